From an optimization exercise on the open Yosys and OpenROAD flow, aimed at small area; shortcuts taken in it are not production practice.
At most, simulation tests tie the RTL to the original design; equivalence was not proved.
Order is by start time. A run may have started before the one above it ended, and the first run may already hold edits.
The series may have gaps, and a smaller design here may also do less where the tests do not look.
No functional check of the RTL was part of runs 3 and 4.
The clock cells of runs 9 and 12 to 14 come from the design's own scripts or RTL, not from TritonCTS.
No driver is modelled on the clock port, so clock power and skew are understated where the tree is cut down; a real chip needs a root buffer or a tree.
No activity file was given, so power comes from the tool's default toggle rates.

==> design/flow/design.v <==
module vga_sync(
    input logic clk,
    input logic rst,
    output logic h_sync,
    output logic v_sync,
    output logic [9:0] xcounter,
    output logic [9:0] ycounter
  );
  wire x_max = (xcounter == 800);  
  always_ff @(posedge clk) begin
    if (rst)
      xcounter <= 0;
    else if (x_max)
      xcounter <= 0;
    else
      xcounter <= xcounter + 1;
  end
  always_ff @(posedge clk) begin
    if (rst)
      h_sync <= 0;
    else
      h_sync <= (xcounter > (640 + 16)) && (xcounter < (640 + 16 + 96));    
  end
  wire y_max = (ycounter == 525);  
  always_ff @(posedge clk) begin
    if (rst)
      ycounter <= 0;
    else if (x_max) begin
      if (y_max)
        ycounter <= 0;
      else
        ycounter <= ycounter + 1;
    end
  end
  always_ff @(posedge clk) begin
    if (rst)
      v_sync <= 0;
    else
      v_sync <= (ycounter > (480 + 10)) && (ycounter < (480 + 10 + 2));    
  end
endmodule
module box_logic (
    input logic clk,                
    input logic rst,
    input logic box_enable,         
    input logic [9:0] max_x,        
    input logic [9:0] max_y,        
    input logic [9:0] box_width,    
    input logic [9:0] box_height,   
    input logic [9:0] xcounter,     
    input logic [9:0] ycounter,     
    output logic [9:0] box_x_pos,   
    output logic [9:0] box_y_pos,   
    output logic x_dir,             
    output logic y_dir              
);
    always_ff @(posedge clk) begin
        if (rst) begin
            box_x_pos <= 0;
            box_y_pos <= 0;
            x_dir <= 0;
            y_dir <= 0;
        end else if (box_x_pos == 0 && box_y_pos == 0) begin
            box_x_pos <= (max_x - box_width) / 2;
            box_y_pos <= (max_y - box_height) / 2;
            x_dir <= 0;   
            y_dir <= 0;   
        end else begin
            if (ycounter == 0 && xcounter == 0) begin
                if (x_dir == 0) begin   
                    if (box_x_pos + box_width >= max_x)
                        x_dir <= 1;   
                    else
                        box_x_pos <= box_x_pos + 1;
                end else begin   
                    if (box_x_pos <= 0)
                        x_dir <= 0;   
                    else
                        box_x_pos <= box_x_pos - 1;
                end
                if (y_dir == 0) begin   
                    if (box_y_pos + box_height >= max_y)
                        y_dir <= 1;   
                    else
                        box_y_pos <= box_y_pos + 1;
                end else begin   
                    if (box_y_pos <= 0)
                        y_dir <= 0;   
                    else
                        box_y_pos <= box_y_pos - 1;
                end
            end
        end
    end
endmodule
module in_display_area_check (
    input logic clk,              
    input logic rst,
    input logic [9:0] xcounter,  
    input logic [9:0] ycounter,  
    input logic [9:0] max_x,     
    input logic [9:0] max_y,     
    output logic inDisplayArea   
);
    always_ff @(posedge clk) begin
        if (rst)
            inDisplayArea <= 0;
        else if (xcounter < max_x && ycounter < max_y)
            inDisplayArea <= 1;
        else
            inDisplayArea <= 0;
    end
endmodule
module display_generator (
    input logic clk,               
    input logic rst,
    input logic inDisplayArea,     
    input logic gradient,          
    input logic red,               
    input logic green,             
    input logic blue,              
    input logic white,             
    input logic box_enable,        
    input logic [9:0] xcounter,    
    input logic [9:0] ycounter,    
    input logic [9:0] max_x,       
    input logic [9:0] max_y,       
    input logic [9:0] box_x_pos,   
    input logic [9:0] box_y_pos,   
    input logic [9:0] box_width,   
    input logic [9:0] box_height,  
    output logic [7:0] VGA_R,      
    output logic [7:0] VGA_G,      
    output logic [7:0] VGA_B       
);
    always_ff @(posedge clk) begin
        if (rst) begin
            VGA_R <= 8'b00000000;
            VGA_G <= 8'b00000000;
            VGA_B <= 8'b00000000;
        end else if (inDisplayArea) begin
            if ((gradient + red + green + blue + white + box_enable) > 1) begin
                VGA_R <= 8'b00000000;
                VGA_G <= 8'b00000000;
                VGA_B <= 8'b00000000;
            end else begin
                if (gradient) begin
                    VGA_R <= (xcounter * 255) / (max_x - 1);    
                    VGA_G <= 8'b00000000;
                    VGA_B <= (ycounter * 255) / (max_y - 1);   
                end else if (red) begin
                    VGA_R <= 8'b11111111;
                    VGA_G <= 8'b00000000;
                    VGA_B <= 8'b00000000;
                end else if (green) begin
                    VGA_R <= 8'b00000000;
                    VGA_G <= 8'b11111111;
                    VGA_B <= 8'b00000000;
                end else if (blue) begin
                    VGA_R <= 8'b00000000;
                    VGA_G <= 8'b00000000;
                    VGA_B <= 8'b11111111;
                end else if (white) begin
                    VGA_R <= 8'b11111111;
                    VGA_G <= 8'b11111111;
                    VGA_B <= 8'b11111111;
                end else if (box_enable) begin
                    if (xcounter >= box_x_pos && 
                        xcounter < (box_x_pos + box_width) && 
                        ycounter >= box_y_pos && 
                        ycounter < (box_y_pos + box_height)) begin
                        VGA_R <= 8'b11111111;
                        VGA_G <= 8'b00000000;
                        VGA_B <= 8'b11111111;
                    end else begin
                        VGA_R <= 8'b00000000;
                        VGA_G <= 8'b00000000;
                        VGA_B <= 8'b00000000;
                    end
                end
            end
        end else begin
            VGA_R <= 8'b00000000;
            VGA_G <= 8'b00000000;
            VGA_B <= 8'b00000000;
        end
    end
endmodule
module top (
    input logic clk,               
    input logic rst,               
    input logic gradient,          
    input logic red,               
    input logic green,             
    input logic blue,              
    input logic white,             
    input logic box_enable,        
    output logic vga_h_sync,       
    output logic vga_v_sync,       
    output logic [7:0] VGA_R,      
    output logic [7:0] VGA_G,      
    output logic [7:0] VGA_B,      
    output logic vga_sync,         
    output logic vga_display       
);
    logic [9:0] xcounter;   
    logic [9:0] ycounter;   
    logic inDisplayArea;     
    wire [9:0] max_x = 10'd640;      
    wire [9:0] max_y = 10'd480;      
    wire [9:0] box_width = 10'd50;   
    wire [9:0] box_height = 10'd50;  
    logic [9:0] box_x_pos;        
    logic [9:0] box_y_pos;        
    logic x_dir;                  
    logic y_dir;                  
    vga_sync sync_gen (
        .clk(clk),
        .rst(rst), 
        .h_sync(vga_h_sync),
        .v_sync(vga_v_sync),
        .xcounter(xcounter),
        .ycounter(ycounter)
    );
    box_logic box_logic (
        .clk(clk),
        .rst(rst),
        .box_enable(box_enable),
        .max_x(max_x),
        .max_y(max_y),
        .box_width(box_width),
        .box_height(box_height),
        .xcounter(xcounter),
        .ycounter(ycounter),
        .box_x_pos(box_x_pos),
        .box_y_pos(box_y_pos),
        .x_dir(x_dir),
        .y_dir(y_dir)
    );
    in_display_area_check display_area (
        .clk(clk),
        .rst(rst),
        .xcounter(xcounter),
        .ycounter(ycounter),
        .max_x(max_x),
        .max_y(max_y),
        .inDisplayArea(inDisplayArea)
    );
    display_generator color_gen (
        .clk(clk),
        .rst(rst),
        .inDisplayArea(inDisplayArea),
        .gradient(gradient),
        .red(red),
        .green(green),
        .blue(blue),
        .white(white),
        .box_enable(box_enable),
        .xcounter(xcounter),
        .ycounter(ycounter),
        .max_x(max_x),
        .max_y(max_y),
        .box_x_pos(box_x_pos),
        .box_y_pos(box_y_pos),
        .box_width(box_width),
        .box_height(box_height),
        .VGA_R(VGA_R),
        .VGA_G(VGA_G),
        .VGA_B(VGA_B)
    );
    assign vga_sync = vga_h_sync & vga_v_sync;
    assign vga_display = inDisplayArea;
endmodule
==> design/flow/run.sh <==
#!/bin/bash
# synth_recipe.tcl (not shown) runs the flow's synth.tcl, then flattens the netlist and writes it again
# the make line also repeats each setting of config.mk as NAME=value (left out here)
make -C /OpenROAD-flow-scripts/flow DESIGN_CONFIG=/design/flow/config.mk WORK_HOME=/design/flow/orfs CLKGATE_MAP_FILE= SYNTH_SCRIPT=/design/flow/synth_recipe.tcl finish
==> design/flow/config.mk <==
export PLATFORM = sky130hd
export DESIGN_NAME = top
export DESIGN_NICKNAME = top
export VERILOG_FILES = /design/flow/design.v
export SDC_FILE = /design/flow/constraint.sdc
export NUM_CORES = 4
export LEC_CHECK = 0
export CAP_MARGIN = 20
export CORE_MARGIN = 2
export CORE_UTILIZATION = 40
export SLEW_MARGIN = 20
==> design/flow/constraint.sdc <==
create_clock -name core_clock -period 20.0 [get_ports {clk}]
set_input_delay 4.0000 -clock core_clock [delete_from_list [all_inputs] [get_ports {clk}]]
set_output_delay 4.0000 -clock core_clock [all_outputs]
set_load 0.01 [all_outputs]
==> flow_metrics.env, run 1 <==
export IMPL_status="finished clean"
export IMPL_synthFlopType="dfxtp_1"
export IMPL_synthesis_nets=2145
export IMPL_hold_viol_final=0
export IMPL_cts_max_path_buffers=2
export IMPL_antenna_found_initial=0
export IMPL_syn_inst=1884
export IMPL_ys_seq_elements=62
export IMPL_fin_skew_ns=0.00963
export IMPL_postCtsSetupBuffers=0
export IMPL_worst_slack_ns=6.82
export IMPL_cts_tree="yes"
export IMPL_routabilityCongestion=0.875
export IMPL_reg2reg_depth=38
export IMPL_dp_hpwl_microns=31900
export IMPL_ioPinCount=36
export IMPL_ir_drop_uv=30.9
export IMPL_cts_buffers=9
export IMPL_drt_vias_per_instance=5.91
export IMPL_timing_fmax_mhz=75.8
export IMPL_grt_pass1_vias=13500
export IMPL_top_layer_used="met4"
export IMPL_end_kind="flip-flop"
export IMPL_setup_viol=0
export IMPL_num_antenna_cells=0
export IMPL_drive_gt1_share_pct=7.86
export IMPL_die_w_microns=197
export IMPL_r2r_start="sync_gen.xcounter[0]"
export IMPL_avgRoutedWirePerCell_microns=16.7
export IMPL_grtUsageTotal_pct=20.6
export IMPL_grt_pass1_wl_microns=66700
export IMPL_worstHoldEndpoint="color_gen.VGA_R[3]"
export IMPL_yosysSeqAreaShare_pct=8.36
export IMPL_min_path_cells=2
export IMPL_m1WireLength_microns=18000
export IMPL_die_area_sq_um=38700
export IMPL_final_net_count=2151
export IMPL_arrival_ns=13.42
export IMPL_drc=0
export IMPL_path_clk_slew_ns=0.06
export IMPL_clock_sinks=62
export IMPL_fillCellCount=3716
export IMPL_met2WireLength_microns=18900
export IMPL_reg2reg_to="color_gen.VGA_R[0]"
export IMPL_port_buffers=35
export IMPL_crit_path_max_incr_delay_ns=0.73
export IMPL_slowest_stage="a2111oi_0"
export IMPL_maxSlewViolCount=0
export IMPL_cts_hold_buf=0
export IMPL_min_path_type="reg -> reg"
export IMPL_met3_length_microns=1630
export IMPL_postCtsResizedCells=0
export IMPL_critPathTopFamily="compound AO/OA/AOI/OAI gates"
export IMPL_rsz0062_at_grt="no"
export IMPL_synth_edff_count=0
export IMPL_leakage_uw=0.00692
export IMPL_synth_cell_type_count=131
export IMPL_slew_headroom_pct=25.8
export IMPL_place_ws_ns=6.79
export IMPL_grt_max_degree=20
export IMPL_die_h_microns=197
export IMPL_start_kind="flip-flop"
export IMPL_ant_nets=0
export IMPL_wirelength_microns=39400
export IMPL_cts_root_buffer="clkbuf_16"
export IMPL_critical_path_required_ns=20.24
export IMPL_finalCritPeriodShare_pct=65.9
export IMPL_grt_ovfl_total=0
export IMPL_detailedRoute_firstIterationViolations=825
export IMPL_powerDensity_nw_per_um2=40.4
export IMPL_synth_area_sq_um=14800
export IMPL_ys_warn_count=4
export IMPL_setup_tns_ns=0
export IMPL_min_period_ns=13.18
export IMPL_synthArstFlopShare_pct=0
export IMPL_postSynthAreaPerCell_sq_um=7.88
export IMPL_htreeDepth=3
export IMPL_syn_to_final_growth_pct=7.00
export IMPL_routed_via_count=14000
export IMPL_worstHoldStart="color_gen.VGA_R[3]"
export IMPL_critPathMaxFanout=11
export IMPL_drv_cap=0
export IMPL_r2r_slack_ns=6.82
export IMPL_rows=70
export IMPL_initial_core_util_pct=40.5
export IMPL_criticalPathCategory="reg -> reg"
export IMPL_core_sq_um=36600
export IMPL_cpMostUsedCell="ha_1"
export IMPL_insertion_delay_ns=0.34
export IMPL_cp_num_buf_inv=3
export IMPL_tightest_slew_ns=1.11
export IMPL_dr_pass1_iters=5
==> worst register-to-register path: cells and delay by family, from the launching register on <==
family          cells  cell delay [ns]
flops               1             0.60
xor+xnor            2             0.44
buf+inv             3             0.29
compound gates     17             6.04
simple gates        8             1.96
mux                 2             1.28
fa+ha+maj           6             2.48
==> cell usage after synthesis, types with 12 or more instances <==
library cell | n | area share, %
a211oi_1 | 16 | 0.81
a21o_1 | 33 | 1.7
a21oi_1 | 122 | 4.1
a31oi_1 | 25 | 1.1
and2_1 | 14 | 0.59
and3_1 | 29 | 1.2
clkbuf_1 | 23 | 0.58
dfxtp_1 | 62 | 8.4
fa_1 | 84 | 11
ha_1 | 169 | 14
inv_1 | 179 | 4.5
mux2i_1 | 23 | 1.6
nand2_1 | 123 | 3.1
nand2b_1 | 24 | 1.0
nand3_1 | 59 | 2.0
nand4_1 | 35 | 1.5
nor2_1 | 163 | 4.1
nor2b_1 | 14 | 0.59
nor3_1 | 38 | 1.3
o2111ai_1 | 14 | 0.83
o211ai_1 | 28 | 1.4
o21a_1 | 23 | 1.2
o21ai_0 | 92 | 3.1
or2_2 | 12 | 0.51
or3_1 | 14 | 0.59
xnor2_1 | 99 | 5.8
xor2_1 | 31 | 1.8
==> registers in the layout, indices dropped and copies added (netlist names) <==
signal / flops
box_logic.x_dir: 1
box_logic.box_x_pos: 10
display_area.inDisplayArea: 1
box_logic.box_y_pos: 10
sync_gen.xcounter: 10
sync_gen.v_sync: 1
sync_gen.ycounter: 10
color_gen.VGA_B: 8
color_gen.VGA_R: 8
sync_gen.h_sync: 1
box_logic.y_dir: 1
color_gen.VGA_G: 1
==> power breakdown <==
| part | total (uW) | internal, uW | switching (uW) |
|---|---|---|---|
| Sequential | 157 | 136 | 21.6 |
| Clock | 164 | 103 | 61.1 |
| Combinational | 320 | 127 | 193 |
==> placed cells by master, fill, tap and decap left out, types with 15 or more instances in the layout <==
cell | netlist | layout
ha_1 | 169 | 169
a31oi_1 | 25 | 25
o21a_1 | 23 | 23
nand4_1 | 35 | 35
inv_1 | 179 | 179
a21oi_1 | 122 | 122
o211ai_1 | 28 | 28
clkdlybuf4s50_1 | 0 | 35
xnor2_1 | 99 | 99
nand3_1 | 59 | 59
xor2_1 | 31 | 31
a211oi_1 | 16 | 15
o21ai_0 | 92 | 92
a21o_1 | 33 | 33
and3_1 | 29 | 29
nor3_1 | 38 | 38
mux2i_1 | 23 | 23
nand2_1 | 123 | 123
dfxtp_1 | 62 | 62
nor2_1 | 163 | 163
fa_1 | 84 | 84
nand2b_1 | 24 | 24
==> area by class of cell <==
type	count	area, sq um	area share, %
Clock buffer	11	253	1.59
Clock inverter	5	56.3	0.354
Inverter	179	672	4.23
Multi-Input combinational cell	1595	12700	79.7
Sequential cell	62	1240	7.81
Tap cell	468	586	3.69
Timing Repair Buffer	43	410	2.58
==> per-stage QoR <==
step / total power [uW] / util [%] / area [sq um] / hold slack, ns / cells
after global routing: 697 / 43.4 / 15900 / 0.559 / 2363
after floorplan: 387 / - / 14800 / 0.510 / 1884
after detailed placement: 477 / 42.5 / 15600 / 0.505 / 2347
after global placement: 473 / 42.5 / 15600 / 0.498 / 2347
after CTS: 647 / 43.4 / 15900 / 0.517 / 2363
final: 641 / 43.4 / 15900 / 0.519 / 2363
==> worst max-delay path by stage <==
stage	cells after the start	start	to	slack (ns)
after floorplan	38	sync_gen.ycounter[7]	color_gen.VGA_B[0]	8.69
after global placement	35	sync_gen.xcounter[0]	color_gen.VGA_R[0]	6.77
after detailed placement	35	sync_gen.xcounter[0]	color_gen.VGA_R[0]	6.79
after CTS	35	sync_gen.xcounter[0]	color_gen.VGA_R[0]	6.74
after global routing	38	sync_gen.xcounter[0]	color_gen.VGA_R[0]	5.61
final	38	sync_gen.xcounter[0]	color_gen.VGA_R[0]	6.82
==> routing by layer <==
metal,up-vias,global-route usage [%]
li1,6896,-
met1,6650,27.1
met2,370,36.3
met3,53,1.44
met4,0,6.15
met5,-,0
==> cell families (layout without fill, tap and decap cells) <==
| family | Yosys count | count (layout) | share of synthesized area (%) |
|---|---|---|---|
| simple gates | 610 | 610 | 21.6 |
| xor+xnor | 132 | 132 | 7.97 |
| mux | 32 | 32 | 2.25 |
| flops | 62 | 62 | 8.36 |
| compound gates | 567 | 567 | 27.8 |
| fa+ha+maj | 254 | 254 | 25.6 |
| buf+inv | 227 | 238 | 6.42 |
==> inputs of run 2 (changes only) <==
==> design/flow/design.v (replaced) <==
module top (
    input  logic       clk,
    input  logic       rst,
    input  logic       gradient,
    input  logic       red,
    input  logic       green,
    input  logic       blue,
    input  logic       white,
    input  logic       box_enable,
    output logic       vga_h_sync,
    output logic       vga_v_sync,
    output logic [7:0] VGA_R,
    output logic [7:0] VGA_G,
    output logic [7:0] VGA_B,
    output logic       vga_sync,
    output logic       vga_display
);
    logic [7:0] xk;
    logic       xc;
    logic [1:0] xj;
    logic [5:0] yq;
    logic [2:0] ya;
    logic       yb;
    logic [9:0] ux;
    logic [8:0] uy;
    logic       dx, dy;
    logic [7:0] r, b;
    logic       g;
    wire x0   = (xk == 8'd0) && !xc && (xj == 2'd0);      
    wire x1   = (xk == 8'd0) && !xc && (xj == 2'd1);      
    wire xend = (xk == 8'd159) && xc && (xj == 2'd1);     
    wire yend = (yq == 6'd34) && (ya == 3'd7) && yb;      
    wire y0   = (yq == 6'd0) && (ya == 3'd0) && !yb;      
    wire fend = xend && yend;
    wire disp_x = !xk[7] && !x0 && !((xk == 8'd127) && xc && (xj == 2'd2));
    wire disp_y = (yq < 6'd31) || ((yq == 6'd31) && !((ya == 3'd7) && yb));
    wire disp   = disp_x && disp_y;
    wire hs = ((xk > 8'd131) && (xk < 8'd150)) ||
              ((xk == 8'd131) && (xc || (xj != 2'd0))) ||
              ((xk == 8'd150) && !xc && (xj == 2'd0));
    wire vs = (yq == 6'd32) && (ya == 3'd5) && (yb == x0);
    assign vga_h_sync  = hs;
    assign vga_v_sync  = vs;
    assign vga_sync    = hs & vs;
    assign vga_display = disp;
    wire xo3 = (xk == 8'd0) || ((xk >= 8'd43) && (xk <= 8'd85));    
    wire xl2 = (xk >= 8'd43) && (xk <= 8'd84);                      
    wire xlo_end = !xc && (xj == (xo3 ? 2'd2 : 2'd1));
    wire xhi_end =  xc && ((xj == (xl2 ? 2'd1 : 2'd2)) || xend);
    always_ff @(posedge clk) begin
        if (rst || xend) begin
            xk <= 8'd0; xc <= 1'b0; xj <= 2'd0;
        end else if (xlo_end) begin
            xc <= 1'b1; xj <= 2'd0;
        end else if (xhi_end) begin
            xk <= xk + 8'd1; xc <= 1'b0; xj <= 2'd0;
        end else begin
            xj <= xj + 2'd1;
        end
    end
    logic [2:0] ys;    
    always_comb begin
        if (yq <= 6'd4) ys = 3'd0;
        else if (yq <= 6'd8) ys = 3'd1;
        else if (yq <= 6'd13) ys = 3'd2;
        else if (yq <= 6'd17) ys = 3'd3;
        else if (yq <= 6'd22) ys = 3'd4;
        else if (yq <= 6'd26) ys = 3'd5;
        else ys = 3'd6;
    end
    wire ysingle = (yq != 6'd0) && (ya == ys);
    always_ff @(posedge clk) begin
        if (rst) begin
            yq <= 6'd0; ya <= 3'd0; yb <= 1'b0;
        end else if (xend) begin
            if (yend) begin
                yq <= 6'd0; ya <= 3'd0; yb <= 1'b0;
            end else if (!yb && !ysingle) begin
                yb <= 1'b1;
            end else begin
                yb <= 1'b0;
                ya <= ya + 3'd1;
                if (ya == 3'd7) yq <= yq + 6'd1;
            end
        end
    end
    wire xhold = (xk >= 8'd128) && (xk <= 8'd130);
    wire yhold = (yq == 6'd34) && !(ya == 3'd7 && yb);
    wire bx_zero = (ux == 10'd785);
    wire bx_max  = (ux <= 10'd195);           
    wire by_zero = (uy == 9'd511);
    wire by_max  = (uy <= 9'd81);             
    wire recentre = x1 && y0 && (ux == 10'd1) && (uy == 9'd0);
    wire mvx_r = fend && !dx && !bx_max;      
    wire mvx_l = fend &&  dx && !bx_zero;     
    wire mvy_d = fend && !dy && !by_max;
    wire mvy_u = fend &&  dy && !by_zero;
    wire       ux_en = !xhold && !mvx_r;
    wire       ux_up = ux[0] || mvx_l;
    wire [8:0] ux_hi = (ux[9] && ux[8] && ux[4]) ? 9'd0 : ux[9:1] + 9'd1;   
    wire       uy_en = xend && !yhold && !mvy_d;
    wire       uy_up = uy[0] || mvy_u;
    always_ff @(posedge clk) begin
        if (rst) begin
            ux <= 10'd491;            
            uy <= 9'd297;             
            dx <= 1'b0;
            dy <= 1'b0;
        end else if (recentre) begin
            ux <= 10'd493;            
            uy <= 9'd297;
            dx <= 1'b0;
            dy <= 1'b0;
        end else begin
            if (ux_en) ux <= {ux_up ? ux_hi : ux[9:1], ux[0] ^ !mvx_l};
            if (uy_en) uy <= {uy_up ? uy[8:1] + 8'd1 : uy[8:1], uy[0] ^ !mvy_u};
            if (fend && !dx && bx_max) dx <= 1'b1;
            if (fend &&  dx && bx_zero) dx <= 1'b0;
            if (fend && !dy && by_max) dy <= 1'b1;
            if (fend &&  dy && by_zero) dy <= 1'b0;
        end
    end
    wire hit = (ux < 10'd50) && (uy < 9'd50);
    wire [2:0] nsel = gradient + red + green + blue + white + box_enable;
    wire none  = (nsel == 3'd0);
    wire black = rst || !disp || (nsel > 3'd1);
    wire [7:0] r_val = gradient ? {xk[6:0], xc} : ((red || white || (box_enable && hit)) ? 8'hff : 8'h00);
    wire       g_val = green || white;
    wire [7:0] b_val = gradient ? {yq[4:0], ya} : ((blue || white || (box_enable && hit)) ? 8'hff : 8'h00);
    always_ff @(posedge clk) begin
        if (black) begin
            r <= 8'h00; g <= 1'b0; b <= 8'h00;
        end else if (!none) begin
            r <= r_val; g <= g_val; b <= b_val;
        end
    end
    assign VGA_R = r;
    assign VGA_G = {8{g}};
    assign VGA_B = b;
endmodule
--- a/design/flow/config.mk
+++ b/design/flow/config.mk
@@ -6,4 +6,5 @@
 export NUM_CORES = 4
 export LEC_CHECK = 0
+export ABC_AREA = 1
 export CAP_MARGIN = 20
 export CORE_MARGIN = 2
==> run 2 against run 1 <==
Net effect:
- still clean on timing, DRC and antenna
- combinational power decreased by 76%
- register-to-register slack better by 10 ns
- sequential cell count fell by 3
- fmax grew 74%
- first-iteration DRC count down 75%
- clock power down 24%
- via count decreased by 74%
- final area shrank 72%
- critical endpoint is now b[4]
==> flow_metrics.env, run 2 <==
export IMPL_drv_cap=0
export IMPL_hold_viol_final=0
export IMPL_finalCritPeriodShare_pct=37.9
export IMPL_final_net_count=614
export IMPL_largest_register_ffs=10
export IMPL_cts_tree="yes"
export IMPL_routed_via_count=3624
export IMPL_status="finished clean"
export IMPL_mostFrequentLayoutCells="nand2_1 (105), inv_1 (76), dfxtp_1 (59)"
export IMPL_syn_to_final_growth_pct=15.5
export IMPL_syn_inst=553
export IMPL_initial_core_util_pct=40.6
export IMPL_fin_skew_ns=0.0111
export IMPL_largest_register="ux"
export IMPL_synthTopCellsByCount="nand2_1 (105), inv_1 (76), dfxtp_1 (59)"
export IMPL_rows=36
export IMPL_critical_path_required_ns=20.27
export IMPL_arrival_ns=7.86
export IMPL_drt_vias_per_instance=5.05
export IMPL_grt_max_degree=19
export IMPL_r2r_start="xc"
export IMPL_avgRoutedWirePerCell_microns=13.5
export IMPL_grt_ovfl_total=0
export IMPL_yosysSeqAreaShare_pct=30.2
export IMPL_wirelength_microns=9720
export IMPL_synth_edff_count=0
export IMPL_ys_seq_elements=59
export IMPL_postCtsResizedCells=0
export IMPL_synth_largest_area_cell="dfxtp_1"
export IMPL_ys_warn_count=1
export IMPL_synth_cell_type_count=51
export IMPL_port_buffers=35
export IMPL_synth_area_top_cells="dfxtp_1 (30%), nand2_1 (10%), ha_1 (7.4%)"
export IMPL_reg2reg_to="ux[3]"
export IMPL_critPathMaxFanout=18
export IMPL_synth_top_cell_area_share_pct=30.2
export IMPL_maxSlewViolCount=0
export IMPL_clock_sinks=59
export IMPL_start_kind="primary input"
export IMPL_die_h_microns=103
export IMPL_drc=0
export IMPL_rsz0062_at_grt="no"
export IMPL_ir_drop_uv=29.3
export IMPL_cts_buffers=9
export IMPL_ioPinCount=36
export IMPL_die_area_sq_um=10600
export IMPL_min_path_type="reg -> reg"
export IMPL_end_kind="flip-flop"
export IMPL_dp_hpwl_microns=7560
export IMPL_cts_hold_buf=0
export IMPL_cts_max_path_buffers=2
export IMPL_postSynthAreaPerCell_sq_um=7.07
export IMPL_core_sq_um=9640
export IMPL_powerDensity_nw_per_um2=74.4
export IMPL_critical_path_startpoint="gradient"
export IMPL_synthArstFlopShare_pct=0
export IMPL_timing_fmax_mhz=132
export IMPL_cts_root_buffer="clkbuf_8"
export IMPL_synth_area_sq_um=3910
export IMPL_routabilityCongestion=0.872
export IMPL_drive_gt1_share_pct=10.6
export IMPL_place_ws_ns=12.06
export IMPL_synth_most_common_cell="nand2_1"
export IMPL_synthesis_nets=587
export IMPL_grtUsageTotal_pct=19.7
export IMPL_antenna_found_initial=0
export IMPL_dr_pass1_iters=5
export IMPL_insertion_delay_ns=0.35
export IMPL_detailedRoute_firstIterationViolations=210
export IMPL_reg_largest_list="ux: 10 flops, uy: 9 flops"
export IMPL_worst_slack_ns=12.41
export IMPL_postCtsSetupBuffers=0
export IMPL_ant_nets=0
export IMPL_layout_commonest_cell="nand2_1"
export IMPL_tightest_slew_ns=0.775
export IMPL_num_antenna_cells=0
export IMPL_min_period_ns=7.59
export IMPL_path_clk_slew_ns=0.07
export IMPL_leakage_uw=0.00194
export IMPL_criticalPathCategory="in -> reg"
export IMPL_setup_tns_ns=0
export IMPL_slew_headroom_pct=48.1
export IMPL_htreeDepth=3
export IMPL_die_w_microns=103
export IMPL_r2r_slack_ns=17.25
export IMPL_grt_pass1_vias=3384
export IMPL_cp_endpoint="b[4]"
export IMPL_synthFlopType="dfxtp_1"
export IMPL_setup_viol=0
export IMPL_reg2reg_depth=11
export IMPL_grt_pass1_wl_microns=16300
run 2: cell count changes after synthesis, moves of 27 or more:
cell     delta
and3_1     -29
xnor2_1    -97
nor2_1    -115
a21o_1     -33
inv_1     -103
o21ai_0    -63
fa_1       -81
a21oi_1    -82
nand3_1    -27
ha_1      -146
run 2: stage by stage:
stage	utilization [%]	hold WS, ns	total power, uW	cells	area [sq um]
after detailed placement	44.6	0.443	215	702	4300
final	46.9	0.452	336	718	4520
after CTS	46.9	0.454	340	718	4520
after global placement	44.6	0.436	214	702	4300
after global routing	46.9	0.476	354	718	4520
after floorplan	-	0.417	187	553	3910
run 2: metal layers:
layer / vias up / track usage, % / part of all wire, %
li1: 1860 / - / -
met1: 1685 / 25.7 / 46
met2: 63 / 32.6 / 48
met3: 16 / 3.19 / 4.0
met4: 0 / 7.89 / 1.8
met5: - / 0 / 0
run 2: critical path, cell delays in order:
cell and delay [ns]:
clkdlybuf4s50_1 0.78, fa_1 0.69, inv_1 0.05, fa_1 0.47, inv_1 0.04, ha_1 0.18
fa_1 0.43, nor2_1 0.11, inv_1 0.08, nor3_2 0.64, o21ai_0 0.23, a21oi_1 0.16
run 2: logic make-up after synthesis:
group	after synthesis	synth area share (%)
compound gates	105	15.5
simple gates	247	31.5
fa+ha+maj	26	8.90
xor+xnor	10	2.24
buf+inv	106	11.7
flops	59	30.2
run 2: how the worst min path moves through the flow:
stage          slack [ns]  startpoint     to  cells after the start
6_report             0.45       xj[0]  xj[0]                      1
5_1_grt              0.48       xj[0]  xj[0]                      1
4_1_cts              0.45       xj[0]  xj[0]                      1
3_5_place_dp         0.44       xj[0]  xj[0]                      1
3_3_place_gp         0.44       xj[0]  xj[0]                      1
2_1_floorplan        0.42       xj[0]  xj[0]                      1
run 2: report_power, final:
group | internal [uW] | total (uW) | switching, uW
Clock | 73.7 | 124 | 50.4
Sequential | 125 | 136 | 10.9
Combinational | 29.9 | 76.0 | 46.2
Total | 229 | 336 | 107
run 2: layout make-up:
type / instances / area, sq um
fill: 973 / 5120
tap: 133 / 166
inverter: 87 / 328
sequential: 59 / 1180
multi-input combinational: 388 / 2270
timing repair buffer: 35 / 350
clock buffer: 12 / 145
clock inverter: 4 / 73.8
==> inputs of run 3 (changes only) <==
--- a/design/flow/design.v
+++ b/design/flow/design.v
@@ -85,20 +85,28 @@
         end
     end
-    wire xhold = (xk >= 8'd128) && (xk <= 8'd130);
+    wire xhold = xk[7] && (xk[6:2] == 5'd0) && !(xk[1] && xk[0]);    
     wire yhold = (yq == 6'd34) && !(ya == 3'd7 && yb);
-    wire bx_zero = (ux == 10'd785);
-    wire bx_max  = (ux <= 10'd195);           
-    wire by_zero = (uy == 9'd511);
-    wire by_max  = (uy <= 9'd81);             
-    wire recentre = x1 && y0 && (ux == 10'd1) && (uy == 9'd0);
-    wire mvx_r = fend && !dx && !bx_max;      
-    wire mvx_l = fend &&  dx && !bx_zero;     
-    wire mvy_d = fend && !dy && !by_max;
-    wire mvy_u = fend &&  dy && !by_zero;
+    wire hx  = (ux < 10'd50);
+    wire hy  = (uy < 9'd50);
+    wire hit = hx && hy;
+    wire fx      = (xk == 8'd127) && xc && (xj == 2'd0) && yend;
+    wire bx_zero = ux[9] && (ux[6:0] == 7'h7f);           
+    wire bx_max  = hx;                                     
+    wire fy      = xend && (yq == 6'd31) && (ya == 3'd7) && !yb;
+    wire by_zero = uy[8] && uy[7] && uy[6] && (uy[4:0] == 5'h1f);    
+    wire by_max  = hy;                                     
+    wire recentre = x1 && y0 && (ux[9:7] == 3'd0) && (uy[8:6] == 3'd0);
+    wire mvx_r = fx && !dx && !bx_max;        
+    wire mvx_l = fx &&  dx && !bx_zero;       
+    wire mvy_d = fy && !dy && !by_max;
+    wire mvy_u = fy &&  dy && !by_zero;
     wire       ux_en = !xhold && !mvx_r;
-    wire       ux_up = ux[0] || mvx_l;
-    wire [8:0] ux_hi = (ux[9] && ux[8] && ux[4]) ? 9'd0 : ux[9:1] + 9'd1;   
+    wire       ux_c  = ux_en && (ux[0] || mvx_l);
+    wire [8:0] ux_hi = (ux_c && ux[9] && ux[8] && ux[4]) ? 9'd0 : ux[9:1] + {8'd0, ux_c};   
+    wire       ux_lo = ux[0] ^ (ux_en && !mvx_l);
     wire       uy_en = xend && !yhold && !mvy_d;
-    wire       uy_up = uy[0] || mvy_u;
+    wire       uy_c  = uy_en && (uy[0] || mvy_u);
+    wire [7:0] uy_hi = uy[8:1] + {7'd0, uy_c};
+    wire       uy_lo = uy[0] ^ (uy_en && !mvy_u);
     always_ff @(posedge clk) begin
         if (rst) begin
@@ -113,25 +121,28 @@
             dy <= 1'b0;
         end else begin
-            if (ux_en) ux <= {ux_up ? ux_hi : ux[9:1], ux[0] ^ !mvx_l};
-            if (uy_en) uy <= {uy_up ? uy[8:1] + 8'd1 : uy[8:1], uy[0] ^ !mvy_u};
-            if (fend && !dx && bx_max) dx <= 1'b1;
-            if (fend &&  dx && bx_zero) dx <= 1'b0;
-            if (fend && !dy && by_max) dy <= 1'b1;
-            if (fend &&  dy && by_zero) dy <= 1'b0;
+            ux <= {ux_hi, ux_lo};
+            uy <= {uy_hi, uy_lo};
+            if (fx && (dx ? bx_zero : bx_max)) dx <= !dx;
+            if (fy && (dy ? by_zero : by_max)) dy <= !dy;
         end
     end
-    wire hit = (ux < 10'd50) && (uy < 9'd50);
-    wire [2:0] nsel = gradient + red + green + blue + white + box_enable;
-    wire none  = (nsel == 3'd0);
-    wire black = rst || !disp || (nsel > 3'd1);
-    wire [7:0] r_val = gradient ? {xk[6:0], xc} : ((red || white || (box_enable && hit)) ? 8'hff : 8'h00);
-    wire       g_val = green || white;
-    wire [7:0] b_val = gradient ? {yq[4:0], ya} : ((blue || white || (box_enable && hit)) ? 8'hff : 8'h00);
+    wire any2 = (gradient && (red || green || blue || white || box_enable)) ||
+                (red && (green || blue || white || box_enable)) ||
+                (green && (blue || white || box_enable)) ||
+                (blue && (white || box_enable)) ||
+                (white && box_enable);
+    wire none = !(gradient || red || green || blue || white || box_enable);
+    wire live = !rst && disp;
+    wire keep = live && none;                  
+    wire one  = live && !any2;                 
+    wire boxc = box_enable && hit;
+    wire g_ok = one && gradient;
+    wire r_s  = one && (red || white || boxc);
+    wire g_s  = one && (green || white);
+    wire b_s  = one && (blue || white || boxc);
     always_ff @(posedge clk) begin
-        if (black) begin
-            r <= 8'h00; g <= 1'b0; b <= 8'h00;
-        end else if (!none) begin
-            r <= r_val; g <= g_val; b <= b_val;
-        end
+        r <= ({8{keep}} & r) | ({8{g_ok}} & {xk[6:0], xc}) | {8{r_s}};
+        g <= (keep & g) | g_s;
+        b <= ({8{keep}} & b) | ({8{g_ok}} & {yq[4:0], ya}) | {8{b_s}};
     end
     assign VGA_R = r;
==> design/flow/flow/run.sh (new file) <==
#!/bin/bash
# Standard ORFS layout, with three changes that only affect cell area:
#  - synthesis maps the logic with an area-only ABC script (no buffering or
#    upsizing against the clock target; flip-flops are mapped as usual),
#  - ports are buffered with buf_1 cells,
#  - the clock tree uses small buffers and no dummy loads.
set -euo pipefail
W=$(pwd)
S=$W/scripts_area
rm -rf "$S"
cp -r "$FLOW_HOME/scripts" "$S"
cp "$W/flow/abc_area.script" "$S/abc_area.script"

bash standard.sh "SCRIPTS_DIR=$S" synth > "$W/run_synth.log" 2>&1

CTS="-sink_clustering_enable -repair_clock_nets -dont_use_dummy_load -sink_clustering_size 30 -buf_list sky130_fd_sc_hd__clkbuf_4"
bash standard.sh "BUFFER_PORTS_ARGS=-buffer_cell sky130_fd_sc_hd__buf_1" "CTS_ARGS=$CTS" finish > "$W/run_layout.log" 2>&1
==> design/flow/flow/abc_area.script (new file) <==
strash
dc2
balance
rewrite
refactor
balance
rewrite
rewrite -z
balance
refactor -z
rewrite -z
balance
dch -f
map -a
topo
==> design/flow/standard.sh (new file) <==
#!/bin/bash
# synth_recipe.tcl (not shown) runs the flow's synth.tcl, then flattens the netlist and writes it again
# the make line also repeats each setting of config.mk as NAME=value (left out here)
make -C /OpenROAD-flow-scripts/flow DESIGN_CONFIG=/design/flow/config.mk WORK_HOME=/design/flow/orfs CLKGATE_MAP_FILE= SYNTH_SCRIPT=/design/flow/synth_recipe.tcl "${@:-finish}"
--- a/design/flow/config.mk
+++ b/design/flow/config.mk
@@ -9,4 +9,4 @@
 export CAP_MARGIN = 20
 export CORE_MARGIN = 2
-export CORE_UTILIZATION = 40
+export CORE_UTILIZATION = 60
 export SLEW_MARGIN = 20
removed: design/flow/run.sh
==> run 3 against run 2 <==
Net effect:
- area after synthesis down 19%
- count of clock-buffer cells in the layout shrank 3
- critical path type is now reg -> out
- final cell count decreased by 26%
- still clean
==> flow_metrics.env, run 3 <==
export IMPL_synthFlopType="dfxtp_1"
export IMPL_die_h_microns=76.9
export IMPL_timing_fmax_mhz=158
export IMPL_die_area_sq_um=5910
export IMPL_postCtsSetupBuffers=0
export IMPL_synth_most_common_cell="clkinv_1"
export IMPL_critical_path_startpoint="xj[0]"
export IMPL_postCtsResizedCells=0
export IMPL_postSynthAreaPerCell_sq_um=7.46
export IMPL_initial_core_util_pct=62.4
export IMPL_port_buffers=35
export IMPL_setup_tns_ns=0
export IMPL_rsz0062_at_grt="no"
export IMPL_tightest_slew_ns=1.07
export IMPL_final_net_count=495
export IMPL_ys_seq_elements=59
export IMPL_synth_area_sq_um=3190
export IMPL_ant_nets=0
export IMPL_ir_drop_uv=54.5
export IMPL_slew_headroom_pct=28.6
export IMPL_drc=0
export IMPL_setup_viol=0
export IMPL_dpl_cell_count=525
export IMPL_maxSlewViolCount=0
export IMPL_clock_sinks=59
export IMPL_antenna_found_initial=0
export IMPL_routed_via_count=3000
export IMPL_reg_largest_list="ux: 10 flops, uy: 9 flops"
export IMPL_synth_top_cell_area_share_pct=37.1
export IMPL_cts_root_buffer="clkbuf_4"
export IMPL_num_antenna_cells=0
export IMPL_cp_num_cells=10
export IMPL_synth_area_top_cells="dfxtp_1 (37%), ha_1 (8.2%), clkinv_1 (7.5%)"
export IMPL_cts_tree="yes"
export IMPL_r2r_start="xk[1]"
export IMPL_ys_warn_count=1
export IMPL_cp_num_buf_inv=3
export IMPL_dp_hpwl_microns=5560
export IMPL_htreeDepth=3
export IMPL_synth_edff_count=0
export IMPL_synthesis_nets=456
export IMPL_layout_commonest_cell="clkinv_1"
export IMPL_die_w_microns=76.9
export IMPL_rows=26
export IMPL_worst_slack_ns=13.69
export IMPL_criticalPathCategory="reg -> out"
export IMPL_cts_buffers=9
export IMPL_largest_register="ux"
export IMPL_grt_pass1_vias=2767
export IMPL_critPathTopFamily="simple AND/OR/NAND/NOR gates"
export IMPL_r2r_slack_ns=16.56
export IMPL_end_kind="output port"
export IMPL_reg2reg_depth=15
export IMPL_hold_viol_final=0
export IMPL_fillCellCount=481
export IMPL_drive_gt1_share_pct=3.23
export IMPL_grt_ovfl_total=0
export IMPL_fin_skew_ns=0.0300
export IMPL_grtUsageTotal_pct=25.9
export IMPL_mostFrequentLayoutCells="clkinv_1 (64), dfxtp_1 (59), nor2_1 (58)"
export IMPL_min_path_type="reg -> reg"
export IMPL_detailedRoute_firstIterationViolations=185
export IMPL_yosysSeqAreaShare_pct=37.1
export IMPL_synth_cell_type_count=30
export IMPL_wirelength_microns=7340
export IMPL_drt_vias_per_instance=5.62
export IMPL_critical_path_required_ns=16.00
export IMPL_routabilityCongestion=0.974
export IMPL_min_path_cells=2
export IMPL_grt_max_degree=19
export IMPL_powerDensity_nw_per_um2=70.2
export IMPL_min_period_ns=6.31
export IMPL_leakage_uw=0.00121
export IMPL_drv_cap=0
export IMPL_synthArstFlopShare_pct=0
export IMPL_finalCritPeriodShare_pct=31.6
export IMPL_path_clk_slew_ns=0.08
export IMPL_ioPinCount=36
export IMPL_worstHoldStart="b[5]"
export IMPL_avgRoutedWirePerCell_microns=13.7
export IMPL_start_kind="flip-flop"
export IMPL_place_ws_ns=14.13
export IMPL_syn_to_final_growth_pct=7.50
export IMPL_synth_largest_area_cell="dfxtp_1"
export IMPL_crit_path_cell_trace="clkinv_1 > ha_1 > clkinv_1 > nor2_1 > nand2_1 > nand3_1 > a21oi_1 > nor4_1 > and2_2 > buf_1"
export IMPL_dr_pass1_iters=5
export IMPL_cts_max_path_buffers=2
export IMPL_cts_hold_buf=0
export IMPL_slowest_stage="nor4_1"
export IMPL_crit_path_max_incr_delay_ns=0.41
export IMPL_arrival_ns=2.31
export IMPL_status="finished clean"
export IMPL_critPathMaxFanout=5
export IMPL_fin_cells=534
export IMPL_synthTopCellsByCount="clkinv_1 (64), dfxtp_1 (59), nor2_1 (58)"
export IMPL_syn_inst=427
export IMPL_core_sq_um=5110
export IMPL_insertion_delay_ns=0.40
export IMPL_grt_pass1_wl_microns=12300
export IMPL_largest_register_ffs=10
export IMPL_cpMostUsedCell="clkinv_1"
-- run 3: cell types whose count changed after synthesis, moves of 11 or more --
cell and change:
a21oi_1 -12, o21ai_1 -11, clkinv_1 +64, o211ai_1 +14, nand2_1 -70, inv_1 -76
-- run 3: metal layers --
metal,wire length (microns),global-route usage (%),up-vias
met3,318,4.24,17
met4,161,12.2,0
li1,-,-,1564
met2,3270,41.5,92
met5,0,0,-
met1,3590,34.1,1327
-- run 3: worst reg2reg max path, cell delays in order (launching register included) --
cell and delay [ns]:
dfxtp_1 0.43, ha_1 0.27, clkinv_1 0.11, nor4_1 0.39, nand3_1 0.23, nor3_1 0.40, nand2_1 0.11, a21boi_0 0.26
ha_1 0.24, ha_1 0.17, and2_2 0.16, nand2_1 0.07, nor2_1 0.17, nand3_1 0.13, xor2_1 0.16, nor2_1 0.11
-- run 3: area by class of cell --
| cell class | count | area (sq um) | share of cell area (%) |
|---|---|---|---|
| multi-input combinational | 296 | 1710 | 49.9 |
| tap | 70 | 87.6 | 2.56 |
| timing repair buffer | 36 | 139 | 4.06 |
| inverter | 64 | 240 | 7.01 |
| sequential | 59 | 1180 | 34.5 |
| clock buffer | 9 | 67.6 | 1.97 |
-- run 3: metrics by stage --
| step | hold slack [ns] | utilization, % | total power [uW] | instance area [sq um] |
|---|---|---|---|---|
| 2_1_floorplan | 0.445 | - | 167 | 3190 |
| 3_3_place_gp | 0.484 | 65.7 | 184 | 3360 |
| 3_5_place_dp | 0.488 | 65.7 | 184 | 3360 |
| 4_1_cts | 0.503 | 67.1 | 241 | 3420 |
| 5_1_grt | 0.534 | 67.1 | 253 | 3420 |
| 6_report | 0.504 | 67.1 | 240 | 3420 |
-- run 3: logic make-up (layout without fill, tap and decap cells) --
family | count (synthesis) | after routing | share of synthesized area (%)
compound gates | 106 | 106 | 20.7
fa+ha+maj | 21 | 21 | 8.25
xor+xnor | 7 | 7 | 1.92
buf+inv | 72 | 109 | 9.43
flops | 59 | 59 | 37.1
simple gates | 162 | 162 | 22.7
-- run 3: worst paths after layout --
kind,endpoint
worst max-delay path,vga_sync
worst min-delay path,b[5]
worst max register to register,ux[9]
worst min register to register,b[5]
-- run 3: report_power, final --
| part | leakage [uW] | internal [uW] | switching (uW) |
|---|---|---|---|
| Clock | 0.0000414 | 20.9 | 37.2 |
| Combinational | 0.000692 | 18.1 | 34.7 |
| Sequential | 0.000478 | 123 | 6.23 |
==> inputs of run 4 (changes only) <==
==> design/flow/flow/run.sh (replaced) <==
#!/bin/bash
# Standard ORFS layout, with changes that only affect cell area:
#  - synthesis maps the logic with an area-only ABC script (no buffering or
#    upsizing against the clock target) and leaves adders to ABC instead of
#    mapping them to half/full-adder cells first; flip-flops are mapped as usual,
#  - ports are buffered with buf_1 cells,
#  - the clock tree uses few, larger clusters and no dummy loads.
set -euo pipefail
W=$(pwd)
S=$W/scripts_area
rm -rf "$S"
cp -r "$FLOW_HOME/scripts" "$S"
cp "$W/flow/abc_area.script" "$S/abc_area.script"

bash standard.sh "SCRIPTS_DIR=$S" "ADDER_MAP_FILE=" synth > "$W/run_synth.log" 2>&1

CTS="-sink_clustering_enable -repair_clock_nets -dont_use_dummy_load -sink_clustering_size 30 -sink_clustering_max_diameter 100 -buf_list sky130_fd_sc_hd__clkbuf_8"
bash standard.sh "BUFFER_PORTS_ARGS=-buffer_cell sky130_fd_sc_hd__buf_1" "CTS_ARGS=$CTS" finish > "$W/run_layout.log" 2>&1
--- a/design/flow/config.mk
+++ b/design/flow/config.mk
@@ -9,4 +9,4 @@
 export CAP_MARGIN = 20
 export CORE_MARGIN = 2
-export CORE_UTILIZATION = 60
+export CORE_UTILIZATION = 75
 export SLEW_MARGIN = 20
==> run 4 against run 3 <==
Net effect:
- setup slack lost 0.66 ns
- utilization grew 19 points
- final cell count shrank 2.6%
- final area shrank 6.2%
- clock power grew 38%
- total power shrank 7.4%
- combinational power shrank 63%
- non-clock buffer count shrank 1
- register-to-register slack lost 0.96 ns
- sequential power shrank 5%
- critical path type unchanged
- highest routed layer unchanged
==> flow_metrics.env, run 4 <==
export IMPL_slowest_stage="dfxtp_1"
export IMPL_start_kind="flip-flop"
export IMPL_synth_area_top_cells="dfxtp_1 (40%), clkinv_1 (12%), nor2_1 (10%)"
export IMPL_yosysSeqAreaShare_pct=40.0
export IMPL_synth_largest_area_cell="dfxtp_1"
export IMPL_die_area_sq_um=4460
export IMPL_initial_core_util_pct=79.5
export IMPL_synthFlopType="dfxtp_1"
export IMPL_die_h_microns=66.8
export IMPL_cts_root_buffer="clkbuf_8"
export IMPL_num_antenna_cells=0
export IMPL_critPathTopFamily="simple AND/OR/NAND/NOR gates"
export IMPL_p_clk_share_pct=35.9
export IMPL_setup_tns_ns=0
export IMPL_r2r_slack_ns=15.60
export IMPL_timing_fmax_mhz=143
export IMPL_p_sw_uw=56.1
export IMPL_antenna_found_initial=0
export IMPL_finalInstanceArea_sq_um=3210
export IMPL_die_w_microns=66.8
export IMPL_cts_tree="yes"
export IMPL_reg_largest_list="ux: 10 flops, uy: 9 flops"
export IMPL_postCtsResizedCells=0
export IMPL_dp_hpwl_microns=5310
export IMPL_postSynthAreaPerCell_sq_um=6.78
export IMPL_syn_to_final_growth_pct=8.64
export IMPL_setup_viol=0
export IMPL_drc=0
export IMPL_routed_via_count=3115
export IMPL_cp_num_buf_inv=4
export IMPL_rows=22
export IMPL_cpMostUsedCell="nor2_1"
export IMPL_grt_pass1_vias=2754
export IMPL_dpl_cell_count=511
export IMPL_combPwrFrac_pct=8.8
export IMPL_final_net_count=482
export IMPL_pwr_share_seq_pct=55.3
export IMPL_fin_cells=520
export IMPL_holdWs_ns=0.495
export IMPL_worstHoldStart="xj[0]"
export IMPL_drt_vias_per_instance=5.99
export IMPL_ys_seq_elements=59
export IMPL_tightest_slew_ns=0.930
export IMPL_grt_pass1_wl_microns=11700
export IMPL_r2r_start="ya[1]"
export IMPL_avgRoutedWirePerCell_microns=13.7
export IMPL_cts_max_path_buffers=2
export IMPL_layout_commonest_cell="clkinv_1"
export IMPL_htreeDepth=3
export IMPL_min_period_ns=6.97
export IMPL_ant_nets=0
export IMPL_reg2reg_to="ux[8]"
export IMPL_leakage_uw=0.00111
export IMPL_synth_cell_type_count=24
export IMPL_status="finished clean"
export IMPL_synth_top_cell_area_share_pct=40.0
export IMPL_synth_edff_count=0
export IMPL_crit_path_max_incr_delay_ns=0.37
export IMPL_maxSlewViolCount=0
export IMPL_criticalPathCategory="reg -> out"
export IMPL_clock_sinks=59
export IMPL_synthesis_nets=444
export IMPL_postCtsSetupBuffers=0
export IMPL_arrival_ns=2.97
export IMPL_grt_max_degree=18
export IMPL_insertion_delay_ns=0.34
export IMPL_fin_skew_ns=0.0111
export IMPL_grt_ovfl_total=0
export IMPL_rsz0062_at_grt="no"
export IMPL_wirelength_microns=7130
export IMPL_fillCellCount=232
export IMPL_core_sq_um=3720
export IMPL_fin_util_pct=86.4
export IMPL_grtUsageTotal_pct=34.6
export IMPL_drive_gt1_share_pct=2.12
export IMPL_path_clk_slew_ns=0.06
export IMPL_synth_area_sq_um=2960
export IMPL_critPathMaxFanout=4
export IMPL_sw_frac_of_total_pct=25.2
export IMPL_end_kind="output port"
export IMPL_ir_drop_uv=54.3
export IMPL_drv_cap=0
export IMPL_mostFrequentLayoutCells="clkinv_1 (97), nor2_1 (80), dfxtp_1 (59)"
export IMPL_largest_register_ffs=10
export IMPL_critical_path_startpoint="xk[0]"
export IMPL_slew_headroom_pct=37.4
export IMPL_ioPinCount=36
export IMPL_cts_hold_buf=0
export IMPL_critical_path_required_ns=16.00
export IMPL_dpl_cell_area_sq_um=3090
export IMPL_min_path_cells=1
export IMPL_hold_viol_final=0
export IMPL_synthArstFlopShare_pct=0
export IMPL_powerDensity_nw_per_um2=69.3
export IMPL_largest_register="ux"
export IMPL_reg2reg_depth=24
export IMPL_ys_warn_count=1
export IMPL_finalCritPeriodShare_pct=34.9
export IMPL_cts_buffers=9
export IMPL_synthTopCellsByCount="clkinv_1 (97), nor2_1 (80), dfxtp_1 (59)"
export IMPL_port_buffers=35
export IMPL_crit_path_cell_trace="clkinv_1 > nor2_1 > clkinv_1 > nor2_1 > nand2_1 > nor2_1 > clkinv_1 > nor3_1 > a21oi_1 > o21ai_0 > nand2_1 > nor2_1 > nand2_1 > nor2_1 > a221oi_1 > buf_1"
export IMPL_min_path_type="reg -> reg"
export IMPL_synth_most_common_cell="clkinv_1"
export IMPL_routabilityCongestion=0.974
export IMPL_detailedRoute_firstIterationViolations=244
export IMPL_worstHoldEndpoint="xj[0]"
export IMPL_power_internal_uw=166
export IMPL_syn_inst=436
export IMPL_dr_pass1_iters=5
[run 4: how the worst max path moves through the flow]
stage / to / slack, ns / cells after the start
floorplan: vga_display / 13.93 / 15
CTS: vga_display / 13.09 / 16
global route: vga_display / 12.69 / 16
finish: vga_display / 13.03 / 16
detailed placement: vga_display / 13.47 / 16
global placement: vga_display / 13.59 / 16
[run 4: area by class of cell]
type | instances | area, sq um | share of cell area (%)
timing repair buffer | 35 | 131 | 4.09
tap | 48 | 60.1 | 1.87
sequential | 59 | 1180 | 36.8
multi-input combinational | 272 | 1350 | 42.0
inverter | 97 | 364 | 11.3
clock buffer | 9 | 124 | 3.86
[run 4: power groups by stage]
stage                     Combinational (uW)  Clock (uW)  Sequential [uW]
final                                   19.6        79.9              123
after detailed placement                19.1           0              125
after floorplan                         13.7           0              125
after global placement                  18.3           0              125
after global routing                    22.2        86.1              123
after CTS                               19.2        79.8              123
[run 4: kinds of logic (layout without fill, tap and decap cells)]
| family | Yosys count | in the layout | share of synthesized area [%] |
|---|---|---|---|
| AO/OA/AOI/OAI | 96 | 96 | 20.1 |
| XOR/XNOR | 1 | 1 | 0.296 |
| adder cells (fa/ha/maj) | 1 | 1 | 0.339 |
| buffers and inverters | 105 | 141 | 14.4 |
| flip-flops | 59 | 59 | 40.0 |
| AND/OR/NAND/NOR | 174 | 174 | 24.9 |
[run 4: through the flow]
step	setup WS [ns]	total power, uW
after detailed placement	13.47	145
after global routing	12.69	231
final	13.03	223
after floorplan	13.93	139
after global placement	13.59	144
after CTS	13.09	222
[run 4: routing by layer]
metal	wire [microns]	GRT usage, %	vias up
li1	-	-	1533
met1	3040	42.9	1387
met2	3330	57.6	183
met3	675	9.46	12
met4	89	12.2	0
met5	0	0	-
==> inputs of run 5 (changes only) <==
--- a/design/flow/design.v
+++ b/design/flow/design.v
@@ -16,5 +16,5 @@
     output logic       vga_display
 );
-    logic [7:0] xk;
+    logic [6:0] xk;
     logic       xc;
     logic [1:0] xj;
@@ -27,16 +27,15 @@
     logic [7:0] r, b;
     logic       g;
-    wire x0   = (xk == 8'd0) && !xc && (xj == 2'd0);      
-    wire x1   = (xk == 8'd0) && !xc && (xj == 2'd1);      
-    wire xend = (xk == 8'd159) && xc && (xj == 2'd1);     
-    wire yend = (yq == 6'd34) && (ya == 3'd7) && yb;      
-    wire y0   = (yq == 6'd0) && (ya == 3'd0) && !yb;      
-    wire fend = xend && yend;
-    wire disp_x = !xk[7] && !x0 && !((xk == 8'd127) && xc && (xj == 2'd2));
+    wire       blank = (xj == 2'd3);
+    wire [7:0] xbl   = {xk, xc};                           
+    wire x0   = (xk == 7'd0) && !xc && (xj == 2'd0);       
+    wire x1   = (xk == 7'd0) && !xc && (xj == 2'd1);       
+    wire xend = blank && xk[6] && (xk[3:0] == 4'hf);       
+    wire yend = (yq == 6'd34) && (ya == 3'd7) && yb;       
+    wire y0   = (yq == 6'd0) && (ya == 3'd0) && !yb;       
+    wire disp_x = !blank && !x0 && !((xk == 7'd127) && xc && (xj == 2'd2));
     wire disp_y = (yq < 6'd31) || ((yq == 6'd31) && !((ya == 3'd7) && yb));
     wire disp   = disp_x && disp_y;
-    wire hs = ((xk > 8'd131) && (xk < 8'd150)) ||
-              ((xk == 8'd131) && (xc || (xj != 2'd0))) ||
-              ((xk == 8'd150) && !xc && (xj == 2'd0));
+    wire hs = blank && (xbl >= 8'd16) && (xbl <= 8'd110);
     wire vs = (yq == 6'd32) && (ya == 3'd5) && (yb == x0);
     assign vga_h_sync  = hs;
@@ -44,15 +43,18 @@
     assign vga_sync    = hs & vs;
     assign vga_display = disp;
-    wire xo3 = (xk == 8'd0) || ((xk >= 8'd43) && (xk <= 8'd85));    
-    wire xl2 = (xk >= 8'd43) && (xk <= 8'd84);                      
+    wire xo3 = (xk == 7'd0) || ((xk >= 7'd43) && (xk <= 7'd85));    
+    wire xl2 = (xk >= 7'd43) && (xk <= 7'd84);                      
     wire xlo_end = !xc && (xj == (xo3 ? 2'd2 : 2'd1));
-    wire xhi_end =  xc && ((xj == (xl2 ? 2'd1 : 2'd2)) || xend);
+    wire xhi_end =  xc && (xj == (xl2 ? 2'd1 : 2'd2));
+    wire [6:0] xk_inc = xk + {6'd0, blank ? xc : 1'b1};
     always_ff @(posedge clk) begin
         if (rst || xend) begin
-            xk <= 8'd0; xc <= 1'b0; xj <= 2'd0;
+            xk <= 7'd0; xc <= 1'b0; xj <= 2'd0;
+        end else if (blank) begin
+            xk <= xk_inc; xc <= !xc;
         end else if (xlo_end) begin
             xc <= 1'b1; xj <= 2'd0;
         end else if (xhi_end) begin
-            xk <= xk + 8'd1; xc <= 1'b0; xj <= 2'd0;
+            xk <= xk_inc; xc <= 1'b0; xj <= (xk == 7'd127) ? 2'd3 : 2'd0;
         end else begin
             xj <= xj + 2'd1;
@@ -85,10 +87,10 @@
         end
     end
-    wire xhold = xk[7] && (xk[6:2] == 5'd0) && !(xk[1] && xk[0]);    
+    wire xhold = blank && (xbl < 8'd15);                   
     wire yhold = (yq == 6'd34) && !(ya == 3'd7 && yb);
     wire hx  = (ux < 10'd50);
     wire hy  = (uy < 9'd50);
     wire hit = hx && hy;
-    wire fx      = (xk == 8'd127) && xc && (xj == 2'd0) && yend;
+    wire fx      = (xk == 7'd127) && xc && (xj == 2'd0) && yend;
     wire bx_zero = ux[9] && (ux[6:0] == 7'h7f);           
     wire bx_max  = hx;                                     
==> run 5 against run 4 <==
Net effect:
- still clean
- sequential cell count is 1 lower
- sequential power is 5% higher
- clock power fell by 2%
- fmax up 9.0%
- sequential share of layout area is 0.24 points higher
- utilization is 1.4 points lower
- hold slack improved by 0.0041 ns
- register-to-register slack gained 0.92 ns
- combinational power up 140%
- clock skew is 0.0061 ns higher
- count of clock-buffer cells in the layout unchanged
- area after synthesis is 2.5% lower
- critical endpoint unchanged
==> flow_metrics.env, run 5 <==
export IMPL_status="finished clean"
export IMPL_path_clk_slew_ns=0.05
export IMPL_r2r_start="yq[1]"
export IMPL_rows=22
export IMPL_postCtsResizedCells=0
export IMPL_final_net_count=464
export IMPL_pwr_share_seq_pct=50.7
export IMPL_die_w_microns=66.0
export IMPL_hold_viol_final=0
export IMPL_setup_tns_ns=0
export IMPL_grt_util_met2_pct=58.7
export IMPL_cts_buffers=9
export IMPL_synth_top_cell_area_share_pct=40.3
export IMPL_maxSlewViolCount=0
export IMPL_grt_busiest_layer="met2"
export IMPL_arrival_ns=2.40
export IMPL_gr_usage_met3_pct=7.67
export IMPL_worstHoldEndpoint="r[5]"
export IMPL_grt_pass1_vias=2750
export IMPL_initial_core_util_pct=78.1
export IMPL_r2r_slack_ns=16.52
export IMPL_routabilityCongestion=1.04
export IMPL_layout_commonest_cell="nor2_1"
export IMPL_dr_pass1_iters=6
export IMPL_mostFrequentLayoutCells="nor2_1 (82), clkinv_1 (72), dfxtp_1 (58)"
export IMPL_rsz0062_at_grt="no"
export IMPL_grt_use_met1_pct=42.0
export IMPL_syn_inst=418
export IMPL_grt_pass1_wl_microns=11700
export IMPL_cts_root_buffer="clkbuf_8"
export IMPL_cts_hold_buf=0
export IMPL_combPwrFrac_pct=18.5
export IMPL_synth_most_common_cell="nor2_1"
export IMPL_ys_seq_elements=58
export IMPL_synth_area_top_cells="dfxtp_1 (40%), nor2_1 (11%), clkinv_1 (9.4%)"
export IMPL_synthesis_nets=426
export IMPL_drc=0
export IMPL_criticalPathCategory="reg -> out"
export IMPL_drive_gt1_share_pct=2.42
export IMPL_critical_path_required_ns=16.00
export IMPL_insertion_delay_ns=0.35
export IMPL_drv_cap=0
export IMPL_drt_vias_per_instance=6.05
export IMPL_synthTopCellsByCount="nor2_1 (82), clkinv_1 (72), dfxtp_1 (58)"
export IMPL_yosysSeqAreaShare_pct=40.3
export IMPL_leakage_uw=0.00106
export IMPL_cts_max_path_buffers=2
export IMPL_sw_frac_of_total_pct=30.9
export IMPL_reg2reg_depth=20
export IMPL_grt_ovfl_total=0
export IMPL_ioPinCount=36
export IMPL_grtUsageTotal_pct=35.3
export IMPL_port_buffers=35
export IMPL_synth_edff_count=0
export IMPL_htreeDepth=3
export IMPL_holdWs_ns=0.500
export IMPL_postCtsSetupBuffers=0
export IMPL_avgRoutedWirePerCell_microns=14.0
export IMPL_setup_viol=0
export IMPL_routed_via_count=3036
export IMPL_synthFlopType="dfxtp_1"
export IMPL_finalCritPeriodShare_pct=32.0
export IMPL_ir_drop_uv=72.0
export IMPL_reg2reg_to="uy[8]"
export IMPL_p_clk_share_pct=30.8
export IMPL_dp_hpwl_microns=5170
export IMPL_end_kind="output port"
export IMPL_p_sw_uw=78.7
export IMPL_tightest_slew_ns=1.03
export IMPL_synth_area_sq_um=2880
export IMPL_largest_register="ux"
export IMPL_clock_sinks=58
export IMPL_die_h_microns=66.0
export IMPL_worstHoldStart="r[5]"
export IMPL_min_path_type="reg -> reg"
export IMPL_reg_largest_list="ux: 10 flops, uy: 9 flops"
export IMPL_postSynthAreaPerCell_sq_um=6.89
export IMPL_grt_max_degree=19
export IMPL_synthArstFlopShare_pct=0
export IMPL_ys_warn_count=1
export IMPL_power_internal_uw=176
export IMPL_core_sq_um=3690
export IMPL_min_period_ns=6.40
export IMPL_syn_to_final_growth_pct=8.86
export IMPL_min_path_cells=2
export IMPL_ant_nets=0
export IMPL_fin_skew_ns=0.0172
export IMPL_timing_fmax_mhz=156
export IMPL_synth_largest_area_cell="dfxtp_1"
export IMPL_num_antenna_cells=0
export IMPL_cts_tree="yes"
export IMPL_start_kind="flip-flop"
export IMPL_antenna_found_initial=0
export IMPL_slew_headroom_pct=30.8
export IMPL_critPathMaxFanout=5
export IMPL_die_area_sq_um=4350
export IMPL_detailedRoute_firstIterationViolations=288
export IMPL_largest_register_ffs=10
export IMPL_powerDensity_nw_per_um2=81.2
export IMPL_synth_cell_type_count=26
export IMPL_wirelength_microns=7050
run 5: cell types whose count changed after synthesis, moves of 3 or more:
cell      change
nand3_1      +20
a21oi_1      -11
o221ai_1     -15
clkinv_1     -25
o211ai_1     +14
nand2_1       -5
nand4_1       -3
run 5: worst max path at each step:
stage,cells after the start,slack [ns],start,end
global placement,8,14.20,yq[1],vga_display
floorplan,6,14.50,xk[3],vga_display
CTS,8,13.72,yq[1],vga_display
detailed placement,8,14.10,yq[1],vga_display
global route,8,13.45,yq[1],vga_display
finish,8,13.60,yq[1],vga_display
run 5: cell type report:
| cell class | count | area, sq um |
|---|---|---|
| flip-flops and latches | 58 | 1160 |
| multi-input cells | 280 | 1390 |
| well taps | 48 | 60.1 |
| clock buffers | 9 | 124 |
| fillers | 247 | 553 |
| repair buffers | 35 | 131 |
| inverters | 72 | 270 |
run 5: cells by family after synthesis:
logic type / count (synthesis) / share of synthesized area (%)
flops: 58 / 40.3
compound gates: 89 / 19.1
buf+inv: 80 / 11.5
xor+xnor: 3 / 0.912
simple gates: 188 / 28.2
run 5: metrics by stage:
stage / setup slack, ns / std cells / total power (uW) / util [%] / cell area [sq um]
6_report: 13.60 / 502 / 255 / 85.0 / 3140
5_1_grt: 13.45 / 502 / 265 / 85.0 / 3140
4_1_cts: 13.72 / 502 / 253 / 85.0 / 3140
3_5_place_dp: 14.10 / 493 / 176 / 81.6 / 3010
3_3_place_gp: 14.20 / 493 / 174 / 81.6 / 3010
2_1_floorplan: 14.50 / 418 / 164 / - / 2880
run 5: layer usage:
| metal | vias to the layer above | wire length (microns) | share of wire (%) |
|---|---|---|---|
| li1 | 1498 | - | - |
| met1 | 1336 | 2900 | 41 |
| met2 | 167 | 3290 | 47 |
| met3 | 35 | 595 | 8.4 |
| met4 | 0 | 258 | 3.7 |
| met5 | - | 0 | 0 |
run 5: power by group through the flow:
stage	Clock, uW	Sequential (uW)	Combinational, uW
after global routing	82.6	129	53.3
final	78.5	129	47.1
after CTS	78.0	129	46.5
after detailed placement	0	131	45.1
after global placement	0	131	43.8
after floorplan	0	130	34.0
run 5: critical path: stages (launching register included):
cell	delay, ns
dfxtp_1	0.37
clkinv_1	0.16
nor2_1	0.18
clkinv_1	0.11
nor2_1	0.18
nand2_1	0.11
nor4_1	0.45
a2111oi_0	0.31
buf_1	0.19
==> inputs of run 6 (changes only) <==
--- a/design/flow/flow/run.sh
+++ b/design/flow/flow/run.sh
@@ -15,4 +15,4 @@
 bash standard.sh "SCRIPTS_DIR=$S" "ADDER_MAP_FILE=" synth > "$W/run_synth.log" 2>&1
 
-CTS="-sink_clustering_enable -repair_clock_nets -dont_use_dummy_load -sink_clustering_size 30 -sink_clustering_max_diameter 100 -buf_list sky130_fd_sc_hd__clkbuf_8"
+CTS="-sink_clustering_enable -repair_clock_nets -dont_use_dummy_load -buf_list sky130_fd_sc_hd__clkbuf_4"
 bash standard.sh "BUFFER_PORTS_ARGS=-buffer_cell sky130_fd_sc_hd__buf_1" "CTS_ARGS=$CTS" finish > "$W/run_layout.log" 2>&1
==> design/flow/flow/abc_area.script (replaced) <==
strash
dc2
balance
 rewrite
 refactor
 balance
 rewrite
 rewrite -z
 balance
 refactor -z
 rewrite -z
 balance
balance
 rewrite
 refactor
 balance
 rewrite
 rewrite -z
 balance
 refactor -z
 rewrite -z
 balance
dch -f
amap
topo
--- a/design/flow/config.mk
+++ b/design/flow/config.mk
@@ -9,4 +9,4 @@
 export CAP_MARGIN = 20
 export CORE_MARGIN = 2
-export CORE_UTILIZATION = 75
+export CORE_UTILIZATION = 80
 export SLEW_MARGIN = 20
==> run 6 against run 5 <==
Net effect:
- still clean on timing, DRC and antenna
- clock skew increased by 0.0058 ns
- setup slack got worse by 1.3 ns
- die area shrank 8.9%
- critical path type unchanged
- largest cell class unchanged
- largest power group unchanged
- highest routed layer unchanged
==> flow_metrics.env, run 6 <==
export IMPL_grt_pass1_wl_microns=12500
export IMPL_synthAdderAreaFrac_pct=0
export IMPL_layout_commonest_cell="nor2_1"
export IMPL_die_area_sq_um=3960
export IMPL_slowest_stage="dfxtp_1"
export IMPL_antenna_found_initial=0
export IMPL_routabilityCongestion=1.01
export IMPL_postCtsResizedCells=0
export IMPL_synth_area_sq_um=2780
export IMPL_arrival_ns=3.70
export IMPL_total_power_uw=234
export IMPL_synth_largest_area_cell="dfxtp_1"
export IMPL_synth_compound_area_share_pct=22.1
export IMPL_dr_pass1_iters=7
export IMPL_htreeDepth=3
export IMPL_setup_viol=0
export IMPL_cts_tree="yes"
export IMPL_cts_buffers=9
export IMPL_cpMostUsedCell="nor2_1"
export IMPL_avgRoutedWirePerCell_microns=16.2
export IMPL_dpl_cell_area_sq_um=2910
export IMPL_cts_max_path_buffers=2
export IMPL_synth_most_common_cell="nor2_1"
export IMPL_cp_num_buf_inv=3
export IMPL_crit_path_max_incr_delay_ns=0.38
export IMPL_critPathTopFamily="simple AND/OR/NAND/NOR gates"
export IMPL_synthSimpleGateAreaFrac_pct=26.1
export IMPL_synthArstFlopShare_pct=0
export IMPL_grtUsageTotal_pct=40.4
export IMPL_synthTopCellsByCount="nor2_1 (67), clkinv_1 (58), dfxtp_1 (58)"
export IMPL_ys_seq_elements=58
export IMPL_syn_inst=386
export IMPL_yosysSeqAreaShare_pct=41.8
export IMPL_synth_xor_area_share_pct=0
export IMPL_critical_path_required_ns=16.00
export IMPL_largest_register_ffs=10
export IMPL_min_path_type="reg -> reg"
export IMPL_start_kind="flip-flop"
export IMPL_ir_drop_uv=57.3
export IMPL_wirelength_microns=7600
export IMPL_finalCritPeriodShare_pct=38.5
export IMPL_status="finished clean"
export IMPL_synth_top_cell_area_share_pct=41.8
export IMPL_ioPinCount=36
export IMPL_cts_root_buffer="clkbuf_4"
export IMPL_dpl_cell_count=459
export IMPL_crit_path_cell_trace="clkinv_1 > nor2_1 > o21ai_0 > a21oi_1 > o22ai_1 > nor3_1 > nor2_1 > nor2_1 > nand2_1 > nand2_1 > nand2_1 > nor2_1 > nand2_1 > nor2_1 > nand2_1 > nor2_1 > clkinv_1 > nor2_1 > nor3_1 > and3_1 > buf_1"
export IMPL_initial_core_util_pct=83.3
export IMPL_largest_register="ux"
export IMPL_slew_headroom_pct=40.2
export IMPL_insertion_delay_ns=0.40
export IMPL_port_buffers=35
export IMPL_clock_sinks=58
export IMPL_path_clk_slew_ns=0.07
export IMPL_mostFrequentLayoutCells="nor2_1 (67), clkinv_1 (58), dfxtp_1 (58)"
export IMPL_num_antenna_cells=0
export IMPL_reg_largest_list="ux: 10 flops, uy: 9 flops"
export IMPL_ant_nets=0
export IMPL_finalInstanceArea_sq_um=2980
export IMPL_ys_warn_count=1
export IMPL_postCtsSetupBuffers=0
export IMPL_drc=0
export IMPL_powerDensity_nw_per_um2=78.7
export IMPL_final_net_count=432
export IMPL_fin_cells=468
export IMPL_core_sq_um=3340
export IMPL_criticalPathCategory="reg -> out"
export IMPL_cts_hold_buf=0
export IMPL_setup_tns_ns=0
export IMPL_postSynthAreaPerCell_sq_um=7.20
export IMPL_synth_area_top_cells="dfxtp_1 (42%), nor2_1 (9.0%), clkinv_1 (7.8%)"
export IMPL_detailedRoute_firstIterationViolations=470
export IMPL_synth_edff_count=0
export IMPL_end_kind="output port"
export IMPL_tightest_slew_ns=0.894
export IMPL_maxSlewViolCount=0
export IMPL_grt_ovfl_total=0
export IMPL_die_w_microns=63.0
export IMPL_synth_cell_type_count=30
export IMPL_fin_skew_ns=0.0231
export IMPL_synth_top_family_by_area="simple AND/OR/NAND/NOR gates"
export IMPL_routed_via_count=3050
export IMPL_drv_cap=0
export IMPL_syn_to_final_growth_pct=7.07
export IMPL_drt_vias_per_instance=6.52
export IMPL_synthesis_nets=394
export IMPL_synthMuxAreaShare_pct=0
export IMPL_synthFlopType="dfxtp_1"
export IMPL_timing_fmax_mhz=130
export IMPL_die_h_microns=63.0
export IMPL_grt_pass1_vias=2814
export IMPL_drive_gt1_share_pct=2.13
export IMPL_grt_max_degree=17
export IMPL_rsz0062_at_grt="no"
export IMPL_dp_hpwl_microns=5480
export IMPL_rows=21
export IMPL_min_period_ns=7.70
export IMPL_hold_viol_final=0
export IMPL_critPathMaxFanout=5
export IMPL_leakage_uw=0.000961
-- run 6: area by class of cell --
class / count / area (sq um)
multi-input cells: 262 / 1340
clock buffers: 9 / 67.6
inverters: 58 / 218
well taps: 46 / 57.6
fillers: 182 / 360
repair buffers: 35 / 131
flip-flops and latches: 58 / 1160
-- run 6: cells by family after synthesis --
kind of cell    count (synthesis)
compound gates                100
buf+inv                        66
flops                          58
simple gates                  162
-- run 6: metal layers --
metal  part of all wire [%]  GRT usage, %  wire length (microns)  vias to the layer above
met5                      0             0                      0                        -
met4                    4.7          20.8                    354                        0
met3                    9.7          10.8                    736                       55
met2                     48          67.7                   3610                      234
met1                     38          47.1                   2900                     1344
li1                       -             -                      -                     1417
-- run 6: report_power, final --
group | internal [uW] | switching (uW)
clock | 20.8 | 37.0
combinational | 15.4 | 32.7
sequential | 123 | 5.73
-- run 6: per-stage QoR --
step	setup slack (ns)	util [%]	hold slack, ns
after floorplan	13.43	-	0.447
after global placement	13.08	87.2	0.447
after detailed placement	12.87	87.2	0.459
after CTS	12.43	89.2	0.476
after global routing	11.93	89.2	0.508
final	12.30	89.2	0.471
-- run 6: worst min-delay path: stages (launching register included) --
cell and delay [ns]:
dfxtp_1 0.33, a21oi_1 0.05, o21ai_0 0.06
-- run 6: worst paths after layout --
check / startpoint / endpoint / slack (ns) / cells after the start
max: xk[1] / vga_display / 12.30 / 21
min: r[3] / r[3] / 0.47 / 2
max reg2reg: xk[1] / b[2] / 15.72 / 24
min reg2reg: r[3] / r[3] / 0.47 / 2
==> inputs of run 7 (changes only) <==
==> design/flow/flow/run.sh (replaced) <==
#!/bin/bash
# Standard ORFS layout, with changes that only affect cell area:
#  - synthesis maps the logic with an area-only ABC script (no buffering or
#    upsizing against the clock target) and leaves adders to ABC instead of
#    mapping them to half/full-adder cells first; flip-flops are mapped as usual,
#  - ports are buffered with buf_1 cells,
#  - the clock is distributed by four clkbuf_8 (flow/clockbuf.tcl) instead of
#    an H-tree; the rest of the CTS step (legalisation, repair) is unchanged.
set -euo pipefail
W=$(pwd)
S=$W/scripts_area
rm -rf "$S"
cp -r "$FLOW_HOME/scripts" "$S"
cp "$W/flow/abc_area.script" "$S/abc_area.script"
sed -i "s#^log_cmd clock_tree_synthesis .*#source $W/flow/clockbuf.tcl#" "$S/cts.tcl"
grep -q "flow/clockbuf.tcl" "$S/cts.tcl"

bash standard.sh "SCRIPTS_DIR=$S" "ADDER_MAP_FILE=" synth > "$W/run_synth.log" 2>&1
export FLOW_CLKBUF=sky130_fd_sc_hd__clkbuf_8
bash standard.sh "SCRIPTS_DIR=$S" "BUFFER_PORTS_ARGS=-buffer_cell sky130_fd_sc_hd__buf_1" finish > "$W/run_layout.log" 2>&1
==> design/flow/flow/clockbuf.tcl (new file) <==
# Clock distribution for this small design: the flip-flops are split into
# four groups by placement (above/below the median y, then left/right of each
# half's median x); each group is driven by one clock buffer placed at its
# centre, and the clock port drives the four buffers. Used in place of
# clock_tree_synthesis by cts.tcl.
set bufcell $::env(FLOW_CLKBUF)
set block [ord::get_db_block]
set port_net [[$block findBTerm clk] getNet]
$port_net setSigType CLOCK
set master [[ord::get_db] findMaster $bufcell]
set sinks {}
foreach it [$port_net getITerms] {
  set loc [[$it getInst] getLocation]
  lappend sinks [list [lindex $loc 0] [lindex $loc 1] $it]
}
proc halves {l idx} {
  set s [lsort -integer -index $idx $l]
  set h [expr {[llength $s] / 2}]
  return [list [lrange $s 0 [expr {$h - 1}]] [lrange $s $h end]]
}
set groups {}
foreach half [halves $sinks 1] {
  foreach q [halves $half 0] { lappend groups $q }
}
set k 0
foreach g $groups {
  set buf [odb::dbInst_create $block $master clkbuf_leaf_$k]
  set net [odb::dbNet_create $block clk_leaf_$k]
  $net setSigType CLOCK
  set sx 0; set sy 0
  foreach s $g {
    incr sx [lindex $s 0]; incr sy [lindex $s 1]
    set it [lindex $s 2]
    $it disconnect
    $it connect $net
  }
  set n [llength $g]
  [$buf findITerm A] connect $port_net
  [$buf findITerm X] connect $net
  $buf setLocation [expr {$sx / $n}] [expr {$sy / $n}]
  $buf setPlacementStatus PLACED
  puts "clockbuf: $bufcell clkbuf_leaf_$k drives $n clock pins"
  incr k
}
set_propagated_clock [all_clocks]
--- a/design/flow/config.mk
+++ b/design/flow/config.mk
@@ -9,4 +9,4 @@
 export CAP_MARGIN = 20
 export CORE_MARGIN = 2
-export CORE_UTILIZATION = 80
+export CORE_UTILIZATION = 88
 export SLEW_MARGIN = 20
==> run 7 against run 6 <==
Net effect:
- the flow now stops in global placement without I/O
- synthesized cell count unchanged
- area after synthesis did not move
==> flow_metrics.env, run 7 <==
export IMPL_status="stopped before the end"
export IMPL_lastStage="global placement without I/O"
export IMPL_error="[ERROR GPL-0301] Utilization 108.097 % exceeds 100%."
export IMPL_synthTopCellsByCount="nor2_1 (67), clkinv_1 (58), dfxtp_1 (58)"
export IMPL_synth_top_cell_area_share_pct=41.8
export IMPL_synth_area_top_cells="dfxtp_1 (42%), nor2_1 (9.0%), clkinv_1 (7.8%)"
export IMPL_initial_core_util_pct=91.8
export IMPL_yosysSeqAreaShare_pct=41.8
export IMPL_synthesis_nets=394
export IMPL_synthFlopType="dfxtp_1"
export IMPL_postSynthAreaPerCell_sq_um=7.20
export IMPL_synth_area_sq_um=2780
export IMPL_ys_warn_count=1
export IMPL_synth_most_common_cell="nor2_1"
export IMPL_ys_seq_elements=58
export IMPL_syn_inst=386
export IMPL_synth_edff_count=0
export IMPL_synthArstFlopShare_pct=0
export IMPL_die_h_microns=60.2
export IMPL_rows=20
export IMPL_synth_cell_type_count=30
export IMPL_die_w_microns=60.2
export IMPL_synth_largest_area_cell="dfxtp_1"
==> run 7: cell counts after synthesis <==
Identical to the previous run, type by type.
==> run 7: cells by family after synthesis <==
| group | count (synthesis) | share of synthesized area [%] |
|---|---|---|
| and+or+nand+nor | 162 | 26.1 |
| AOI/OAI and AO/OA | 100 | 22.1 |
| DFF | 58 | 41.8 |
| buffers and inverters | 66 | 9.99 |
==> inputs of run 8 (changes only) <==
--- a/design/flow/config.mk
+++ b/design/flow/config.mk
@@ -9,4 +9,4 @@
 export CAP_MARGIN = 20
 export CORE_MARGIN = 2
-export CORE_UTILIZATION = 88
+export CORE_UTILIZATION = 82
 export SLEW_MARGIN = 20
==> run 8 against run 7 <==
Net effect:
- the run fails in global placement
- synthesized cell count unchanged
- area after synthesis unchanged
==> flow_metrics.env, run 8 <==
export IMPL_die_w_microns=62.2
export IMPL_lastStage="global placement"
export IMPL_yosysSeqAreaShare_pct=41.8
export IMPL_die_h_microns=62.2
export IMPL_ys_warn_count=1
export IMPL_error="[ERROR GPL-0301] Utilization 101.589 % exceeds 100%."
export IMPL_synth_area_top_cells="dfxtp_1 (42%), nor2_1 (9.0%), clkinv_1 (7.8%)"
export IMPL_synth_largest_area_cell="dfxtp_1"
export IMPL_rows=21
export IMPL_port_buffers=35
export IMPL_postSynthAreaPerCell_sq_um=7.20
export IMPL_synth_most_common_cell="nor2_1"
export IMPL_syn_inst=386
export IMPL_synthFlopType="dfxtp_1"
export IMPL_synth_cell_type_count=30
export IMPL_status="stopped before the end"
export IMPL_synthesis_nets=394
export IMPL_synth_edff_count=0
export IMPL_synthArstFlopShare_pct=0
export IMPL_synth_area_sq_um=2780
export IMPL_synthTopCellsByCount="nor2_1 (67), clkinv_1 (58), dfxtp_1 (58)"
export IMPL_synth_top_cell_area_share_pct=41.8
export IMPL_ys_seq_elements=58
export IMPL_initial_core_util_pct=84.6
export IMPL_ioPinCount=36
## run 8: cell counts after synthesis
Identical to the previous run, type by type.
## run 8: kinds of logic after synthesis
family / Yosys count / synth area share, %
buffers and inverters: 66 / 9.99
AND/OR/NAND/NOR: 162 / 26.1
flip-flops: 58 / 41.8
AO/OA/AOI/OAI: 100 / 22.1
==> inputs of run 9 (changes only) <==
--- a/design/flow/config.mk
+++ b/design/flow/config.mk
@@ -9,4 +9,4 @@
 export CAP_MARGIN = 20
 export CORE_MARGIN = 2
-export CORE_UTILIZATION = 82
+export CORE_UTILIZATION = 80
 export SLEW_MARGIN = 20
==> run 9 against run 8 <==
Net effect:
- synthesized cell count did not move
- area after synthesis did not move
- now clean on timing, DRC and antenna
==> flow_metrics.env, run 9 <==
export IMPL_status="finished clean"
export IMPL_synthArstFlopShare_pct=0
export IMPL_total_power_uw=224
export IMPL_slowest_stage="dfxtp_1"
export IMPL_maxSlewViolCount=0
export IMPL_synth_area_sq_um=2780
export IMPL_detailedRoute_firstIterationViolations=498
export IMPL_initial_core_util_pct=83.3
export IMPL_die_area_sq_um=3960
export IMPL_synth_area_top_cells="dfxtp_1 (42%), nor2_1 (9.0%), clkinv_1 (7.8%)"
export IMPL_grt_pass1_vias=2749
export IMPL_insertion_delay_ns=0.16
export IMPL_path_clk_slew_ns=0.08
export IMPL_drive_gt1_share_pct=0.959
export IMPL_critPathMaxFanout=5
export IMPL_arrival_ns=3.52
export IMPL_synthTopCellsByCount="nor2_1 (67), clkinv_1 (58), dfxtp_1 (58)"
export IMPL_leakage_uw=0.000948
export IMPL_postCtsResizedCells=0
export IMPL_ys_seq_elements=58
export IMPL_end_kind="output port"
export IMPL_ys_warn_count=1
export IMPL_yosysSeqAreaShare_pct=41.8
export IMPL_drt_vias_per_instance=6.47
export IMPL_ant_nets=0
export IMPL_cpMostUsedCell="nor2_1"
export IMPL_postSynthAreaPerCell_sq_um=7.20
export IMPL_layout_commonest_cell="nor2_1"
export IMPL_routabilityCongestion=1.01
export IMPL_place_ws_ns=12.87
export IMPL_rsz0062_at_grt="no"
export IMPL_ioPinCount=36
export IMPL_synthSimpleGateAreaFrac_pct=26.1
export IMPL_die_w_microns=63.0
export IMPL_setup_viol=0
export IMPL_mostFrequentLayoutCells="nor2_1 (67), clkinv_1 (58), dfxtp_1 (58)"
export IMPL_synth_top_cell_area_share_pct=41.8
export IMPL_syn_inst=386
export IMPL_die_h_microns=63.0
export IMPL_slew_headroom_pct=41.6
export IMPL_fin_skew_ns=0.0148
export IMPL_worst_slack_ns=12.48
export IMPL_synth_cell_type_count=30
export IMPL_postCtsSetupBuffers=0
export IMPL_setup_tns_ns=0
export IMPL_cts_hold_buf=0
export IMPL_avgRoutedWirePerCell_microns=15.6
export IMPL_timing_fmax_mhz=133
export IMPL_synth_most_common_cell="nor2_1"
export IMPL_tightest_slew_ns=0.873
export IMPL_finalCritPeriodShare_pct=37.6
export IMPL_synthesis_nets=394
export IMPL_synth_xor_area_share_pct=0
export IMPL_hold_viol_final=0
export IMPL_core_sq_um=3340
export IMPL_crit_path_cell_trace="clkinv_1 > nor2_1 > o21ai_0 > a21oi_1 > o22ai_1 > nor3_1 > nor2_1 > nor2_1 > nand2_1 > nand2_1 > nand2_1 > nor2_1 > nand2_1 > nor2_1 > nand2_1 > nor2_1 > clkinv_1 > nor2_1 > nor3_1 > and3_1 > buf_1"
export IMPL_syn_to_final_growth_pct=6.62
export IMPL_criticalPathCategory="reg -> out"
export IMPL_powerDensity_nw_per_um2=75.5
export IMPL_synth_compound_area_share_pct=22.1
export IMPL_routed_via_count=2996
export IMPL_num_antenna_cells=0
export IMPL_crit_path_max_incr_delay_ns=0.39
export IMPL_wirelength_microns=7240
export IMPL_grt_max_degree=17
export IMPL_antenna_found_initial=0
export IMPL_grt_ovfl_total=0
export IMPL_synth_edff_count=0
export IMPL_grtUsageTotal_pct=37.3
export IMPL_dp_hpwl_microns=5480
export IMPL_drv_cap=0
export IMPL_min_path_type="reg -> reg"
export IMPL_largest_register="ux"
export IMPL_grt_pass1_wl_microns=12300
export IMPL_largest_register_ffs=10
export IMPL_final_net_count=427
export IMPL_synth_largest_area_cell="dfxtp_1"
export IMPL_synthFlopType="dfxtp_1"
export IMPL_synth_top_family_by_area="simple AND/OR/NAND/NOR gates"
export IMPL_dr_pass1_iters=8
export IMPL_drc=0
export IMPL_ir_drop_uv=71.8
export IMPL_rows=21
export IMPL_synthAdderAreaFrac_pct=0
export IMPL_reg_largest_list="ux: 10 flops, uy: 9 flops"
export IMPL_min_period_ns=7.52
export IMPL_port_buffers=35
export IMPL_synthMuxAreaShare_pct=0
export IMPL_critical_path_required_ns=16.00
export IMPL_start_kind="flip-flop"
[run 9: cell counts after synthesis]
Identical to the previous run, type by type.
[run 9: path summary, 6_finish.rpt]
check / start / endpoint / cells after the start / slack (ns)
setup / recovery: xk[1] / vga_display / 21 / 12.48
hold / removal: r[3] / r[3] / 2 / 0.48
setup reg to reg: xk[1] / r[2] / 24 / 15.68
hold reg to reg: r[3] / r[3] / 2 / 0.48
[run 9: routing by layer]
layer	share of wire, %	track usage [%]	vias to the layer above
li1	-	-	1406
met1	39	46.9	1347
met2	49	67.4	206
met3	7.9	2.88	37
met4	4.4	11.7	0
met5	0	0	-
[run 9: cells by family (layout without fill, tap and decap cells)]
group,Yosys count,count (layout)
buffers and inverters,66,97
flip-flops,58,58
AND/OR/NAND/NOR,162,162
AO/OA/AOI/OAI,100,100
[run 9: layout make-up]
| cell class | instances | area (sq um) |
|---|---|---|
| Inverter | 58 | 218 |
| Timing Repair Buffer | 35 | 131 |
| Multi-Input combinational cell | 262 | 1340 |
| Buffer | 4 | 55.1 |
| Sequential cell | 58 | 1160 |
| Tap cell | 46 | 57.6 |
| Fill cell | 195 | 373 |
[run 9: report_power, final]
part / internal [uW] / switching (uW) / leakage (uW)
Sequential: 123 / 5.93 / 0.000470
Combinational: 15.4 / 32.7 / 0.000450
Clock: 18.5 / 28.6 / 0.0000288
[run 9: critical path: cells and delay by family, from the launching register on]
kind	cells	cell delay [ns]
AND/OR/NAND/NOR	15	2.13
flip-flops	1	0.39
AO/OA/AOI/OAI	3	0.43
buffers and inverters	3	0.40
[run 9: per-stage QoR]
step                      utilization [%]  instance area [sq um]  cells  hold slack (ns)
after detailed placement             87.2                   2910    459            0.459
after CTS                            88.8                   2960    463            0.479
after global routing                 88.8                   2960    463            0.507
after global placement               87.2                   2910    459            0.447
after floorplan                         -                   2780    386            0.447
final                                88.8                   2960    463            0.476
==> inputs of run 10 (changes only) <==
--- a/design/flow/design.v
+++ b/design/flow/design.v
@@ -87,5 +87,4 @@
         end
     end
-    wire xhold = blank && (xbl < 8'd15);                   
     wire yhold = (yq == 6'd34) && !(ya == 3'd7 && yb);
     wire hx  = (ux < 10'd50);
@@ -103,7 +102,8 @@
     wire mvy_d = fy && !dy && !by_max;
     wire mvy_u = fy &&  dy && !by_zero;
-    wire       ux_en = !xhold && !mvx_r;
+    wire       ux_en = !mvx_r;
     wire       ux_c  = ux_en && (ux[0] || mvx_l);
-    wire [8:0] ux_hi = (ux_c && ux[9] && ux[8] && ux[4]) ? 9'd0 : ux[9:1] + {8'd0, ux_c};   
+    wire       ux_wrap = ux[9] && ux[8] && ux[5];                
+    wire [8:0] ux_hi = ux[9:1] + {8'd0, ux_c};
     wire       ux_lo = ux[0] ^ (ux_en && !mvx_l);
     wire       uy_en = xend && !yhold && !mvy_d;
@@ -113,15 +113,15 @@
     always_ff @(posedge clk) begin
         if (rst) begin
-            ux <= 10'd491;            
+            ux <= 10'd506;            
             uy <= 9'd297;             
             dx <= 1'b0;
             dy <= 1'b0;
         end else if (recentre) begin
-            ux <= 10'd493;            
+            ux <= 10'd508;            
             uy <= 9'd297;
             dx <= 1'b0;
             dy <= 1'b0;
         end else begin
-            ux <= {ux_hi, ux_lo};
+            ux <= ux_wrap ? 10'd0 : {ux_hi, ux_lo};
             uy <= {uy_hi, uy_lo};
             if (fx && (dx ? bx_zero : bx_max)) dx <= !dx;
==> run 10 against run 9 <==
Net effect:
- synthesized cell count decreased by 1.6%
- area after synthesis increased by 0.14%
- the flow now stops in global placement
==> flow_metrics.env, run 10 <==
export IMPL_status="stopped before the end"
export IMPL_lastStage="global placement"
export IMPL_error="[ERROR GPL-0301] Utilization 100.154 % exceeds 100%."
export IMPL_synth_area_top_cells="dfxtp_1 (42%), nor2_1 (8.9%), clkinv_1 (8.5%)"
export IMPL_ys_seq_elements=58
export IMPL_rows=21
export IMPL_synthTopCellsByCount="nor2_1 (66), clkinv_1 (63), dfxtp_1 (58)"
export IMPL_synth_largest_area_cell="dfxtp_1"
export IMPL_syn_inst=380
export IMPL_synth_most_common_cell="nor2_1"
export IMPL_synth_cell_type_count=34
export IMPL_die_h_microns=63.0
export IMPL_ioPinCount=36
export IMPL_synth_top_cell_area_share_pct=41.7
export IMPL_initial_core_util_pct=83.4
export IMPL_synthFlopType="dfxtp_1"
export IMPL_die_w_microns=63.0
export IMPL_synthArstFlopShare_pct=0
export IMPL_ys_warn_count=1
export IMPL_synth_edff_count=0
export IMPL_synthesis_nets=388
export IMPL_synth_area_sq_um=2780
export IMPL_postSynthAreaPerCell_sq_um=7.33
export IMPL_yosysSeqAreaShare_pct=41.7
export IMPL_port_buffers=35
==> run 10: changes by cell type after synthesis, sizes merged, moves of 2 or more <==
cell,change
a21oi,-9
o221ai,+4
nor4,-4
or2,-5
o32ai,-2
nand4,+4
a2111oi,+2
nand3,+2
clkinv,+5
or3,-4
o21ai,-6
o32a,+2
==> run 10: cells by family after synthesis <==
kind of cell           Yosys count  share of synthesized area (%)
buffers and inverters           71                           10.7
AND/OR/NAND/NOR                152                           23.8
AO/OA/AOI/OAI                   99                           23.8
flip-flops                      58                           41.7
==> inputs of run 11 (changes only) <==
--- a/design/flow/config.mk
+++ b/design/flow/config.mk
@@ -8,4 +8,6 @@
 export ABC_AREA = 1
 export CAP_MARGIN = 20
+export CELL_PAD_IN_SITES_DETAIL_PLACEMENT = 0
+export CELL_PAD_IN_SITES_GLOBAL_PLACEMENT = 0
 export CORE_MARGIN = 2
 export CORE_UTILIZATION = 80
==> run 11 against run 10 <==
Net effect:
- area after synthesis unchanged
- synthesized cell count stayed put
- the flow again stops in global placement
==> flow_metrics.env, run 11 <==
export IMPL_status="stopped before the end"
export IMPL_lastStage="global placement"
export IMPL_error="[ERROR GPL-0301] Utilization 100.154 % exceeds 100%."
export IMPL_synth_area_sq_um=2780
export IMPL_synth_area_top_cells="dfxtp_1 (42%), nor2_1 (8.9%), clkinv_1 (8.5%)"
export IMPL_synthArstFlopShare_pct=0
export IMPL_die_w_microns=63.0
export IMPL_synth_top_cell_area_share_pct=41.7
export IMPL_die_h_microns=63.0
export IMPL_ioPinCount=36
export IMPL_synthesis_nets=388
export IMPL_synth_edff_count=0
export IMPL_yosysSeqAreaShare_pct=41.7
export IMPL_rows=21
export IMPL_ys_warn_count=1
export IMPL_synth_cell_type_count=34
export IMPL_synthFlopType="dfxtp_1"
export IMPL_synth_most_common_cell="nor2_1"
export IMPL_ys_seq_elements=58
export IMPL_postSynthAreaPerCell_sq_um=7.33
export IMPL_syn_inst=380
export IMPL_initial_core_util_pct=83.4
export IMPL_port_buffers=35
export IMPL_synthTopCellsByCount="nor2_1 (66), clkinv_1 (63), dfxtp_1 (58)"
export IMPL_synth_largest_area_cell="dfxtp_1"
## run 11: kinds of logic after synthesis
| family | count (synthesis) | share of synthesized area (%) |
|---|---|---|
| and+or+nand+nor | 152 | 23.8 |
| AOI/OAI and AO/OA | 99 | 23.8 |
| buffers and inverters | 71 | 10.7 |
| DFF | 58 | 41.7 |
==> inputs of run 12 (changes only) <==
--- a/design/flow/config.mk
+++ b/design/flow/config.mk
@@ -8,7 +8,5 @@
 export ABC_AREA = 1
 export CAP_MARGIN = 20
-export CELL_PAD_IN_SITES_DETAIL_PLACEMENT = 0
-export CELL_PAD_IN_SITES_GLOBAL_PLACEMENT = 0
 export CORE_MARGIN = 2
-export CORE_UTILIZATION = 80
+export CORE_UTILIZATION = 75
 export SLEW_MARGIN = 20
==> run 12 against run 11 <==
Net effect:
- now clean on timing, DRC and antenna
- synthesized cell count is the same
- area after synthesis did not move
==> flow_metrics.env, run 12 <==
export IMPL_status="finished clean"
export IMPL_synthesis_nets=388
export IMPL_synthAdderAreaFrac_pct=0
export IMPL_final_net_count=421
export IMPL_synthFlopType="dfxtp_1"
export IMPL_synthArstFlopShare_pct=0
export IMPL_end_kind="output port"
export IMPL_avgRoutedWirePerCell_microns=13.6
export IMPL_routed_via_count=2787
export IMPL_synth_compound_area_share_pct=23.8
export IMPL_rows=22
export IMPL_start_kind="flip-flop"
export IMPL_hold_viol_final=0
export IMPL_min_path_type="reg -> reg"
export IMPL_grtUsageTotal_pct=30.1
export IMPL_critPathMaxFanout=8
export IMPL_combPwrFrac_pct=18.1
export IMPL_synthMuxAreaShare_pct=0
export IMPL_routabilityCongestion=0.874
export IMPL_ioPinCount=36
export IMPL_synth_most_common_cell="nor2_1"
export IMPL_mostFrequentLayoutCells="nor2_1 (66), clkinv_1 (63), dfxtp_1 (58)"
export IMPL_insertion_delay_ns=0.15
export IMPL_drt_vias_per_instance=6.07
export IMPL_p_clk_share_pct=22.3
export IMPL_cts_hold_buf=0
export IMPL_die_w_microns=64.9
export IMPL_dpl_cell_area_sq_um=2920
export IMPL_powerDensity_nw_per_um2=72.3
export IMPL_ys_warn_count=1
export IMPL_drive_gt1_share_pct=0.973
export IMPL_layout_commonest_cell="nor2_1"
export IMPL_yosysSeqAreaShare_pct=41.7
export IMPL_pwr_share_seq_pct=59.5
export IMPL_grt_pass1_wl_microns=10500
export IMPL_path_clk_slew_ns=0.10
export IMPL_total_power_uw=215
export IMPL_criticalPathCategory="reg -> out"
export IMPL_synth_top_cell_area_share_pct=41.7
export IMPL_drv_cap=0
export IMPL_synth_cell_type_count=34
export IMPL_synth_largest_area_cell="dfxtp_1"
export IMPL_leakage_uw=0.000969
export IMPL_synth_edff_count=0
export IMPL_drc=0
export IMPL_antenna_found_initial=0
export IMPL_reg_largest_list="ux: 10 flops, uy: 9 flops"
export IMPL_grt_ovfl_total=0
export IMPL_critical_path_required_ns=16.00
export IMPL_ant_nets=0
export IMPL_sw_frac_of_total_pct=28.8
export IMPL_setup_viol=0
export IMPL_arrival_ns=2.35
export IMPL_num_antenna_cells=0
export IMPL_finalInstanceArea_sq_um=2970
export IMPL_die_area_sq_um=4220
export IMPL_synth_top_family_by_area="compound AO/OA/AOI/OAI gates"
export IMPL_postCtsResizedCells=0
export IMPL_die_h_microns=64.9
export IMPL_power_internal_uw=153
export IMPL_grt_max_degree=17
export IMPL_port_buffers=35
export IMPL_fin_skew_ns=0.0105
export IMPL_dr_pass1_iters=5
export IMPL_synthSimpleGateAreaFrac_pct=23.8
export IMPL_wirelength_microns=6220
export IMPL_detailedRoute_firstIterationViolations=212
export IMPL_setup_tns_ns=0
export IMPL_postSynthAreaPerCell_sq_um=7.33
export IMPL_rsz0062_at_grt="no"
export IMPL_largest_register="ux"
export IMPL_synth_area_sq_um=2780
export IMPL_ys_seq_elements=58
export IMPL_largest_register_ffs=10
export IMPL_synth_xor_area_share_pct=0
export IMPL_grt_pass1_vias=2449
export IMPL_dp_hpwl_microns=4710
export IMPL_ir_drop_uv=55.2
export IMPL_min_period_ns=6.35
export IMPL_tightest_slew_ns=0.712
export IMPL_timing_fmax_mhz=158
export IMPL_postCtsSetupBuffers=0
export IMPL_core_sq_um=3610
export IMPL_maxSlewViolCount=0
export IMPL_fillCellCount=264
export IMPL_syn_to_final_growth_pct=6.70
export IMPL_syn_inst=380
export IMPL_p_sw_uw=61.8
export IMPL_finalCritPeriodShare_pct=31.7
export IMPL_initial_core_util_pct=77.2
export IMPL_synthTopCellsByCount="nor2_1 (66), clkinv_1 (63), dfxtp_1 (58)"
export IMPL_synth_area_top_cells="dfxtp_1 (42%), nor2_1 (8.9%), clkinv_1 (8.5%)"
export IMPL_slew_headroom_pct=52.0
==> run 12: cell counts after synthesis <==
No cell type changed its count.
==> run 12: worst paths after layout <==
| path | start | end | slack (ns) | cells after the start |
|---|---|---|---|---|
| hold / removal | b[1] | b[1] | 0.48 | 2 |
| setup reg to reg | xk[0] | ux[8] | 16.71 | 16 |
| hold reg to reg | b[1] | b[1] | 0.48 | 2 |
| setup / recovery | xk[5] | vga_sync | 13.65 | 9 |
==> run 12: area by class of cell <==
cell class,count,area [sq um],area share (%)
buffer,4,55.1,1.85
inverter,63,236,7.96
multi-input combinational,251,1330,44.7
sequential,58,1160,39.1
tap,48,60.1,2.02
timing repair buffer,35,131,4.42
==> run 12: cells by family after synthesis <==
group	after synthesis
simple gates	152
flops	58
compound gates	99
buf+inv	71
==> run 12: worst max-delay path, stage by stage, from the launching register on <==
cell and delay, ns:
dfxtp_1 0.33, clkinv_1 0.13, nand3_1 0.12, nor3_1 0.23
nand4_1 0.17, nor3_1 0.27, nor2_1 0.06, a2111oi_0 0.53
nor2b_1 0.20, buf_1 0.15
==> run 12: layer usage <==
| metal | routed length, microns | share of wire, % | vias up | global-route usage [%] |
|---|---|---|---|---|
| li1 | - | - | 1403 | - |
| met1 | 2850 | 46 | 1285 | 40.0 |
| met2 | 2940 | 47 | 94 | 54.5 |
| met3 | 368 | 5.9 | 5 | 2.08 |
| met4 | 63 | 1.0 | 0 | 4.26 |
| met5 | 0 | 0 | - | 0 |
==> run 12: power by group through the flow <==
| stage | clock network (uW) | logic (uW) | registers (uW) |
|---|---|---|---|
| floorplan | 0 | 28.8 | 129 |
| global placement | 0 | 36.4 | 130 |
| detailed placement | 0 | 37.8 | 130 |
| CTS | 47.8 | 38.1 | 128 |
| global route | 50.6 | 43.5 | 129 |
| finish | 48.0 | 39.0 | 128 |
==> run 12: metrics by stage <==
| step | utilization (%) | hold WS, ns | instances | worst slack (ns) |
|---|---|---|---|---|
| floorplan | - | 0.451 | 380 | 13.97 |
| global placement | 80.8 | 0.449 | 455 | 14.07 |
| detailed placement | 80.8 | 0.458 | 455 | 13.95 |
| CTS | 82.4 | 0.481 | 459 | 13.75 |
| global route | 82.4 | 0.505 | 459 | 13.57 |
| finish | 82.4 | 0.477 | 459 | 13.65 |
==> inputs of run 13 (changes only) <==
==> design/flow/flow/run.sh (replaced) <==
#!/bin/bash
# Standard ORFS layout, with changes that only affect cell area:
#  - synthesis maps the logic with area-only ABC scripts (no buffering or
#    upsizing against the clock target) and leaves adders to ABC instead of
#    mapping them to half/full-adder cells first; flip-flops are mapped as
#    usual. It is run once per script in flow/abc_*.script and the script
#    giving the smallest netlist is used for the layout,
#  - ports are buffered with buf_1 cells,
#  - the clock is distributed by four clkbuf_8 (flow/clockbuf.tcl) instead of
#    an H-tree; the rest of the CTS step (legalisation, repair) is unchanged.
set -euo pipefail
W=$(pwd)
S=$W/scripts_area
rm -rf "$S"
cp -r "$FLOW_HOME/scripts" "$S"
sed -i "s#^log_cmd clock_tree_synthesis .*#source $W/flow/clockbuf.tcl#" "$S/cts.tcl"
grep -q "flow/clockbuf.tcl" "$S/cts.tcl"
STAT=$W/orfs/reports/sky130hd/top/base/synth_stat.txt

best=""
best_area=""
for f in "$W"/flow/abc_*.script; do
  name=$(basename "$f" .script)
  rm -rf "$W/orfs"
  cp "$f" "$S/abc_area.script"
  bash standard.sh "SCRIPTS_DIR=$S" "ADDER_MAP_FILE=" synth > "$W/run_synth_$name.log" 2>&1
  area=$(awk '/Chip area for module/ {print $NF}' "$STAT")
  echo "$name $area" >> "$W/run_synth_areas.log"
  if [[ -z "$best" ]] || awk -v a="$area" -v b="$best_area" 'BEGIN{exit !(a < b)}'; then
    best=$f; best_area=$area
  fi
done
echo "using $(basename "$best") ($best_area)" >> "$W/run_synth_areas.log"

rm -rf "$W/orfs"
cp "$best" "$S/abc_area.script"
bash standard.sh "SCRIPTS_DIR=$S" "ADDER_MAP_FILE=" synth > "$W/run_synth.log" 2>&1

export FLOW_CLKBUF=sky130_fd_sc_hd__clkbuf_8
bash standard.sh "SCRIPTS_DIR=$S" "BUFFER_PORTS_ARGS=-buffer_cell sky130_fd_sc_hd__buf_1" finish > "$W/run_layout.log" 2>&1
==> design/flow/flow/abc_m1.script (new file) <==
strash
dc2
balance
 rewrite
 refactor
 balance
 rewrite
 rewrite -z
 balance
 refactor -z
 rewrite -z
 balance
balance
 rewrite
 refactor
 balance
 rewrite
 rewrite -z
 balance
 refactor -z
 rewrite -z
 balance
dch -f
amap
topo
==> design/flow/flow/abc_m6.script (new file) <==
strash
dc2
balance
 rewrite
 refactor
 balance
 rewrite
 rewrite -z
 balance
 refactor -z
 rewrite -z
 balance
balance
 rewrite
 refactor
 balance
 rewrite
 rewrite -z
 balance
 refactor -z
 rewrite -z
 balance
balance
 rewrite
 refactor
 balance
 rewrite
 rewrite -z
 balance
 refactor -z
 rewrite -z
 balance
dch -f
amap
topo
==> design/flow/flow/abc_m7.script (new file) <==
strash
dc2
balance
 rewrite
 refactor
 balance
 rewrite
 rewrite -z
 balance
 refactor -z
 rewrite -z
 balance
dc2
balance
 rewrite
 refactor
 balance
 rewrite
 rewrite -z
 balance
 refactor -z
 rewrite -z
 balance
dch -f
amap
topo
==> design/flow/flow/abc_n4.script (new file) <==
strash
dc2
balance
 rewrite
 refactor
 balance
 rewrite
 rewrite -z
 balance
 refactor -z
 rewrite -z
 balance
balance
 rewrite
 refactor
 balance
 rewrite
 rewrite -z
 balance
 refactor -z
 rewrite -z
 balance
&get -n
&dch -f
&nf
&put
==> design/flow/flow/abc_s3.script (new file) <==
strash
dc2
balance
 rewrite
 refactor
 balance
 rewrite
 rewrite -z
 balance
 refactor -z
 rewrite -z
 balance
dch -f
map -a
topo
--- a/design/flow/config.mk
+++ b/design/flow/config.mk
@@ -9,4 +9,4 @@
 export CAP_MARGIN = 20
 export CORE_MARGIN = 2
-export CORE_UTILIZATION = 75
+export CORE_UTILIZATION = 76
 export SLEW_MARGIN = 20
removed: design/flow/flow/abc_area.script
==> run 13 against run 12 <==
Net effect:
- still clean
- setup slack better by 0.18 ns
- final cell count down 1.1%
- register-to-register slack worse by 0.45 ns
- total power up 0.76%
- global-route usage up 2.0 points
- fmax up 3.0%
- hold slack better by 0.0059 ns
- final area down 0.59%
- sequential share of layout area up 0.23 points
- clock skew up 0.0038 ns
- largest power group unchanged
- highest routed layer unchanged
==> flow_metrics.env, run 13 <==
export IMPL_end_kind="output port"
export IMPL_setup_tns_ns=0
export IMPL_min_period_ns=6.16
export IMPL_fin_util_pct=86.4
export IMPL_die_w_microns=64.4
export IMPL_dpl_cell_count=450
export IMPL_drc=0
export IMPL_tightest_slew_ns=0.809
export IMPL_largest_register_ffs=10
export IMPL_seqCellArea_sq_um=1160
export IMPL_synth_largest_area_cell="dfxtp_1"
export IMPL_ir_drop_uv=68.0
export IMPL_synthesis_nets=385
export IMPL_path_clk_slew_ns=0.09
export IMPL_met3_length_microns=474
export IMPL_synth_area_top_cells="dfxtp_1 (42%), clkinv_1 (8.1%), nor2_1 (8.0%)"
export IMPL_cts_hold_buf=0
export IMPL_synthFlopType="dfxtp_1"
export IMPL_fin_cells=454
export IMPL_port_buffers=35
export IMPL_synth_cell_type_count=30
export IMPL_min_path_type="reg -> reg"
export IMPL_finalCritPeriodShare_pct=30.8
export IMPL_largest_register="ux"
export IMPL_routed_via_count=2832
export IMPL_setup_viol=0
export IMPL_core_sq_um=3420
export IMPL_grt_pass1_wl_microns=11100
export IMPL_postCtsResizedCells=0
export IMPL_synthTopCellsByCount="clkinv_1 (60), nor2_1 (59), dfxtp_1 (58)"
export IMPL_yosysSeqAreaShare_pct=41.9
export IMPL_synth_area_sq_um=2770
export IMPL_start_kind="flip-flop"
export IMPL_postSynthAreaPerCell_sq_um=7.34
export IMPL_critPathMaxFanout=8
export IMPL_arrival_ns=2.16
export IMPL_final_net_count=418
export IMPL_rsz0062_at_grt="no"
export IMPL_grt_max_degree=17
export IMPL_avgRoutedWirePerCell_microns=14.0
export IMPL_postCtsSetupBuffers=0
export IMPL_critical_path_required_ns=16.00
export IMPL_antenna_found_initial=0
export IMPL_dr_pass1_iters=6
export IMPL_timing_fmax_mhz=162
export IMPL_synth_edff_count=0
export IMPL_powerDensity_nw_per_um2=73.3
export IMPL_rows=21
export IMPL_mostFrequentLayoutCells="clkinv_1 (60), nor2_1 (59), dfxtp_1 (58)"
export IMPL_num_antenna_cells=0
export IMPL_ioPinCount=36
export IMPL_hold_viol_final=0
export IMPL_synthArstFlopShare_pct=0
export IMPL_status="finished clean"
export IMPL_drv_cap=0
export IMPL_reg_largest_list="ux: 10 flops, uy: 9 flops"
export IMPL_die_h_microns=64.4
export IMPL_holdWs_ns=0.483
export IMPL_wirelength_microns=6380
export IMPL_drive_gt1_share_pct=0.980
export IMPL_maxSlewViolCount=0
export IMPL_leakage_uw=0.000943
export IMPL_grtUsageTotal_pct=32.0
export IMPL_multi_input_area_sq_um=1320
export IMPL_routabilityCongestion=0.896
export IMPL_met2WireLength_microns=3080
export IMPL_ant_nets=0
export IMPL_detailedRoute_firstIterationViolations=235
export IMPL_die_area_sq_um=4140
export IMPL_dp_hpwl_microns=4920
export IMPL_drt_vias_per_instance=6.24
export IMPL_syn_to_final_growth_pct=6.64
export IMPL_m1WireLength_microns=2690
export IMPL_syn_inst=377
export IMPL_criticalPathCategory="reg -> out"
export IMPL_fillCellCount=200
export IMPL_synth_top_cell_area_share_pct=41.9
export IMPL_insertion_delay_ns=0.15
export IMPL_initial_core_util_pct=81.1
export IMPL_top_layer_used="met4"
export IMPL_grt_pass1_vias=2637
export IMPL_ys_warn_count=1
export IMPL_fin_skew_ns=0.0142
export IMPL_synth_most_common_cell="clkinv_1"
export IMPL_grt_ovfl_total=0
export IMPL_slew_headroom_pct=45.5
export IMPL_ys_seq_elements=58
export IMPL_layout_commonest_cell="clkinv_1"
==> run 13: cell count changes in the layout (fill, tap and decap cells not counted), sizes merged, moves of 3 or more <==
cell and change:
a21oi +5, o21ai +7, nor3 -3, or3 +3
nand3 -5, nor2 -7, clkinv -3
==> run 13: kinds of logic (layout without fill, tap and decap cells) <==
group / after synthesis / count (layout) / synth area share [%]
buffers and inverters: 68 / 99 / 10.3
AOI/OAI and AO/OA: 107 / 107 / 24.8
DFF: 58 / 58 / 41.9
and+or+nand+nor: 144 / 144 / 23.0
==> run 13: worst max-delay path: stages (launching register included) <==
cell and delay, ns:
dfxtp_1 0.39, clkinv_1 0.20, or4_1 0.57, or3_1 0.35
o21ai_0 0.21, a31oi_1 0.12, buf_1 0.17
==> run 13: final timing paths <==
kind / startpoint / endpoint / slack, ns / cells past startpoint
worst max-delay path: yq[3] / vga_display / 13.84 / 6
worst min-delay path: b[7] / b[7] / 0.48 / 2
worst max register to register: yq[5] / ux[8] / 16.26 / 12
worst min register to register: b[7] / b[7] / 0.48 / 2
==> run 13: per-layer routing <==
layer,global-route usage (%),up-vias
li1,-,1392
met1,41.7,1282
met2,57.8,139
met3,1.76,19
met4,8.51,0
met5,0,-
==> run 13: cell type report <==
type,count,area share (%)
inverters,60,7.63
plain buffers,4,1.86
repair buffers,35,4.45
well taps,46,1.95
multi-input cells,251,44.8
flip-flops and latches,58,39.3
==> run 13: power by group <==
part / leakage [uW] / internal, uW / switching, uW
registers: 0.000471 / 122 / 6.00
clock network: 0.0000288 / 18.5 / 28.4
logic: 0.000443 / 12.9 / 28.8
==> run 13: per-stage QoR <==
| step | instance area, sq um | setup WS [ns] | power, uW |
|---|---|---|---|
| 4_1_cts | 2950 | 13.87 | 215 |
| 3_3_place_gp | 2900 | 14.09 | 168 |
| 2_1_floorplan | 2770 | 14.24 | 159 |
| 3_5_place_dp | 2900 | 14.02 | 171 |
| 5_1_grt | 2950 | 13.71 | 227 |
| 6_report | 2950 | 13.84 | 216 |
==> inputs of run 14 (changes only) <==
==> design/flow/flow/abc_q1.script (new file) <==
strash
dc2
resub -K 6
 rewrite
 resub -K 6 -N 2
 refactor
 resub -K 8
 balance
 resub -K 8 -N 2
 rewrite
 resub -K 10
 rewrite -z
 resub -K 10 -N 2
 balance
 resub -K 12
 refactor -z
 resub -K 12 -N 2
 rewrite -z
 balance
dch -f
amap
topo
==> design/flow/flow/abc_q5.script (new file) <==
strash
dc2
balance
 rewrite
 refactor
 balance
 rewrite
 rewrite -z
 balance
 refactor -z
 rewrite -z
 balance
dc2
dch -f
amap
topo
==> design/flow/flow/abc_q7.script (new file) <==
strash
dc2
resub -K 6
 rewrite
 resub -K 6 -N 2
 refactor
 resub -K 8
 balance
 resub -K 8 -N 2
 rewrite
 resub -K 10
 rewrite -z
 resub -K 10 -N 2
 balance
 resub -K 12
 refactor -z
 resub -K 12 -N 2
 rewrite -z
 balance
resub -K 6
 rewrite
 resub -K 6 -N 2
 refactor
 resub -K 8
 balance
 resub -K 8 -N 2
 rewrite
 resub -K 10
 rewrite -z
 resub -K 10 -N 2
 balance
 resub -K 12
 refactor -z
 resub -K 12 -N 2
 rewrite -z
 balance
dch -f
amap
topo
==> design/flow/flow/abc_q9.script (new file) <==
strash
dc2
resub -K 6
 rewrite
 resub -K 6 -N 2
 refactor
 resub -K 8
 balance
 resub -K 8 -N 2
 rewrite
 resub -K 10
 rewrite -z
 resub -K 10 -N 2
 balance
 resub -K 12
 refactor -z
 resub -K 12 -N 2
 rewrite -z
 balance
dc2
resub -K 6
 rewrite
 resub -K 6 -N 2
 refactor
 resub -K 8
 balance
 resub -K 8 -N 2
 rewrite
 resub -K 10
 rewrite -z
 resub -K 10 -N 2
 balance
 resub -K 12
 refactor -z
 resub -K 12 -N 2
 rewrite -z
 balance
dch -f
amap
topo
removed: design/flow/flow/abc_n4.script
removed: design/flow/flow/abc_s3.script
==> run 14 against run 13 <==
Net effect:
- area after synthesis decreased by 0.68%
- first-iteration DRC count decreased by 23%
- largest power group unchanged
- critical path type unchanged
- hold slack got worse by 0.0079 ns
- die area decreased by 0.64%
==> flow_metrics.env, run 14 <==
export IMPL_synthAdderAreaFrac_pct=0
export IMPL_ir_drop_uv=69.9
export IMPL_synthTopCellsByCount="clkinv_1 (62), nor2_1 (60), dfxtp_1 (58)"
export IMPL_syn_inst=374
export IMPL_synthesis_nets=382
export IMPL_drive_gt1_share_pct=0.988
export IMPL_ant_nets=0
export IMPL_fin_cells=451
export IMPL_postCtsResizedCells=0
export IMPL_routabilityCongestion=0.924
export IMPL_routed_via_count=2780
export IMPL_wirelength_microns=6170
export IMPL_slew_headroom_pct=39.6
export IMPL_path_clk_slew_ns=0.10
export IMPL_insertion_delay_ns=0.15
export IMPL_fin_skew_ns=0.0147
export IMPL_drc=0
export IMPL_slowest_stage="or4_1"
export IMPL_arrival_ns=1.99
export IMPL_pwr_share_seq_pct=60.1
export IMPL_synth_most_common_cell="clkinv_1"
export IMPL_grt_pass1_wl_microns=10400
export IMPL_core_sq_um=3420
export IMPL_initial_core_util_pct=80.5
export IMPL_synth_top_cell_area_share_pct=42.2
export IMPL_end_kind="output port"
export IMPL_start_kind="flip-flop"
export IMPL_dp_hpwl_microns=4690
export IMPL_ys_warn_count=1
export IMPL_antenna_found_initial=0
export IMPL_synth_edff_count=0
export IMPL_grt_max_degree=17
export IMPL_powerDensity_nw_per_um2=72.5
export IMPL_synth_area_top_cells="dfxtp_1 (42%), clkinv_1 (8.5%), nor2_1 (8.2%)"
export IMPL_power_internal_uw=152
export IMPL_crit_path_max_incr_delay_ns=0.49
export IMPL_mostFrequentLayoutCells="clkinv_1 (62), nor2_1 (60), dfxtp_1 (58)"
export IMPL_criticalPathCategory="reg -> out"
export IMPL_postSynthAreaPerCell_sq_um=7.35
export IMPL_ioPinCount=36
export IMPL_grt_util_met2_pct=55.3
export IMPL_rsz0062_at_grt="no"
export IMPL_leakage_uw=0.000929
export IMPL_synthSimpleGateAreaFrac_pct=22.1
export IMPL_setup_viol=0
export IMPL_synth_compound_area_share_pct=25.1
export IMPL_detailedRoute_firstIterationViolations=182
export IMPL_crit_path_cell_trace="clkinv_1 > nor2_1 > nand2_1 > or4_1 > o211ai_1 > a311oi_1 > buf_1"
export IMPL_die_area_sq_um=4120
export IMPL_gr_usage_met3_pct=2.82
export IMPL_sw_frac_of_total_pct=28.3
export IMPL_min_path_type="reg -> reg"
export IMPL_syn_to_final_growth_pct=6.69
export IMPL_rows=21
export IMPL_p_sw_uw=60.2
export IMPL_drt_vias_per_instance=6.16
export IMPL_synthFlopType="dfxtp_1"
export IMPL_num_antenna_cells=0
export IMPL_worstHoldStart="b[7]"
export IMPL_setup_tns_ns=0
export IMPL_avgRoutedWirePerCell_microns=13.7
export IMPL_critical_path_required_ns=16.00
export IMPL_finalCritPeriodShare_pct=29.9
export IMPL_combPwrFrac_pct=17.8
export IMPL_critPathTopFamily="simple AND/OR/NAND/NOR gates"
export IMPL_cts_hold_buf=0
export IMPL_critPathMaxFanout=5
export IMPL_grtUsageTotal_pct=30.2
export IMPL_holdWs_ns=0.475
export IMPL_dr_pass1_iters=5
export IMPL_dpl_cell_count=447
export IMPL_grt_use_met1_pct=38.3
export IMPL_grt_busiest_layer="met2"
export IMPL_synth_area_sq_um=2750
export IMPL_synthMuxAreaShare_pct=0
export IMPL_grt_ovfl_total=0
export IMPL_postCtsSetupBuffers=0
export IMPL_final_net_count=415
export IMPL_synthArstFlopShare_pct=0
export IMPL_grt_pass1_vias=2493
export IMPL_cp_num_buf_inv=2
export IMPL_yosysSeqAreaShare_pct=42.2
export IMPL_hold_viol_final=0
export IMPL_r2r_start="yq[1]"
export IMPL_largest_register_ffs=10
export IMPL_largest_register="ux"
export IMPL_timing_fmax_mhz=167
export IMPL_tightest_slew_ns=0.898
export IMPL_reg_largest_list="ux: 10 flops, uy: 9 flops"
export IMPL_drv_cap=0
export IMPL_port_buffers=35
export IMPL_die_h_microns=64.2
export IMPL_min_period_ns=5.99
export IMPL_synth_largest_area_cell="dfxtp_1"
export IMPL_status="finished clean"
export IMPL_maxSlewViolCount=0
export IMPL_synth_top_family_by_area="compound AO/OA/AOI/OAI gates"
export IMPL_layout_commonest_cell="clkinv_1"
export IMPL_fin_util_pct=85.9
export IMPL_critical_path_startpoint="yq[1]"
export IMPL_ys_seq_elements=58
export IMPL_synth_cell_type_count=35
export IMPL_p_clk_share_pct=22.1
export IMPL_die_w_microns=64.2
export IMPL_synth_xor_area_share_pct=0
-- run 14: cell families (layout without fill, tap and decap cells) --
group / Yosys count / in the layout
buffers and inverters: 70 / 101
DFF: 58 / 58
AOI/OAI and AO/OA: 107 / 107
and+or+nand+nor: 139 / 139
-- run 14: final timing paths --
path	to	slack, ns	cells past startpoint
setup / recovery	vga_display	14.01	7
hold reg to reg	b[7]	0.48	2
setup reg to reg	uy[8]	16.34	16
hold / removal	b[7]	0.48	2
-- run 14: area by class of cell --
cell class / count / area [sq um]
Sequential cell: 58 / 1160
Buffer: 4 / 55.1
Multi-Input combinational cell: 246 / 1300
Timing Repair Buffer: 35 / 131
Tap cell: 46 / 57.6
Fill cell: 233 / 482
Inverter: 62 / 233
-- run 14: layer usage --
| layer | vias to the layer above | share of wire [%] |
|---|---|---|
| li1 | 1376 | - |
| met1 | 1266 | 43 |
| met2 | 128 | 48 |
| met3 | 10 | 7.4 |
| met4 | 0 | 1.3 |
| met5 | - | 0 |
-- run 14: worst min-delay path, stage by stage, from the launching register on --
cell,delay [ns]
dfxtp_1,0.34
a21oi_1,0.06
o21ai_0,0.06
-- run 14: metrics by stage --
step | cell area, sq um | total power [uW] | worst slack [ns]
final | 2930 | 213 | 14.01
after global placement | 2880 | 165 | 14.09
after detailed placement | 2880 | 167 | 13.95
after global routing | 2930 | 221 | 13.80
after floorplan | 2750 | 157 | 14.49
after CTS | 2930 | 211 | 14.03
-- run 14: power groups by stage --
| stage | clock [uW] | sequential [uW] | combinational, uW |
|---|---|---|---|
| global placement | 0 | 130 | 35.2 |
| CTS | 46.8 | 128 | 36.8 |
| global route | 50.4 | 128 | 42.6 |
| detailed placement | 0 | 130 | 36.6 |
| floorplan | 0 | 129 | 27.5 |
| finish | 47.0 | 128 | 37.8 |

-- port drivers added, routing unchanged --
The results above use ideal ports. As a check the final layouts listed here were re-extracted and re-timed, cells and wires unchanged. Step 1 sets driving cells, clkbuf_16 on the clock port and buf_2 on the other inputs (assumed; they add their load-dependent delay and slew). Step 2 also shifts input and output timing later by t, the mid clock arrival at the registers, as if the neighbouring blocks saw the same clock. Three values: no drivers, after step 1, after step 2; two values: the first two.
run	t (ns)	setup slack, ns	hold WS [ns]	worst setup path after step 2	pins driven straight from the clock port
run 1	0.388	6.815 / 6.815 / 6.815	0.519 / 0.519 / 0.519	register to register	1
run 2	0.371	12.411 / 12.417 / 12.045	0.452 / 0.452 / 0.452	input to register	1
run 3	0.415	13.685 / 13.657 / 14.072	0.504 / 0.504 / 0.504	register to output	1
run 4	0.359	13.030 / 13.002 / 13.361	0.495 / 0.495 / 0.495	register to output	1
run 5	0.364	13.604 / 13.577 / 13.942	0.500 / 0.500 / 0.500	register to output	1
run 6	0.417	12.297 / 12.270 / 12.687	0.471 / 0.471 / 0.471	register to output	1
run 9	0.206	12.483 / 12.425 / 12.631	0.476 / 0.476 / 0.476	register to output	4
run 12	0.205	13.654 / 13.598 / 13.802	0.477 / 0.477 / 0.477	register to output	4
run 13	0.202	13.837 / 13.783 / 13.944	0.483 / 0.483 / 0.483	input to register	4
run 14	0.203	14.012 / 13.956 / 13.908	0.475 / 0.475 / 0.475	input to register	4
After both steps setup and hold are still met in every run listed. The setup slack of run 2, which loses most, moves by +0.006 ns with the drivers and by -0.366 ns with both steps.
